This design comes from an exercise in tuning for small area on the open sky130 flow, not from production work. Only simulation tests tie the RTL to the original design; equivalence was not proved. Order is by start time. A run may have started before the one above it ended, and the first run may already hold edits. Some runs may be left out. An edit can pass the tests and still lose a function that they never use. Power is estimated from default activity; no workload was simulated.

==> flow/design.v <==
module autofeeder (
	input  logic clk,					 
	input  logic reset,
	input  logic tag,					 
	input  logic [3:0] col, 			 
	output logic [3:0] row, 			 
	output logic [6:0] seg,				 
	output logic L1, L2, L3, L4, LC, 	 
	output logic M1, M1B, M2, M2B,  	 
	output logic interrupt,
	output logic [2:0] EncodedState);	 
	logic [2:0] rp;
	logic slwen;
	logic [3:0] keys0, keys1, keys2, keys3;
	always_ff @(posedge clk)
		if (~reset) rp <= 0;
		else        rp <= rp + 1;
	assign slwen = (rp == 3'b011);
	always_comb
		case (rp[1:0])
			2'b00: row = 4'b1110;
			2'b01: row = 4'b1101;
			2'b10: row = 4'b1011;
			2'b11: row = 4'b0111;
		endcase
	always_ff @(posedge clk)
		if      (~reset)            {keys0, keys1, keys2, keys3} <= 16'hFFFF;
		else if (rp[1:0] == 2'b00) keys0 <= col;
		else if (rp[1:0] == 2'b01) keys1 <= col;
		else if (rp[1:0] == 2'b10) keys2 <= col;
		else                       keys3 <= col;
	function automatic logic onez(input logic [3:0] k);
		case (k)
			4'b1110, 4'b1101, 4'b1011, 4'b0111: onez = 1'b1;
			default:                            onez = 1'b0;
		endcase
	endfunction
	logic pressed;
	assign pressed = ~&{keys0, keys1, keys2, keys3};
	logic [3:0] bkeys;
	logic [1:0] brow;
	always_comb
		if      (onez(keys0)) begin brow = 2'd0; bkeys = keys0; end
		else if (onez(keys1)) begin brow = 2'd1; bkeys = keys1; end
		else if (onez(keys2)) begin brow = 2'd2; bkeys = keys2; end
		else                  begin brow = 2'd3; bkeys = keys3; end
	logic [6:0] kst;
	logic ButtonPressed;
	always_ff @(posedge clk)
		if (~reset) kst <= 0;
		else if (slwen) begin
			if      (kst == 7'd0)  begin if (pressed)  kst <= 7'd1; end
			else if (kst == 7'd35) begin if (~pressed) kst <= 7'd36; end
			else if (kst == 7'd67) kst <= 7'd0;
			else                   kst <= kst + 1;
		end
	assign ButtonPressed = (kst == 7'd2);
	logic mode, edit, cfg, DigitPressed;
	logic [3:0] digit;
	assign mode = ButtonPressed & (keys0 == 4'b0111);
	assign edit = ButtonPressed & ~onez(keys0) & (keys1 == 4'b0111);
	assign cfg  = ButtonPressed & ~onez(keys0) & ~onez(keys1) & (keys2 == 4'b0111);
	always_comb begin
		DigitPressed = ButtonPressed;
		digit = 4'd0;
		case ({brow, bkeys})
			6'b00_1110: digit = 4'd1;
			6'b00_1101: digit = 4'd2;
			6'b00_1011: digit = 4'd3;
			6'b01_1110: digit = 4'd4;
			6'b01_1101: digit = 4'd5;
			6'b01_1011: digit = 4'd6;
			6'b10_1110: digit = 4'd7;
			6'b10_1101: digit = 4'd8;
			6'b10_1011: digit = 4'd9;
			6'b11_1101: digit = 4'd0;
			default:    DigitPressed = 1'b0;
		endcase
	end
	logic [5:0] dcnt;
	always_ff @(posedge clk)
		if (~reset)              dcnt <= 0;
		else if (dcnt == 6'd61)  dcnt <= 6'd11;
		else                     dcnt <= dcnt + 1;
	assign L1 = ~((dcnt >= 6'd51) & (dcnt <= 6'd59));
	assign L2 = ~((dcnt >= 6'd11) & (dcnt <= 6'd18));
	assign L3 = ~((dcnt >= 6'd21) & (dcnt <= 6'd28));
	assign L4 = ~((dcnt >= 6'd31) & (dcnt <= 6'd38));
	assign LC = ~((dcnt >= 6'd41) & (dcnt <= 6'd48));
	localparam logic [3:0] WRLD = 4'b0000, WRWT = 4'b0010, FDTM = 4'b0011,
	                       FRWT = 4'b0100, FAMT = 4'b0101, ARWT = 4'b0110,
	                       RES  = 4'b1000, WSTR = 4'b1010, FSTR = 4'b1100,
	                       ASTR = 4'b1110;
	logic [3:0] state, nextstate;
	logic stinterrupt, rfinterrupt;
	logic [2:0] cnt;
	logic RFID;
	always_ff @(posedge clk)
		if (~reset)     state <= RES;
		else if (slwen) state <= nextstate;
	always_comb begin
		nextstate = state;
		stinterrupt = 1'b0;
		case (state)
			RES:  begin nextstate = WRLD; stinterrupt = 1'b1; end
			WRLD: if (mode) begin nextstate = FDTM; stinterrupt = 1'b1; end
			      else if (edit) begin nextstate = WSTR; stinterrupt = 1'b1; end
			WSTR: nextstate = WRWT;
			WRWT: if (cnt == 3'd4) begin nextstate = WRLD; stinterrupt = 1'b1; end
			FDTM: if (mode) begin nextstate = FAMT; stinterrupt = 1'b1; end
			      else if (edit) begin nextstate = FSTR; stinterrupt = 1'b1; end
			FSTR: nextstate = FRWT;
			FRWT: if (cnt == 3'd4) begin nextstate = FDTM; stinterrupt = 1'b1; end
			FAMT: if (mode) begin nextstate = WRLD; stinterrupt = 1'b1; end
			      else if (edit) begin nextstate = ASTR; stinterrupt = 1'b1; end
			ASTR: nextstate = ARWT;
			ARWT: if (cnt == 3'd2) begin nextstate = FAMT; stinterrupt = 1'b1; end
			default: nextstate = RES;
		endcase
	end
	assign interrupt = stinterrupt | rfinterrupt;
	assign EncodedState = state[3] ? 3'b111 :
	                      {state[2:1], state[0] | (RFID & (state[2:0] == 3'b000))};
	logic [7:0] coloncnt;
	logic flash, PrevF0, SecondInc;
	always_ff @(posedge clk)
		if (~reset) begin
			coloncnt <= 0;
			RFID <= 0;
			flash <= 0;
			rfinterrupt <= 0;
			PrevF0 <= 0;
		end else if (slwen) begin
			PrevF0 <= flash;
			coloncnt <= coloncnt + 1;
			rfinterrupt <= 0;
			if (coloncnt == 8'd75) flash <= 1;
			else if (coloncnt == 8'd150) begin
				flash <= 0;
				coloncnt <= 0;
			end else if (cfg) begin
				RFID <= ~RFID;
				rfinterrupt <= 1;
			end
		end
	assign SecondInc = flash ^ PrevF0;
	logic [2:0] WT1, WT3, FT1, FT3, RF1, RF3, P1, P3;
	logic [3:0] WT2, WT4, FT2, FT4, RF2, RF4, P2, P4;
	logic [3:0] FA3, FA4;
	logic [3:0] D1, D2, D3, D4;
	logic DC;			 
	logic feedstart;
	function automatic logic [13:0] tinc(input logic [13:0] t);
		logic [2:0] a, c; logic [3:0] b, d;
		{a, b, c, d} = t;
		if (d != 4'd9) d = d + 1;
		else begin
			d = 0;
			if (c != 3'd5) c = c + 1;
			else begin
				c = 0;
				if (b != 4'd9) b = b + 1;
				else begin
					b = 0;
					if (a != 3'd5) a = a + 1;
					else a = 0;
				end
			end
		end
		tinc = {a, b, c, d};
	endfunction
	wire [13:0] WT = {WT1, WT2, WT3, WT4};
	wire [13:0] FT = {FT1, FT2, FT3, FT4};
	wire [13:0] RF = {RF1, RF2, RF3, RF4};
	wire [13:0] PT = {P1, P2, P3, P4};
	wire digbig = (digit >= 4'd6);
	always_ff @(posedge clk) begin
		if (~reset) begin
			{WT1, WT2, WT3, WT4} <= 14'b0;
			{FT1, FT2, FT3, FT4} <= 14'b0;
			{RF1, RF2, RF3, RF4} <= 14'b0;
			{FA3, FA4} <= 8'b0;
			{D1, D2, D3, D4} <= 16'hEEEE;
			DC <= 1'b0;
		end else if (slwen) begin
			if (SecondInc) begin
				{WT1, WT2, WT3, WT4} <= tinc(WT);
				if (state == WRWT) {P1, P2, P3, P4} <= tinc(PT);
				if (RF4 != 0) RF4 <= RF4 - 1;
				else begin
					RF4 <= 4'd9;
					if (RF3 != 0) RF3 <= RF3 - 1;
					else begin
						RF3 <= 3'd5;
						if (RF2 != 0) RF2 <= RF2 - 1;
						else begin
							RF2 <= 4'd9;
							if (RF1 != 0) RF1 <= RF1 - 1;
							else if (feedstart) {RF1, RF2, RF3, RF4} <= FT;
							else {RF1, RF2, RF3, RF4} <= 14'b0;
						end
					end
				end
			end
			case (state)
				WRLD: begin
					cnt <= 0;
					{D1, D2, D3, D4} <= {1'b0, WT1, WT2, 1'b0, WT3, WT4};
					DC <= flash;
				end
				WSTR: begin
					{P1, P2, P3, P4} <= WT;
					{D1, D2, D3, D4} <= 16'hEEEE;
					DC <= 1'b1;
				end
				WRWT:
					if (DigitPressed) begin
						cnt <= cnt + 1;
						case (cnt)
							3'd0: begin
								WT1 <= digit[2:0]; D1 <= digit;
								if (digbig) begin cnt <= 4; {WT1, WT2, WT3, WT4} <= PT; end
							end
							3'd1: begin WT2 <= digit; D2 <= digit; end
							3'd2: begin
								WT3 <= digit[2:0]; D3 <= digit;
								if (digbig) begin cnt <= 4; {WT1, WT2, WT3, WT4} <= PT; end
							end
							3'd3: begin WT4 <= digit; D4 <= digit; end
							default: ;
						endcase
					end else if (edit) begin
						cnt <= 4;
						{WT1, WT2, WT3, WT4} <= PT;
					end
				FDTM: begin
					cnt <= 0;
					if (RFID) {D1, D2, D3, D4} <= {1'b0, RF1, RF2, 1'b0, RF3, RF4};
					else      {D1, D2, D3, D4} <= {1'b0, FT1, FT2, 1'b0, FT3, FT4};
					DC <= 1'b1;
				end
				FSTR: begin
					{P1, P2, P3, P4} <= FT;
					{D1, D2, D3, D4} <= 16'hEEEE;
					DC <= 1'b1;
				end
				FRWT:
					if (DigitPressed) begin
						cnt <= cnt + 1;
						case (cnt)
							3'd0: begin
								FT1 <= digit[2:0]; D1 <= digit;
								if (digbig) begin cnt <= 4; {FT1, FT2, FT3, FT4} <= PT; end
							end
							3'd1: begin FT2 <= digit; D2 <= digit; end
							3'd2: begin
								FT3 <= digit[2:0]; D3 <= digit;
								if (digbig) begin cnt <= 4; {FT1, FT2, FT3, FT4} <= PT; end
							end
							3'd3: begin
								FT4 <= digit; D4 <= digit;
								{RF1, RF2, RF3, RF4} <= FT;
							end
							default: ;
						endcase
					end else if (edit) begin
						cnt <= 4;
						{FT1, FT2, FT3, FT4} <= PT;
					end
				FAMT: begin
					cnt <= 0;
					{D1, D2, D3, D4} <= {8'hEE, FA3, FA4};
					DC <= 1'b0;
				end
				ASTR: begin
					P2 <= FA3;
					P4 <= FA4;
					{D1, D2, D3, D4} <= 16'hEEEE;
					DC <= 1'b0;
				end
				ARWT:
					if (DigitPressed) begin
						cnt <= cnt + 1;
						if (cnt == 3'd0) begin FA3 <= digit; D3 <= digit; end
						else if (cnt == 3'd1) begin FA4 <= digit; D4 <= digit; end
					end else if (edit) begin
						cnt <= 2;
						FA3 <= P2;
						FA4 <= P4;
					end
				default: ;
			endcase
		end
	end
	logic [3:0] dsel;
	always_comb
		if      (dcnt >= 6'd51) dsel = D1;
		else if (dcnt <= 6'd10) dsel = 4'd11;
		else if (dcnt <= 6'd20) dsel = D2;
		else if (dcnt <= 6'd30) dsel = D3;
		else if (dcnt <= 6'd40) dsel = D4;
		else                    dsel = {3'b111, DC};
	always_comb
		case (dsel)
			4'b0000 : seg = 7'b0000001;  
			4'b0001 : seg = 7'b1001111;  
			4'b0010 : seg = 7'b0010010;  
			4'b0011 : seg = 7'b0000110;  
			4'b0100 : seg = 7'b1001100;  
			4'b0101 : seg = 7'b0100100;  
			4'b0110 : seg = 7'b0100000;  
			4'b0111 : seg = 7'b0001111;  
			4'b1000 : seg = 7'b0000000;  
			4'b1001 : seg = 7'b0000100;  
			4'b1011 : seg = 7'b1000010;  
			4'b1100 : seg = 7'b1100000;  
			4'b1110 : seg = 7'b1111111;  
			4'b1111 : seg = 7'b0010000;  
			default : seg = 7'b1111110;  
		endcase
	always_ff @(posedge clk)
		if (~reset) feedstart <= 0;
		else if (slwen)
			if (RFID) feedstart <= tag & (RF == 14'b0);
			else      feedstart <= (WT == FT);
	localparam logic [1:0] IDLE = 2'd0, BUSY = 2'd1, DONE = 2'd2;
	logic [1:0] mstate;
	logic [4:0] QStep;
	logic [5:0] Step;
	logic [3:0] R3, R4;		 
	logic Finished;
	always_ff @(posedge clk)
		if (~reset) mstate <= IDLE;
		else if (slwen)
			case (mstate)
				IDLE: if (feedstart) mstate <= BUSY;
				BUSY: if (Finished) mstate <= DONE;
				default: mstate <= IDLE;
			endcase
	always_ff @(posedge clk) begin
		if (~reset) begin
			QStep <= 0;
			Step <= 0;
			{R3, R4} <= 8'b0;
			Finished <= 0;
			{M1, M1B, M2, M2B} <= 4'b0;
		end else if (slwen) begin
			QStep <= QStep + 1;
			if (mstate == IDLE) begin
				QStep <= 0;
				{R3, R4} <= 8'b0;
				Finished <= 0;
				{M1, M1B, M2, M2B} <= 4'b0;
			end else if (mstate == BUSY) begin
				if ((R3 > FA3) | ((R3 == FA3) & (R4 >= FA4))) Finished <= 1;
			end
			if (QStep == 5'd5) {M1, M1B, M2, M2B} <= 4'b1001;
			else if (QStep == 5'd10) {M1, M1B, M2, M2B} <= 4'b1010;
			else if (QStep == 5'd15) {M1, M1B, M2, M2B} <= 4'b0110;
			else if (QStep == 5'd20) begin
				QStep <= 0;
				{M1, M1B, M2, M2B} <= 4'b0101;
				if (Step == 6'd49) begin
					Step <= 0;
					if (R4 == 4'd9) {R3, R4} <= {R3 + 4'd1, 4'd0};
					else            {R3, R4} <= {R3, R4 + 4'd1};
				end else Step <= Step + 1;
			end else if (mstate == DONE) {M1, M1B, M2, M2B} <= 4'b0;
		end
	end
endmodule
==> flow/run.sh <==
#!/bin/bash
# synth_recipe.tcl (not shown) runs the flow's synth.tcl, then flattens the netlist and writes it again
# the make line also repeats each setting of config.mk as NAME=value (left out here)
make -C /OpenROAD-flow-scripts/flow DESIGN_CONFIG=/design/flow/config.mk WORK_HOME=/design/flow/orfs CLKGATE_MAP_FILE= SYNTH_SCRIPT=/design/flow/synth_recipe.tcl finish
==> flow/config.mk <==
export PLATFORM = sky130hd
export DESIGN_NAME = autofeeder
export DESIGN_NICKNAME = autofeeder
export VERILOG_FILES = /design/flow/design.v
export SDC_FILE = /design/flow/constraint.sdc
export NUM_CORES = 4
export LEC_CHECK = 0
export CAP_MARGIN = 20
export CORE_MARGIN = 2
export CORE_UTILIZATION = 40
export SLEW_MARGIN = 20
==> flow/constraint.sdc <==
create_clock -name core_clock -period 12.0 [get_ports {clk}]
set_input_delay 2.4000 -clock core_clock [delete_from_list [all_inputs] [get_ports {clk}]]
set_output_delay 2.4000 -clock core_clock [all_outputs]
set_load 0.01 [all_outputs]
==> results.toml, run 1 <==
[setup_path]
r2r-start = "keys0[1]"
r2r_end = "WT2[0]"
path_buf_inv = 2
reg2reg_slack_ns = 7.53
crit_path_end_kind = "primary output"
cp_max_fo = 13
start_kind = "register"
required_ns = 9.60
cp_cell_sequence = "and2_0 > a31o_2 > o21ai_0 > o22ai_1 > o211ai_1 > o21ai_1 > inv_1 > ha_1 > mux2_2 > a21oi_1 > clkdlybuf4s50_1"
critPathTopFamily = "compound AO/OA/AOI/OAI gates"
worstRegToRegCells = 9
crit_cells = 11
crit_type = "register to primary output"
slowest_delay_ns = 0.55
cp_slowest_cell = "clkdlybuf4s50_1"
crit_arrival_ns = 3.87

[synthesis]
syn_area_sq_um = 11770
synth_edf_count = 17
netlist.area_leader.share = 0.2415
synth_area_leaders = "dfxtp_1, nand2_1, ha_1"
avgSynthCellArea_sq_um = 7.573
synth.distinct_cells = 90
synth_top_area_cell = "dfxtp_1"
ys_async_sr_fraction = 0
ys_warn_count = 1
postSynthCellCount = 1554
synth_seq_cells = 159
syn_nets = 1611
ys.flop_type = "dfxtp_1"
ys_seq_area_frac = 0.2849

[global_route]
grt_pass1_vias = 10736
antenna_found_initial = 0
track_usage = 0.2422
grt_overflow = 0
grt_pass1_wl_um = 59670
grt_max_degree = 64

[pwr]
peakVddDrop_uv = 90.45
power_density_nw_per_um2 = 111.7
power_leakage_nw = 4.515

[cts]
worstSkewPairLatency_ns = 0.44
cts_tree = "done"
cts_root_buf = "clkbuf_16"
path_clk_slew_ns = 0.06
cts_resized = 0
clock_sinks = 159
cts_setup_buffers = 0
cts_hold_buf = 0
clock_path_buffers = 2
cts_buffers = 17
h-tree-depth = 4

[die]
die_area_sq_um = 30810
core-area_sq_um = 28860
boundaryPins = 31
placementRows = 62
fp.dieW_um = 175.5
dieHeight_um = 175.5
start_util = 0.4078

[sta]
fin_crit_ns = 6.273
max_freq_mhz = 159.4
skew_ns = 0.01446
max_slew_margin = 0.2633
post-route-period-util = 0.5227
finalHoldViolCount = 0
worstMarginPinSlew_ns = 1.101
slew_viol_final = 0
tns_ns = 0
setup_violations = 0
rsz0062_at_grt = "false"

[status]
outcome = "no timing/DRC/antenna violations"

[layout]
fill_cells = 2949
area_growth_pct = 9.728
stdcell_area_sq_um = 12910
insertedDiodeCount = 0
multi_input_area_sq_um = 7756
regArea_sq_um = 3353
finalNetCount = 1569
drive_above_1_share = 0.06492

[placed_design]
dpl_cell_area_sq_um = 12230
io_buffers = 30
hpwl_um = 27150
gp_congestion = 0.9698

[route]
wl_per_cell_um = 19.83
detail-route-antenna-nets = 0
first_pass_iters = 7
drc = 0
via_per_inst = 6.206
first_iter_violations = 1460
vias = 11847
wl_um = 37850

[hold_path]
worstHoldStart = "M2B"
min_path_type = "register to register"
hold_path_depth = 2
whs_endpoint = "M2B"

[job]
drv_cap = 0
==> kinds of logic after synthesis <==
family | after synthesis | share of synthesized area
simple gates | 574 | 0.2292
compound gates | 488 | 0.2811
buf+inv | 169 | 0.05699
flops | 159 | 0.2849
mux | 69 | 0.06039
fa+ha+maj | 51 | 0.05401
xor+xnor | 44 | 0.03338
==> how the worst max path moves through the flow <==
stage / start / to / slack (ns)
CTS: dcnt[3] / seg[2] / 5.76
global route: dcnt[3] / seg[2] / 5.47
detailed placement: dcnt[3] / seg[3] / 6.24
finish: dcnt[3] / seg[2] / 5.73
floorplan: dcnt[0] / seg[2] / 7.15
global placement: dcnt[3] / seg[2] / 6.33
==> worst reg2reg max path, cell delays in order (launching register included) <==
cell and delay, ns:
dfxtp_1 0.54, and4b_4 0.29, a311o_2 0.42, nor2_1 0.26, o2111ai_1 0.24, a211oi_4 0.55
a211o_1 0.63, nand2_1 0.77, nor4_1 0.51, o31ai_1 0.14
==> state kept, by name, indices dropped and copies added, names as in the netlist, 5 cells and up <==
register  cells
kst           7
coloncnt      8
Step          6
QStep         5
dcnt          6
==> layer usage <==
layer | global-route usage | up-vias | wire length (um)
li1 | - | 5643 | -
met1 | 0.3440 | 5613 | 16910
met2 | 0.3689 | 512 | 16500
met3 | 0.03918 | 79 | 3179
met4 | 0.09022 | 0 | 1266
met5 | 0 | - | 0
==> layout by cell type, fill, tap and decap left out, types with 23 or more instances in the layout <==
master,count
nand2_1,167
nor2_1,164
dfxtp_1,142
a21oi_1,120
o21ai_0,108
inv_1,61
nor3_1,54
nand3_1,54
mux2i_1,53
ha_1,49
clkdlybuf4s50_1,29
o211ai_1,25
a211oi_1,23
xor2_1,23
==> metrics by stage <==
stage | hold slack, ns | std cells | setup slack, ns | power (mW) | utilization
floorplan | 0.4477 | 1554 | 7.147 | 0.7379 | -
global placement | 0.4428 | 1877 | 6.331 | 0.8027 | 0.4238
detailed placement | 0.4510 | 1877 | 6.239 | 0.8046 | 0.4238
CTS | 0.4604 | 1909 | 5.760 | 1.444 | 0.4474
global route | 0.4800 | 1909 | 5.468 | 1.488 | 0.4475
finish | 0.4564 | 1909 | 5.727 | 1.442 | 0.4475
==> synthesized netlist by cell type, types with 7 or more instances <==
cell type / instances
buf_2: 11
nor4_1: 15
inv_1: 61
nand4_1: 17
dfxtp_1: 142
nor3_1: 54
a2111oi_0: 7
and2_1: 7
o2111ai_1: 8
a222oi_1: 12
o211ai_1: 25
nand2_1: 167
ha_1: 50
nand2b_1: 18
a22oi_1: 14
o21ai_0: 108
a211oi_1: 23
nor2b_1: 17
mux2i_1: 53
mux2_2: 16
and3_1: 13
a21oi_1: 120
nand4b_1: 7
o22ai_1: 20
nand3_1: 54
xnor2_1: 20
nor2_1: 164
edfxtp_1: 17
a21o_1: 12
or2_2: 8
a31oi_1: 17
o31ai_1: 10
xor2_1: 23
a221oi_1: 14
clkbuf_1: 85
==> layout make-up <==
| cell class | instances | share of cell area |
|---|---|---|
| multi-input cells | 1226 | 0.6006 |
| well taps | 384 | 0.03721 |
| clock buffers | 17 | 0.03294 |
| repair buffers | 45 | 0.03159 |
| clock inverters | 15 | 0.01967 |
| inverters | 63 | 0.01831 |
| flip-flops and latches | 159 | 0.2597 |
==> report_power, final <==
part | switching, mW | leakage (nW) | internal, mW
combinational | 0.161 | 2.88 | 0.0742
sequential | 0.0200 | 1.30 | 0.546
clock | 0.246 | 0.330 | 0.394
total | 0.427 | 4.51 | 1.01
==> run 2: changes to the inputs <==
--- a/flow/design.v
+++ b/flow/design.v
@@ -11,7 +11,6 @@
 	output logic [2:0] EncodedState);	 
 	logic [2:0] rp;
 	logic slwen;
-	logic [3:0] keys0, keys1, keys2, keys3;
 	always_ff @(posedge clk)
 		if (~reset) rp <= 0;
 		else        rp <= rp + 1;
@@ -23,27 +22,35 @@
 			2'b10: row = 4'b1011;
 			2'b11: row = 4'b0111;
 		endcase
-	always_ff @(posedge clk)
-		if      (~reset)            {keys0, keys1, keys2, keys3} <= 16'hFFFF;
-		else if (rp[1:0] == 2'b00) keys0 <= col;
-		else if (rp[1:0] == 2'b01) keys1 <= col;
-		else if (rp[1:0] == 2'b10) keys2 <= col;
-		else                       keys3 <= col;
-	function automatic logic onez(input logic [3:0] k);
-		case (k)
-			4'b1110, 4'b1101, 4'b1011, 4'b0111: onez = 1'b1;
-			default:                            onez = 1'b0;
+	logic cone, cany;
+	logic [1:0] cidx;
+	always_comb begin
+		cone = 1'b1;
+		cidx = 2'd0;
+		case (col)
+			4'b1110: cidx = 2'd0;
+			4'b1101: cidx = 2'd1;
+			4'b1011: cidx = 2'd2;
+			4'b0111: cidx = 2'd3;
+			default: cone = 1'b0;
 		endcase
-	endfunction
+	end
+	assign cany = ~&col;
+	logic [2:0] k0, k1;		 
+	logic [3:0] r23;		 
+	always_ff @(posedge clk) begin
+		if (rp[1:0] == 2'b00) k0 <= cone ? {1'b1, cidx} : {1'b0, cany, 1'b0};
+		if (rp[1:0] == 2'b01) k1 <= cone ? {1'b1, cidx} : {1'b0, cany, 1'b0};
+	end
+	always_ff @(posedge clk)
+		if (~reset) r23 <= 4'b0;
+		else if (rp[1:0] == 2'b11) r23 <= {cany, 1'b0, 1'b0, (col == 4'b1101)};
+		else if (rp[1:0] == 2'b10) begin
+			r23[3] <= r23[3] | cany;
+			if (cone) r23[2:0] <= {1'b1, cidx};
+		end
 	logic pressed;
-	assign pressed = ~&{keys0, keys1, keys2, keys3};
-	logic [3:0] bkeys;
-	logic [1:0] brow;
-	always_comb
-		if      (onez(keys0)) begin brow = 2'd0; bkeys = keys0; end
-		else if (onez(keys1)) begin brow = 2'd1; bkeys = keys1; end
-		else if (onez(keys2)) begin brow = 2'd2; bkeys = keys2; end
-		else                  begin brow = 2'd3; bkeys = keys3; end
+	assign pressed = k0[2] | k0[1] | k1[2] | k1[1] | r23[3];
 	logic [6:0] kst;
 	logic ButtonPressed;
 	always_ff @(posedge clk)
@@ -57,25 +64,34 @@
 	assign ButtonPressed = (kst == 7'd2);
 	logic mode, edit, cfg, DigitPressed;
 	logic [3:0] digit;
-	assign mode = ButtonPressed & (keys0 == 4'b0111);
-	assign edit = ButtonPressed & ~onez(keys0) & (keys1 == 4'b0111);
-	assign cfg  = ButtonPressed & ~onez(keys0) & ~onez(keys1) & (keys2 == 4'b0111);
+	assign mode = ButtonPressed & (k0 == 3'b111);
+	assign edit = ButtonPressed & ~k0[2] & (k1 == 3'b111);
+	assign cfg  = ButtonPressed & ~k0[2] & ~k1[2] & (r23[2:0] == 3'b111);
 	always_comb begin
 		DigitPressed = ButtonPressed;
 		digit = 4'd0;
-		case ({brow, bkeys})
-			6'b00_1110: digit = 4'd1;
-			6'b00_1101: digit = 4'd2;
-			6'b00_1011: digit = 4'd3;
-			6'b01_1110: digit = 4'd4;
-			6'b01_1101: digit = 4'd5;
-			6'b01_1011: digit = 4'd6;
-			6'b10_1110: digit = 4'd7;
-			6'b10_1101: digit = 4'd8;
-			6'b10_1011: digit = 4'd9;
-			6'b11_1101: digit = 4'd0;
-			default:    DigitPressed = 1'b0;
-		endcase
+		if (k0[2])
+			case (k0[1:0])
+				2'd0: digit = 4'd1;
+				2'd1: digit = 4'd2;
+				2'd2: digit = 4'd3;
+				default: DigitPressed = 1'b0;
+			endcase
+		else if (k1[2])
+			case (k1[1:0])
+				2'd0: digit = 4'd4;
+				2'd1: digit = 4'd5;
+				2'd2: digit = 4'd6;
+				default: DigitPressed = 1'b0;
+			endcase
+		else
+			case (r23[2:0])
+				3'd4: digit = 4'd7;
+				3'd5: digit = 4'd8;
+				3'd6: digit = 4'd9;
+				3'd1: digit = 4'd0;
+				default: DigitPressed = 1'b0;
+			endcase
 	end
 	logic [5:0] dcnt;
 	always_ff @(posedge clk)
@@ -150,30 +166,36 @@
 	logic [3:0] D1, D2, D3, D4;
 	logic DC;			 
 	logic feedstart;
+	function automatic logic [3:0] inc10(input logic [3:0] d);
+		inc10 = (d[3] & d[0]) ? 4'd0 : d + 4'd1;
+	endfunction
+	function automatic logic [2:0] inc6(input logic [2:0] d);
+		inc6 = (d[2] & d[0]) ? 3'd0 : d + 3'd1;
+	endfunction
 	function automatic logic [13:0] tinc(input logic [13:0] t);
 		logic [2:0] a, c; logic [3:0] b, d;
+		logic c1, c2, c3;
 		{a, b, c, d} = t;
-		if (d != 4'd9) d = d + 1;
-		else begin
-			d = 0;
-			if (c != 3'd5) c = c + 1;
-			else begin
-				c = 0;
-				if (b != 4'd9) b = b + 1;
-				else begin
-					b = 0;
-					if (a != 3'd5) a = a + 1;
-					else a = 0;
-				end
-			end
-		end
-		tinc = {a, b, c, d};
+		c1 = d[3] & d[0];
+		c2 = c1 & c[2] & c[0];
+		c3 = c2 & b[3] & b[0];
+		tinc = {c3 ? inc6(a) : a, c2 ? inc10(b) : b, c1 ? inc6(c) : c, inc10(d)};
 	endfunction
 	wire [13:0] WT = {WT1, WT2, WT3, WT4};
 	wire [13:0] FT = {FT1, FT2, FT3, FT4};
 	wire [13:0] RF = {RF1, RF2, RF3, RF4};
 	wire [13:0] PT = {P1, P2, P3, P4};
 	wire digbig = (digit >= 4'd6);
+	logic [13:0] rdec;
+	always_comb begin
+		logic b1, b2, b3;
+		b1 = (RF4 == 4'd0);
+		b2 = b1 & (RF3 == 3'd0);
+		b3 = b2 & (RF2 == 4'd0);
+		rdec = {b3 ? RF1 - 3'd1 : RF1, b2 ? (RF2 == 4'd0 ? 4'd9 : RF2 - 4'd1) : RF2,
+		        b1 ? (RF3 == 3'd0 ? 3'd5 : RF3 - 3'd1) : RF3, b1 ? 4'd9 : RF4 - 4'd1};
+		if (b3 & (RF1 == 3'd0)) rdec = feedstart ? FT : 14'b0;
+	end
 	always_ff @(posedge clk) begin
 		if (~reset) begin
 			{WT1, WT2, WT3, WT4} <= 14'b0;
@@ -186,21 +208,7 @@
 			if (SecondInc) begin
 				{WT1, WT2, WT3, WT4} <= tinc(WT);
 				if (state == WRWT) {P1, P2, P3, P4} <= tinc(PT);
-				if (RF4 != 0) RF4 <= RF4 - 1;
-				else begin
-					RF4 <= 4'd9;
-					if (RF3 != 0) RF3 <= RF3 - 1;
-					else begin
-						RF3 <= 3'd5;
-						if (RF2 != 0) RF2 <= RF2 - 1;
-						else begin
-							RF2 <= 4'd9;
-							if (RF1 != 0) RF1 <= RF1 - 1;
-							else if (feedstart) {RF1, RF2, RF3, RF4} <= FT;
-							else {RF1, RF2, RF3, RF4} <= 14'b0;
-						end
-					end
-				end
+				{RF1, RF2, RF3, RF4} <= rdec;
 			end
 			case (state)
 				WRLD: begin
@@ -341,8 +349,6 @@
 		if (~reset) begin
 			QStep <= 0;
 			Step <= 0;
-			{R3, R4} <= 8'b0;
-			Finished <= 0;
 			{M1, M1B, M2, M2B} <= 4'b0;
 		end else if (slwen) begin
 			QStep <= QStep + 1;
--- a/flow/config.mk
+++ b/flow/config.mk
@@ -5,6 +5,7 @@
 export SDC_FILE = /design/flow/constraint.sdc
 export NUM_CORES = 4
 export LEC_CHECK = 0
+export ABC_AREA = 1
 export CAP_MARGIN = 20
 export CORE_MARGIN = 2
 export CORE_UTILIZATION = 40
==> run 2 against run 1 <==
Core utilization about the same. Critical path depth up 1. Routed wire length is 3.4% lower. Total power decreased by 13%. Sequential power decreased by 3%. Die area is 5.2% lower. Register-to-register slack better by 1.3 ns. Non-clock buffer count down 9. Via count down 2.4%. Cell count rose by 10%. Clock power is 14% lower. Maximum frequency rose by 11%.
==> results.toml, run 2 <==
[route]
first_iter_violations = 1175
drc = 0
wl_um = 36550
wl_met3_um = 2855
wl_met2_um = 16300
detail-route-antenna-nets = 0
first_pass_iters = 6
topRoutingLayerUsed = "met4"
wl_per_cell_um = 17.36
wl_met1_um = 15590
via_per_inst = 5.491
vias = 11563

[setup_path]
required_ns = 9.60
crit_arrival_ns = 3.27
worstRegToRegCells = 9
cp_max_fo = 7
r2r-start = "rp[1]"
reg2reg_slack_ns = 8.81
crit_type = "register to primary output"
r2r_end = "coloncnt[6]"
crit_path_end_kind = "primary output"
startpoint = "dcnt[1]"
start_kind = "register"

[global_route]
antenna_found_initial = 0
grt_pass1_wl_um = 58030
grt_overflow = 0
track_usage = 0.2561
grt_max_degree = 47
grt_pass1_vias = 10742

[sta]
post-route-period-util = 0.4722
slew_viol_final = 0
fin_crit_ns = 5.667
whs_ns = 0.4818
worstMarginPinSlew_ns = 0.9883
max_freq_mhz = 176.5
setup_violations = 0
finalHoldViolCount = 0
rsz0062_at_grt = "false"
skew_ns = 0.008611
max_slew_margin = 0.3387
tns_ns = 0

[cts]
clock_sinks = 153
cts_hold_buf = 0
cts_tree = "done"
h-tree-depth = 4
cts_setup_buffers = 0
cts_resized = 0
cts_root_buf = "clkbuf_16"
cts_buffers = 17
path_clk_slew_ns = 0.07
worstSkewPairLatency_ns = 0.45
clock_path_buffers = 2

[layout]
largest_reg_flops = 8
finalNetCount = 1779
multi_input_area_sq_um = 6626
reg_top3 = "coloncnt: 8 flops, kst: 7 flops"
area_growth_pct = 10.98
regArea_sq_um = 3383
layout.cells.most_common = "nand2_1"
insertedDiodeCount = 0
drive_above_1_share = 0.07755
largest_register = "coloncnt"
most-common-layout-cells = "nand2_1, inv_1, nor2_1"
fill_cells = 2922
fin_util = 0.4476

[synthesis]
syn_area_sq_um = 11140
synth.distinct_cells = 55
ys.flop_type = "dfxtp_1"
ys_async_sr_fraction = 0
synth_edf_count = 32
avgSynthCellArea_sq_um = 6.546
syn_nets = 1766
synth_area_leaders = "dfxtp_1, nand2_1, edfxtp_1"
synth.most_common_cell = "nand2_1"
synth_top_area_cell = "dfxtp_1"
synthTopCellsByCount = "nand2_1, inv_1, nor2_1"
postSynthCellCount = 1702
ys_warn_count = 1
synth_seq_cells = 153
ys_seq_area_frac = 0.3036
netlist.area_leader.share = 0.2174

[pwr]
peakVddDrop_uv = 58.19
power_density_nw_per_um2 = 101.8
power_leakage_nw = 5.290

[die]
placementRows = 61
dieHeight_um = 170.9
die_area_sq_um = 29210
core-area_sq_um = 27630
fp.dieW_um = 170.9
start_util = 0.4033
boundaryPins = 31

[job]
drv_cap = 0

[hold_path]
min_path_type = "register to register"
hold_path_depth = 2
worstHoldStart = "D4[1]"
whs_endpoint = "D4[1]"

[placed_design]
hpwl_um = 26920
gp_congestion = 0.9773
io_buffers = 30

[status]
outcome = "no timing/DRC/antenna violations"
-- run 2: cell count changes after synthesis, sizes merged, moves of 30 or more --
| cell | previous run | this run |
|---|---|---|
| clkbuf | 85 | 22 |
| inv | 61 | 249 |
| mux2i | 53 | 1 |
| nand2 | 167 | 431 |
| nand3 | 54 | 114 |
| o21ai | 114 | 144 |
-- run 2: metal layers --
layer	track usage	vias to the layer above
li1	-	5690
met1	0.3363	5266
met2	0.4017	494
met3	0.04557	113
met4	0.1349	0
met5	0	-
-- run 2: report_power, final --
group          switching, mW  internal (mW)  leakage [nW]
Combinational          0.115         0.0463          3.73
Sequential            0.0121          0.535          1.27
Clock                  0.270          0.281         0.288
Total                  0.397          0.862          5.29
-- run 2: worst max path at each step --
stage / cells after the start / end / slack, ns
global route: 12 / seg[3] / 6.03
global placement: 12 / seg[3] / 6.84
CTS: 12 / seg[3] / 6.32
detailed placement: 12 / seg[3] / 6.81
floorplan: 12 / seg[1] / 7.62
finish: 12 / seg[3] / 6.33
-- run 2: cell type report --
type / count / area share
well taps: 378 / 0.03825
flip-flops and latches: 153 / 0.2736
repair buffers: 36 / 0.02752
multi-input cells: 1254 / 0.5359
clock buffers: 17 / 0.03440
clock inverters: 15 / 0.01356
inverters: 253 / 0.07680
-- run 2: critical path, stage by stage, from the launching register on --
cell and delay [ns]:
dfxtp_1 0.44, ha_1 0.26, inv_1 0.08, a21oi_1 0.30, nor2_1 0.13, inv_1 0.10, a21oi_1 0.06, a21oi_1 0.33
ha_1 0.33, nand2_1 0.12, nand3_1 0.07, nand2_1 0.07, clkdlybuf4s50_1 0.52
-- run 2: logic make-up after synthesis --
family,share of synthesized area
buf+inv,0.1019
fa+ha+maj,0.06401
mux,0.0008984
flops,0.3036
xor+xnor,0.01808
compound gates,0.1973
simple gates,0.3142
-- run 2: stage by stage --
step | power [mW] | instances | worst slack, ns | area, sq um
4_1_cts | 1.264 | 2106 | 6.319 | 12370
3_3_place_gp | 0.7160 | 2074 | 6.835 | 11770
2_1_floorplan | 0.6656 | 1702 | 7.616 | 11140
6_report | 1.259 | 2106 | 6.333 | 12370
5_1_grt | 1.310 | 2106 | 6.033 | 12370
3_5_place_dp | 0.7162 | 2074 | 6.809 | 11770
==> run 3: changes to the inputs <==
--- a/flow/design.v
+++ b/flow/design.v
@@ -51,17 +51,19 @@
 		end
 	logic pressed;
 	assign pressed = k0[2] | k0[1] | k1[2] | k1[1] | r23[3];
+	localparam logic [6:0] K_SCAN = 7'b0000001, K_UNDO = 7'b0000111,
+	                       K_DISP = 7'b0101100, K_LAST = 7'b0001110;
 	logic [6:0] kst;
 	logic ButtonPressed;
 	always_ff @(posedge clk)
-		if (~reset) kst <= 0;
+		if (~reset) kst <= K_SCAN;
 		else if (slwen) begin
-			if      (kst == 7'd0)  begin if (pressed)  kst <= 7'd1; end
-			else if (kst == 7'd35) begin if (~pressed) kst <= 7'd36; end
-			else if (kst == 7'd67) kst <= 7'd0;
-			else                   kst <= kst + 1;
+			if      (kst == K_SCAN) begin if (pressed)  kst <= {kst[5:0], kst[6] ^ kst[0]}; end
+			else if (kst == K_DISP) begin if (~pressed) kst <= {kst[5:0], kst[6] ^ kst[0]}; end
+			else if (kst == K_LAST) kst <= K_SCAN;
+			else                    kst <= {kst[5:0], kst[6] ^ kst[0]};
 		end
-	assign ButtonPressed = (kst == 7'd2);
+	assign ButtonPressed = (kst == K_UNDO);
 	logic mode, edit, cfg, DigitPressed;
 	logic [3:0] digit;
 	assign mode = ButtonPressed & (k0 == 3'b111);
@@ -137,23 +139,24 @@
 	assign interrupt = stinterrupt | rfinterrupt;
 	assign EncodedState = state[3] ? 3'b111 :
 	                      {state[2:1], state[0] | (RFID & (state[2:0] == 3'b000))};
+	localparam logic [7:0] C_0 = 8'b00000001, C_75 = 8'b11000110, C_150 = 8'b01000110;
 	logic [7:0] coloncnt;
 	logic flash, PrevF0, SecondInc;
 	always_ff @(posedge clk)
 		if (~reset) begin
-			coloncnt <= 0;
+			coloncnt <= C_0;
 			RFID <= 0;
 			flash <= 0;
 			rfinterrupt <= 0;
 			PrevF0 <= 0;
 		end else if (slwen) begin
 			PrevF0 <= flash;
-			coloncnt <= coloncnt + 1;
+			coloncnt <= {coloncnt[6:0], coloncnt[7] ^ coloncnt[2]};
 			rfinterrupt <= 0;
-			if (coloncnt == 8'd75) flash <= 1;
-			else if (coloncnt == 8'd150) begin
+			if (coloncnt == C_75) flash <= 1;
+			else if (coloncnt == C_150) begin
 				flash <= 0;
-				coloncnt <= 0;
+				coloncnt <= C_0;
 			end else if (cfg) begin
 				RFID <= ~RFID;
 				rfinterrupt <= 1;
@@ -333,6 +336,9 @@
 			else      feedstart <= (WT == FT);
 	localparam logic [1:0] IDLE = 2'd0, BUSY = 2'd1, DONE = 2'd2;
 	logic [1:0] mstate;
+	localparam logic [4:0] Q_0 = 5'b00001, Q_5 = 5'b11110, Q_10 = 5'b10100,
+	                       Q_15 = 5'b11000, Q_20 = 5'b10000;
+	localparam logic [5:0] S_0 = 6'b000001, S_49 = 6'b010100;
 	logic [4:0] QStep;
 	logic [5:0] Step;
 	logic [3:0] R3, R4;		 
@@ -347,30 +353,30 @@
 			endcase
 	always_ff @(posedge clk) begin
 		if (~reset) begin
-			QStep <= 0;
-			Step <= 0;
+			QStep <= Q_0;
+			Step <= S_0;
 			{M1, M1B, M2, M2B} <= 4'b0;
 		end else if (slwen) begin
-			QStep <= QStep + 1;
+			QStep <= {QStep[3:0], QStep[4] ^ QStep[0]};
 			if (mstate == IDLE) begin
-				QStep <= 0;
+				QStep <= Q_0;
 				{R3, R4} <= 8'b0;
 				Finished <= 0;
 				{M1, M1B, M2, M2B} <= 4'b0;
 			end else if (mstate == BUSY) begin
 				if ((R3 > FA3) | ((R3 == FA3) & (R4 >= FA4))) Finished <= 1;
 			end
-			if (QStep == 5'd5) {M1, M1B, M2, M2B} <= 4'b1001;
-			else if (QStep == 5'd10) {M1, M1B, M2, M2B} <= 4'b1010;
-			else if (QStep == 5'd15) {M1, M1B, M2, M2B} <= 4'b0110;
-			else if (QStep == 5'd20) begin
-				QStep <= 0;
+			if (QStep == Q_5) {M1, M1B, M2, M2B} <= 4'b1001;
+			else if (QStep == Q_10) {M1, M1B, M2, M2B} <= 4'b1010;
+			else if (QStep == Q_15) {M1, M1B, M2, M2B} <= 4'b0110;
+			else if (QStep == Q_20) begin
+				QStep <= Q_0;
 				{M1, M1B, M2, M2B} <= 4'b0101;
-				if (Step == 6'd49) begin
-					Step <= 0;
+				if (Step == S_49) begin
+					Step <= S_0;
 					if (R4 == 4'd9) {R3, R4} <= {R3 + 4'd1, 4'd0};
 					else            {R3, R4} <= {R3, R4 + 4'd1};
-				end else Step <= Step + 1;
+				end else Step <= {Step[4:0], Step[5] ^ Step[0]};
 			end else if (mstate == DONE) {M1, M1B, M2, M2B} <= 4'b0;
 		end
 	end
==> flow/flow/run.sh (new file) <==
#!/bin/bash
# Standard layout, with one change: the synthesis's ABC step uses the area
# script in flow/abc_area.script (deeper logic optimisation before mapping).
# Every other synthesis step, and every step after synthesis, is standard.sh's.
set -euo pipefail
rm -rf scripts_mod
cp -r "$FLOW_HOME/scripts" scripts_mod
cp flow/abc_area.script scripts_mod/abc_area.script
bash standard.sh SCRIPTS_DIR="$PWD/scripts_mod" synth > synth.log 2>&1
bash standard.sh > layout.log 2>&1
==> flow/flow/abc_area.script (new file) <==
strash
&get -n
&fraig -x
&put
dc2
strash
&get -n
&deepsyn -T 60
&put
strash
&get -n
&dch -f
&nf -R 1000
&put
topo
dnsize -c
==> flow/standard.sh (new file) <==
#!/bin/bash
# synth_recipe.tcl (not shown) runs the flow's synth.tcl, then flattens the netlist and writes it again
# the make line also repeats each setting of config.mk as NAME=value (left out here)
make -C /OpenROAD-flow-scripts/flow DESIGN_CONFIG=/design/flow/config.mk WORK_HOME=/design/flow/orfs CLKGATE_MAP_FILE= SYNTH_SCRIPT=/design/flow/synth_recipe.tcl "${@:-finish}"
removed: flow/run.sh
==> run 3 against run 2 <==
Maximum frequency down 13%. First-iteration DRC count down 22%. Largest cell class unchanged. Still clean. Via count down 27%. Largest power group is now registers. Critical path depth unchanged. Sequential share of layout area up 6.5 points.
==> results.toml, run 3 <==
[status]
outcome = "no timing/DRC/antenna violations"

[global_route]
track_usage = 0.2467
grt-busiest-layer = "met2"
grt_max_degree = 33
antenna_found_initial = 0
grt_pass1_wl_um = 43220
use_met2 = 0.3910
grt_overflow = 0
grtUsageMet3 = 0.04398
use_met1 = 0.3340
grt_pass1_vias = 7857

[layout]
largest_register = "coloncnt"
largest_reg_flops = 8
area_growth_pct = 15.11
drive_above_1_share = 0.03904
stdcell_count = 1402
finalNetCount = 1169
layout.cells.most_common = "nand2_1"
fin_util = 0.4722
insertedDiodeCount = 0
reg_top3 = "coloncnt: 8 flops, kst: 7 flops"
fill_cells = 2104
most-common-layout-cells = "nand2_1, dfxtp_1, nor2_1"

[cts]
cts_root_buf = "clkbuf_16"
clock_sinks = 153
worstSkewPairLatency_ns = 0.44
cts_hold_buf = 0
cts_tree = "done"
path_clk_slew_ns = 0.06
h-tree-depth = 4
cts_buffers = 17
cts_setup_buffers = 0
cts_resized = 0
clock_path_buffers = 2

[pwr]
peakVddDrop_uv = 100.1
power_density_nw_per_um2 = 118.5
power.total_mw = 1.184
power_leakage_nw = 3.684

[synthesis]
syn_nets = 1110
ys_warn_count = 1
synth.distinct_cells = 56
synth_edf_count = 32
postSynthCellCount = 1055
synth_area_leaders = "dfxtp_1, edfxtp_1, nand2_1"
synthTopCellsByCount = "nand2_1, dfxtp_1, nor2_1"
synth.most_common_cell = "nand2_1"
synth_seq_cells = 153
ys_async_sr_fraction = 0
ys_seq_area_frac = 0.3899
syn_area_sq_um = 8677
ys.flop_type = "dfxtp_1"
avgSynthCellArea_sq_um = 8.225
synth_top_area_cell = "dfxtp_1"
netlist.area_leader.share = 0.2792

[sta]
rsz0062_at_grt = "false"
fin_crit_ns = 6.512
skew_ns = 0.008524
whs_ns = 0.4573
worstMarginPinSlew_ns = 0.9544
max_slew_margin = 0.3598
slew_viol_final = 0
setup_violations = 0
finalHoldViolCount = 0
max_freq_mhz = 153.6
post-route-period-util = 0.5426
tns_ns = 0

[placed_design]
io_buffers = 30
dp.cells = 1370
hpwl_um = 20430
gp_congestion = 0.9870

[setup_path]
cp_max_fo = 7
required_ns = 9.60
crit_arrival_ns = 4.11
r2r-start = "k0[2]"
worstRegToRegCells = 10
crit_type = "register to primary output"
startpoint = "dcnt[0]"
start_kind = "register"
crit_path_end_kind = "primary output"

[hold_path]
hold_path_depth = 2
min_path_type = "register to register"
worstHoldStart = "r23[3]"

[route]
detail-route-antenna-nets = 0
wl_um = 27350
drc = 0
first_pass_iters = 6
vias = 8479
wl_per_cell_um = 19.51
first_iter_violations = 919
via_per_inst = 6.048

[die]
placementRows = 53
core-area_sq_um = 21150
fp.dieW_um = 151.3
die_area_sq_um = 22890
dieHeight_um = 151.3
boundaryPins = 31
start_util = 0.4102

[job]
drv_cap = 0
-- run 3: cell count changes in the layout (fill, tap and decap cells not counted), moves of 24 or more --
cell      change
a21oi_1      -65
clkinv_1     +48
inv_1       -221
inv_2        -28
nand2_1     -251
nand2b_1     +24
nand3_1      -65
nor2_1       -50
o21ai_0      -28
-- run 3: report_power, final --
group / switching (mW) / total, mW / internal [mW]
logic: 0.0686 / 0.106 / 0.0372
clock network: 0.230 / 0.526 / 0.297
registers: 0.0154 / 0.551 / 0.536
total: 0.314 / 1.18 / 0.870
-- run 3: final timing paths --
check                               to  slack (ns)
worst min-delay path            r23[3]        0.46
worst max register to register  RF4[1]        7.20
worst min register to register  r23[3]        0.46
worst max-delay path            seg[1]        5.49
-- run 3: cells by family (layout without fill, tap and decap cells) --
family / count (synthesis) / after routing / synth area share
buffers and inverters: 52 / 124 / 0.02249
muxes: 10 / 10 / 0.01168
xor gates and xnor gates: 18 / 18 / 0.01817
DFF: 153 / 153 / 0.3899
adders and majority gates: 48 / 48 / 0.06921
and+or+nand+nor: 442 / 442 / 0.2326
AOI/OAI and AO/OA: 332 / 332 / 0.2559
-- run 3: routing by layer --
layer	wire, um	share of wire
met1	11930	0.44
met2	12320	0.45
met3	2208	0.081
met4	894	0.033
met5	0	0
-- run 3: area by class of cell --
class	instances	area, sq um	share of cell area
well taps	275	344.1	0.03445
flip-flops and latches	153	3383	0.3387
clock buffers	22	495.5	0.04961
repair buffers	40	375.4	0.03758
clock inverters	10	81.33	0.008142
inverters	52	195.2	0.01954
multi-input cells	850	5114	0.5120
-- run 3: per-stage QoR --
step | instance area (sq um) | worst slack (ns)
after floorplan | 8677 | 6.397
after global placement | 9405 | 5.669
after detailed placement | 9405 | 5.642
after CTS | 9982 | 5.140
after global routing | 9988 | 5.118
final | 9988 | 5.489
-- run 3: worst max-delay path, cell delays in order (launching register included) --
cell and delay [ns]:
dfxtp_1 0.45, clkinv_1 0.20, ha_1 0.28, nor2_1 0.10, o21ai_0 0.10, nor2b_1 0.19, nand2_1 0.12, nor2_1 0.06
nor4_2 0.62, clkinv_1 0.32, ha_1 0.26, a2111oi_0 0.37, clkdlybuf4s50_1 0.61
==> run 4: changes to the inputs <==
==> flow/flow/run.sh (replaced) <==
#!/bin/bash
# Standard layout, with these changes:
# - the synthesis's ABC step uses the area script in flow/abc_area.script
#   (deeper logic optimisation before mapping); every other synthesis step
#   is standard.sh's;
# - the port buffers are sky130_fd_sc_hd__buf_1;
# - the clock tree uses sky130_fd_sc_hd__clkbuf_8 and no dummy loads.
# Everything else is standard.sh's.
set -euo pipefail
rm -rf scripts_mod
cp -r "$FLOW_HOME/scripts" scripts_mod
cp flow/abc_area.script scripts_mod/abc_area.script
bash standard.sh SCRIPTS_DIR="$PWD/scripts_mod" synth > synth.log 2>&1
bash standard.sh "BUFFER_PORTS_ARGS=-buffer_cell sky130_fd_sc_hd__buf_1" \
  "CTS_ARGS=-sink_clustering_enable -repair_clock_nets -dont_use_dummy_load -buf_list sky130_fd_sc_hd__clkbuf_8" \
  > layout.log 2>&1
==> run 4 against run 3 <==
Largest power group unchanged. Die area fell by 0.13%. Area after synthesis fell by 0.13%. Cell count fell by 1.2%. Worst hold slack got worse by 0.018 ns. Still clean on timing, DRC and antenna. Final area fell by 5.4%. Sequential power fell by 0.9%. Combinational power fell by 16%. Critical endpoint unchanged.
==> results.toml, run 4 <==
[status]
outcome = "no timing/DRC/antenna violations"

[synthesis]
syn_nets = 1107
synthTopCellsByCount = "nand2_1, dfxtp_1, nor2_1"
synth.distinct_cells = 60
syn_area_sq_um = 8666
postSynthCellCount = 1052
synth_area_leaders = "dfxtp_1, edfxtp_1, ha_1"
ys.flop_type = "dfxtp_1"
synth_seq_cells = 153
synth_top_area_cell = "dfxtp_1"
synth_edf_count = 32
ys_async_sr_fraction = 0
ys_seq_area_frac = 0.3904
ys_warn_count = 1
synth.most_common_cell = "nand2_1"
avgSynthCellArea_sq_um = 8.237
netlist.area_leader.share = 0.2795

[setup_path]
slowest_delay_ns = 0.77
cp_cell_sequence = "clkinv_1 > ha_1 > nor2_1 > o21ai_0 > nor2b_1 > nand2_1 > nor2_1 > nor4_1 > clkinv_1 > ha_1 > or3_1 > nand3_1 > buf_1"
r2r-start = "k0[2]"
reg2reg_slack_ns = 7.51
r2r_end = "WT1[2]"
cp_max_fo = 6
crit_cells = 13
start_kind = "register"
crit_arrival_ns = 3.83
worstRegToRegCells = 14
crit_path_end_kind = "primary output"
path_buf_inv = 3
cp_slowest_cell = "nor4_1"
crit_type = "register to primary output"
required_ns = 9.60
critPathTopFamily = "simple AND/OR/NAND/NOR gates"

[job]
drv_cap = 0

[sta]
finalHoldViolCount = 0
max_slew_margin = 0.2127
rsz0062_at_grt = "false"
slew_viol_final = 0
max_freq_mhz = 160.6
skew_ns = 0.03279
setup_violations = 0
tns_ns = 0
post-route-period-util = 0.5190
worst_slack_ns = 5.772
worstMarginPinSlew_ns = 1.169
fin_crit_ns = 6.228

[hold_path]
whs_endpoint = "r23[3]"
hold_path_depth = 2
worstHoldStart = "r23[3]"
min_path_type = "register to register"

[layout]
finalNetCount = 1167
largest_register = "coloncnt"
multi_input_area_sq_um = 5057
reg_top3 = "coloncnt: 8 flops, kst: 7 flops"
largest_reg_flops = 8
most-common-layout-cells = "nand2_1, dfxtp_1, nor2_1"
drive_above_1_share = 0.02793
insertedDiodeCount = 0
fill_cells = 2112
regArea_sq_um = 3383
area_growth_pct = 9.024
layout.cells.most_common = "nand2_1"

[global_route]
track_usage = 0.2422
grt_pass1_vias = 7699
grt_overflow = 0
grt_max_degree = 55
grt_pass1_wl_um = 42390
antenna_found_initial = 0

[cts]
cts_hold_buf = 0
cts_setup_buffers = 0
cts_tree = "done"
clock_path_buffers = 2
path_clk_slew_ns = 0.07
cts_resized = 0
worstSkewPairLatency_ns = 0.46
clock_sinks = 153
cts_root_buf = "clkbuf_8"
cts_buffers = 17
h-tree-depth = 4

[die]
core-area_sq_um = 21150
die_area_sq_um = 22860
fp.dieW_um = 151.2
start_util = 0.4097
placementRows = 53
dieHeight_um = 151.2
boundaryPins = 31

[route]
drc = 0
wl_per_cell_um = 19.56
first_iter_violations = 950
first_pass_iters = 9
detail-route-antenna-nets = 0
wl_um = 27100
via_per_inst = 6.019
vias = 8337

[placed_design]
io_buffers = 30
hpwl_um = 20150
gp_congestion = 0.9637
pre_cts_slack_ns = 6.241

[pwr]
power_density_nw_per_um2 = 97.90
power_leakage_nw = 3.355
peakVddDrop_uv = 61.80
==> run 4: through the flow <==
| stage | instances | hold slack, ns | instance area, sq um | power (mW) | util |
|---|---|---|---|---|---|
| 2_1_floorplan | 1052 | 0.4166 | 8666 | 0.6096 | - |
| 5_1_grt | 1385 | 0.4660 | 9448 | 0.9675 | 0.4466 |
| 4_1_cts | 1385 | 0.4446 | 9448 | 0.9307 | 0.4466 |
| 3_5_place_dp | 1368 | 0.4348 | 9214 | 0.6447 | 0.4356 |
| 6_report | 1385 | 0.4393 | 9448 | 0.9250 | 0.4466 |
| 3_3_place_gp | 1368 | 0.4338 | 9209 | 0.6444 | 0.4353 |
==> run 4: area by class of cell <==
type                       count  area share
tap                          275     0.03642
clock buffer                  17     0.02476
timing repair buffer          41     0.02079
sequential                   153      0.3581
inverter                      62     0.02463
multi-input combinational    837      0.5353
==> run 4: worst max-delay path by stage <==
stage | from | endpoint | slack [ns]
global route | dcnt[2] | seg[1] | 5.27
global placement | dcnt[2] | seg[1] | 6.32
finish | dcnt[0] | seg[1] | 5.77
detailed placement | dcnt[2] | seg[1] | 6.24
floorplan | dcnt[2] | seg[1] | 6.76
CTS | dcnt[2] | seg[1] | 5.76
==> run 4: worst register-to-register path, delay by kind of cell, from the launching register on <==
family / cells / cell delay (ns)
AO/OA/AOI/OAI: 7 / 2.03
AND/OR/NAND/NOR: 6 / 1.73
flip-flops: 1 / 0.57
buffers and inverters: 1 / 0.10
==> run 4: cells by family after synthesis <==
logic type / count (synthesis) / synth area share
and+or+nand+nor: 422 / 0.2238
DFF: 153 / 0.3904
xor gates and xnor gates: 12 / 0.01213
muxes: 11 / 0.01299
AOI/OAI and AO/OA: 344 / 0.2645
buffers and inverters: 62 / 0.02685
adders and majority gates: 48 / 0.06930
==> run 4: layer usage <==
metal,GRT usage,up-vias,routed length [um],share of wire
met1,0.3259,3851,11910,0.44
met3,0.06175,69,2443,0.090
met4,0.09206,0,852,0.031
li1,-,4049,-,-
met2,0.3740,368,11890,0.44
met5,0,-,0,0
==> run 4: power breakdown <==
| part | total (mW) | internal (mW) | switching [mW] |
|---|---|---|---|
| registers | 0.546 | 0.534 | 0.0122 |
| logic | 0.0888 | 0.0273 | 0.0615 |
| clock network | 0.290 | 0.125 | 0.165 |
==> run 5: changes to the inputs <==
==> flow/flow/run.sh (replaced) <==
#!/bin/bash
# Standard layout, with these changes:
# - the synthesis's ABC step uses the area script in flow/abc_area.script
#   (deeper logic optimisation before mapping); every other synthesis step
#   is standard.sh's, except that adders are left to ABC instead of being
#   mapped to the library's half/full-adder cells beforehand;
# - the port buffers are sky130_fd_sc_hd__buf_1;
# - the clock tree uses sky130_fd_sc_hd__clkbuf_8 and no dummy loads.
# Everything else is standard.sh's.
set -euo pipefail
rm -rf scripts_mod
cp -r "$FLOW_HOME/scripts" scripts_mod
cp flow/abc_area.script scripts_mod/abc_area.script
bash standard.sh SCRIPTS_DIR="$PWD/scripts_mod" ADDER_MAP_FILE= synth > synth.log 2>&1
bash standard.sh "BUFFER_PORTS_ARGS=-buffer_cell sky130_fd_sc_hd__buf_1" \
  "CTS_ARGS=-sink_clustering_enable -repair_clock_nets -dont_use_dummy_load -buf_list sky130_fd_sc_hd__clkbuf_8" \
  > layout.log 2>&1
==> run 5 against run 4 <==
Critical path type is now input port to register. Via count down 6.7%. Sequential cell count unchanged. Sequential power about the same. Area after synthesis down 10%. Non-clock buffer count unchanged. Total power down 2.2%. Global-route usage up 1.1 points.
==> results.toml, run 5 <==
[status]
outcome = "no timing/DRC/antenna violations"

[placed_design]
hpwl_um = 18840
io_buffers = 30
gp_congestion = 1.014
dp.cells = 1252

[sta]
setup_violations = 0
max_freq_mhz = 170.3
fin_crit_ns = 5.874
rsz0062_at_grt = "false"
skew_ns = 0.02847
max_slew_margin = 0.2836
slew_viol_final = 0
tns_ns = 0
finalHoldViolCount = 0
worstMarginPinSlew_ns = 1.071
post-route-period-util = 0.4895

[pwr]
power.total_mw = 0.9050
peakVddDrop_uv = 67.04
switchingPower_mw = 0.2270
clkPwrFrac = 0.332
p_int_mw = 0.6780
seqPwrFrac = 0.604
comb_power_share = 0.064
swShare = 0.2508
power_leakage_nw = 2.853
power_density_nw_per_um2 = 105.9

[route]
drc = 0
detail-route-antenna-nets = 0
first_pass_iters = 8
first_iter_violations = 1034
wl_um = 25560
vias = 7776
via_per_inst = 6.128
wl_per_cell_um = 20.14

[layout]
insertedDiodeCount = 0
largest_reg_flops = 8
finalNetCount = 1013
most-common-layout-cells = "nand2_1, dfxtp_1, nor2_1"
drive_above_1_share = 0.02988
layout.cells.most_common = "nand2_1"
largest_register = "coloncnt"
stdcell_count = 1269
fill_cells = 2029
fin_util = 0.4434
reg_top3 = "coloncnt: 8 flops, kst: 7 flops"
area_growth_pct = 9.809

[setup_path]
required_ns = 12.36
r2r-start = "kst[1]"
crit_type = "input port to register"
cp_max_fo = 36
crit_arrival_ns = 6.24
start_kind = "input port"
startpoint = "reset"
crit_path_end_kind = "register"

[job]
drv_cap = 0

[synthesis]
postSynthCellCount = 946
ys_seq_area_frac = 0.4348
syn_nets = 953
ys_warn_count = 1
synthTopCellsByCount = "nand2_1, dfxtp_1, nor2_1"
synth.distinct_cells = 56
syn_area_sq_um = 7781
synth_edf_count = 32
synth_seq_cells = 153
synth_area_leaders = "dfxtp_1, edfxtp_1, nand2_1"
ys_async_sr_fraction = 0
synth.most_common_cell = "nand2_1"
synth_top_area_cell = "dfxtp_1"
avgSynthCellArea_sq_um = 8.225
ys.flop_type = "dfxtp_1"
netlist.area_leader.share = 0.3113

[cts]
cts_tree = "done"
clock_path_buffers = 2
cts_root_buf = "clkbuf_8"
cts_buffers = 17
cts_hold_buf = 0
worstSkewPairLatency_ns = 0.48
cts_setup_buffers = 0
clock_sinks = 153
path_clk_slew_ns = 0.08
cts_resized = 0
h-tree-depth = 4

[global_route]
grt_pass1_wl_um = 39630
grt_max_degree = 37
track_usage = 0.2531
grt_pass1_vias = 6960
grt_overflow = 0
antenna_found_initial = 0

[die]
fp.dieW_um = 143.5
boundaryPins = 31
start_util = 0.4038
placementRows = 51
core-area_sq_um = 19270
die_area_sq_um = 20590
dieHeight_um = 143.5

[hold_path]
worstHoldStart = "D3[3]"
min_path_type = "register to register"
## run 5: cell count changes in the layout (fill, tap and decap cells not counted), moves of 7 or more
cell      previous run  this run
a221o_1              5        12
a31oi_1             18        10
clkinv_1            62        47
ha_1                48         0
nand2_1            144       135
nor2_1             120       102
nor2b_1             23        11
nor3_1              18        29
o21ai_0            104        88
o22ai_1             17        24
## run 5: final timing paths
kind                            depth (start not counted)  endpoint  slack, ns
worst min-delay path                                    2     D3[3]       0.47
worst min register to register                          2     D3[3]       0.47
worst max register to register                         11    RF4[3]       8.03
worst max-delay path                                    7    RF4[3]       6.13
## run 5: layout make-up
class,count,area (sq um),share of cell area
clock buffers,17,234.0,0.02738
multi-input cells,746,4225,0.4945
repair buffers,41,193.9,0.02270
flip-flops and latches,153,3383,0.3960
well taps,265,331.6,0.03881
inverters,47,176.4,0.02065
## run 5: cells by family (layout without fill, tap and decap cells)
logic type | Yosys count | in the layout | synth area share
AND/OR/NAND/NOR | 387 | 387 | 0.2269
AO/OA/AOI/OAI | 333 | 333 | 0.2851
flip-flops | 153 | 153 | 0.4348
buffers and inverters | 47 | 105 | 0.02267
XOR/XNOR | 19 | 19 | 0.02139
multiplexers | 5 | 5 | 0.006593
adder cells (fa/ha/maj) | 2 | 2 | 0.002573
## run 5: per-stage QoR
step,hold slack (ns),area [sq um],worst slack (ns)
after floorplan,0.4240,7781,7.148
after global placement,0.4371,8304,5.835
after detailed placement,0.4483,8309,5.731
after CTS,0.4691,8543,6.216
after global routing,0.4866,8544,5.902
final,0.4689,8544,6.126
## run 5: layer usage
metal | part of all wire | wire, um | GRT usage
met1 | 0.43 | 10950 | 0.3436
met5 | 0 | 0 | 0
met2 | 0.45 | 11510 | 0.3937
met4 | 0.038 | 965 | 0.1058
met3 | 0.083 | 2128 | 0.05032
## run 5: power by group through the flow
| stage | logic [mW] | clock network, mW | registers [mW] |
|---|---|---|---|
| floorplan | 0.0364 | 0 | 0.555 |
| global placement | 0.0560 | 0 | 0.558 |
| detailed placement | 0.0562 | 0 | 0.558 |
| CTS | 0.0565 | 0.301 | 0.547 |
| global route | 0.0638 | 0.323 | 0.549 |
| finish | 0.0577 | 0.301 | 0.547 |
## run 5: critical path, cell delays in order
cell	delay, ns
clkbuf_2	0.66
clkinv_1	0.84
or4_1	0.87
o21ai_0	0.68
nand2b_1	0.37
a22oi_1	0.14
a221o_1	0.27
==> run 6: changes to the inputs <==
==> flow/flow/run.sh (replaced) <==
#!/bin/bash
# Standard layout, with these changes:
# - synthesis is standard.sh's, except that its ABC step uses the area
#   script in flow/abc_area.script (a randomised deep logic optimisation
#   before mapping) and that adders are left to ABC instead of being mapped
#   to the library's half/full-adder cells beforehand. The synthesis runs
#   with four seeds of that optimisation and keeps the smallest netlist;
# - the port buffers are sky130_fd_sc_hd__buf_1;
# - the clock tree uses sky130_fd_sc_hd__clkbuf_8 and no dummy loads.
# Everything else is standard.sh's.
set -euo pipefail
for S in 1 2 3 4; do
  rm -rf syn_$S; mkdir -p syn_$S
  cp -r "$FLOW_HOME/scripts" syn_$S/scripts
  sed "s/SEED/$S/" flow/abc_area.script > syn_$S/scripts/abc_area.script
  bash standard.sh WORK_HOME="$PWD/syn_$S/orfs" SCRIPTS_DIR="$PWD/syn_$S/scripts" ADDER_MAP_FILE= synth \
    > syn_$S/synth.log 2>&1 &
done
wait
best=""; besta=""
for S in 1 2 3 4; do
  a=$(sed -n "s/.*Chip area for module.*: \([0-9.]*\).*/\1/p" syn_$S/orfs/reports/sky130hd/autofeeder/base/synth_stat.txt || true)
  echo "seed $S area $a" >> synth_choice.log
  if [[ -n "$a" ]] && { [[ -z "$besta" ]] || awk "BEGIN{exit !($a < $besta)}"; }; then best=$S; besta=$a; fi
done
echo "chosen seed $best area $besta" >> synth_choice.log
rm -rf orfs
mv syn_$best/orfs orfs
bash standard.sh "BUFFER_PORTS_ARGS=-buffer_cell sky130_fd_sc_hd__buf_1" \
  "CTS_ARGS=-sink_clustering_enable -repair_clock_nets -dont_use_dummy_load -buf_list sky130_fd_sc_hd__clkbuf_8" \
  > layout.log 2>&1
==> flow/flow/abc_area.script (replaced) <==
strash
&get -n
&fraig -x
&put
dc2
strash
&get -n
&deepsyn -T 60 -S SEED
&put
strash
&get -n
&dch -f
&nf -p -R 1000
&put
topo
dnsize -c
==> run 6 against run 5 <==
Still clean on timing, DRC and antenna. Worst setup slack worse by 0.074 ns. Sequential share of layout area up 0.56 points. First-iteration DRC count down 5.6%. Clock skew up 0.0041 ns. Area after synthesis down 1.2%. Via count down 3.6%. Core utilization up 0.55 points. Sequential power about the same. Critical path type is now register to primary output. Critical endpoint is now seg[3].
==> results.toml, run 6 <==
[placed_design]
io_buffers = 30
hpwl_um = 18380
gp_congestion = 0.9519
dp.cells = 1211

[hold_path]
min_path_type = "register to register"
worstHoldStart = "M1"
hold_path_depth = 2
whs_endpoint = "M1"

[die]
dieHeight_um = 142.6
fp.dieW_um = 142.6
start_util = 0.4096
boundaryPins = 31
core-area_sq_um = 18770
die_area_sq_um = 20340
placementRows = 50

[sta]
tns_ns = 0
rsz0062_at_grt = "false"
post-route-period-util = 0.4956
fin_crit_ns = 5.947
max_freq_mhz = 168.1
setup_violations = 0
max_slew_margin = 0.2992
worstMarginPinSlew_ns = 1.040
skew_ns = 0.03256
finalHoldViolCount = 0
slew_viol_final = 0

[cts]
cts_setup_buffers = 0
cts_resized = 0
cts_root_buf = "clkbuf_8"
cts_hold_buf = 0
cts_buffers = 17
worstSkewPairLatency_ns = 0.46
path_clk_slew_ns = 0.08
clock_path_buffers = 2
cts_tree = "done"
h-tree-depth = 4
clock_sinks = 153

[layout]
finalNetCount = 1003
multi_input_area_sq_um = 4180
most-common-layout-cells = "nand2_1, dfxtp_1, nor2_1"
regArea_sq_um = 3383
insertedDiodeCount = 0
reg_top3 = "coloncnt: 8 flops, kst: 7 flops"
drive_above_1_share = 0.03119
fill_cells = 1922
fin_util = 0.4489
stdcell_count = 1228
layout.cells.most_common = "nand2_1"
largest_register = "coloncnt"
area_growth_pct = 9.603
largest_reg_flops = 8

[setup_path]
r2r-start = "kst[6]"
cp_max_fo = 7
required_ns = 9.60
worstRegToRegCells = 12
reg2reg_slack_ns = 7.61
crit_path_end_kind = "primary output"
crit_type = "register to primary output"
r2r_end = "WT2[0]"
crit_arrival_ns = 3.55
start_kind = "register"

[synthesis]
syn_area_sq_um = 7687
ys_warn_count = 1
synth.distinct_cells = 56
netlist.area_leader.share = 0.3151
avgSynthCellArea_sq_um = 8.231
synth_area_leaders = "dfxtp_1, edfxtp_1, nand2_1"
synth_seq_cells = 153
synth.most_common_cell = "nand2_1"
ys_async_sr_fraction = 0
synthTopCellsByCount = "nand2_1, dfxtp_1, nor2_1"
postSynthCellCount = 934
synth_top_area_cell = "dfxtp_1"
ys_seq_area_frac = 0.4401
ys.flop_type = "dfxtp_1"
syn_nets = 941
synth_edf_count = 32

[global_route]
antenna_found_initial = 0
grt_pass1_wl_um = 38550
track_usage = 0.2488
grt_pass1_vias = 6848
grt_max_degree = 46
grt_overflow = 0

[route]
wl_um = 24730
first_pass_iters = 8
first_iter_violations = 976
vias = 7497
detail-route-antenna-nets = 0
wl_per_cell_um = 20.14
drc = 0
via_per_inst = 6.105

[pwr]
power_leakage_nw = 2.872
peakVddDrop_uv = 94.90
power_density_nw_per_um2 = 115.7

[status]
outcome = "no timing/DRC/antenna violations"

[job]
drv_cap = 0
## run 6: changes by cell type in the layout (fill, tap and decap cells not counted), moves of 8 or more
| cell | previous run | this run |
|---|---|---|
| nor3_1 | 29 | 18 |
| nand3_1 | 35 | 26 |
| nand2_1 | 135 | 157 |
| a221o_1 | 12 | 4 |
| clkinv_1 | 47 | 33 |
## run 6: final cells by class
cell class / count / share of cell area
multi-input combinational: 748 / 0.4961
tap: 234 / 0.03475
timing repair buffer: 43 / 0.02510
clock buffer: 17 / 0.02777
sequential: 153 / 0.4015
inverter: 33 / 0.01470
## run 6: logic make-up (layout without fill, tap and decap cells)
group	after synthesis	after routing	share of synthesized area
simple gates	404	404	0.2404
fa+ha+maj	2	2	0.002604
flops	153	153	0.4401
mux	2	2	0.002604
xor+xnor	23	23	0.02620
buf+inv	33	93	0.01611
compound gates	317	317	0.2720
## run 6: where the power goes
| part | total (mW) | switching, mW | internal, mW |
|---|---|---|---|
| clock | 0.291 | 0.167 | 0.125 |
| sequential | 0.548 | 0.0123 | 0.535 |
| combinational | 0.136 | 0.0979 | 0.0378 |
| total | 0.975 | 0.277 | 0.698 |
## run 6: how the worst max path moves through the flow
stage,end,from,depth (start not counted),slack [ns]
6_report,seg[3],dcnt[0],15,6.05
5_1_grt,seg[3],dcnt[0],15,5.59
4_1_cts,seg[3],dcnt[0],15,6.07
3_5_place_dp,P1[2],reset,9,5.96
3_3_place_gp,P1[0],reset,9,6.20
2_1_floorplan,seg[3],dcnt[0],14,6.95
## run 6: stage by stage
| step | setup slack (ns) | area (sq um) | power (mW) | hold WS, ns |
|---|---|---|---|---|
| after floorplan | 6.950 | 7687 | 0.6376 | 0.4340 |
| after global placement | 6.196 | 8192 | 0.6916 | 0.4333 |
| after detailed placement | 5.962 | 8192 | 0.6901 | 0.4478 |
| after CTS | 6.067 | 8426 | 0.9782 | 0.4647 |
| after global routing | 5.588 | 8426 | 1.015 | 0.4746 |
| final | 6.053 | 8426 | 0.9747 | 0.4605 |
## run 6: worst max-delay path, stage by stage (launching register included)
cell	delay (ns)
dfxtp_1	0.35
nor2_1	0.15
nor2b_1	0.08
o21ai_0	0.27
nor2_1	0.14
a22oi_1	0.37
nor2_1	0.08
nor3_1	0.65
nand2_1	0.14
nand2_1	0.12
nor2_1	0.05
nand2_1	0.06
nand3_1	0.10
o221a_1	0.25
o21a_1	0.17
buf_1	0.12
## run 6: per-layer routing
layer	GRT usage	share of wire	vias up	wire length (um)
li1	-	-	3603	-
met1	0.3582	0.46	3475	11460
met2	0.3616	0.42	364	10410
met3	0.05097	0.081	55	2007
met4	0.1053	0.034	0	844
met5	0	0	-	0
==> run 7: changes to the inputs <==
--- a/flow/config.mk
+++ b/flow/config.mk
@@ -9,4 +9,5 @@
 export CAP_MARGIN = 20
 export CORE_MARGIN = 2
 export CORE_UTILIZATION = 40
+export GPL_TIMING_DRIVEN = 0
 export SLEW_MARGIN = 20
==> run 7 against run 6 <==
Via count shrank 1.5%. Clock power hardly changed. Largest cell class unchanged. Sequential power about the same. Critical path type is now input port to register. Worst setup slack better by 0.059 ns. Routed wire length decreased by 4.7%. First-iteration DRC count shrank 20%. Cell count fell by 1.4%. Clock skew down 0.0021 ns. Sequential cell count is the same. Core utilization down 0.35 points. Non-clock buffer count is 11 lower.
==> results.toml, run 7 <==
[setup_path]
required_ns = 12.36
crit_type = "input port to register"
slowest_delay_ns = 0.67
cp_slowest_cell = "nand2_1"
cp_max_fo = 24
crit_path_end_kind = "register"
reg2reg_slack_ns = 6.79
start_kind = "input port"
cp_cell_sequence = "buf_2 > nand2_1 > clkinv_1 > nand2_1 > nor3_1 > nand2_1 > o21ai_0 > nor2b_1 > nand2_1 > o21ai_0"
crit_top_cell = "nand2_1"
crit_arrival_ns = 6.25

[sta]
fin_crit_ns = 5.888
rsz0062_at_grt = "false"
skew_ns = 0.03049
whs_ns = 0.4575
slew_viol_final = 0
finalHoldViolCount = 0
worstMarginPinSlew_ns = 1.091
setup_violations = 0
tns_ns = 0
max_slew_margin = 0.2714
max_freq_mhz = 169.8
post-route-period-util = 0.4907

[die]
core-area_sq_um = 18710
placementRows = 50
dieHeight_um = 142.2
fp.dieW_um = 142.2
boundaryPins = 31
start_util = 0.4082
die_area_sq_um = 20210

[cts]
cts_buffers = 17
cts_setup_buffers = 0
cts_resized = 0
cts_hold_buf = 0
path_clk_slew_ns = 0.08
clock_sinks = 153
worstSkewPairLatency_ns = 0.46
clock_path_buffers = 2
h-tree-depth = 4
cts_root_buf = "clkbuf_8"
cts_tree = "done"

[synthesis]
synth_edf_count = 32
synth_top_area_cell = "dfxtp_1"
ys.flop_type = "dfxtp_1"
avgSynthCellArea_sq_um = 8.227
syn_area_sq_um = 7635
synth_seq_cells = 153
ys_seq_area_frac = 0.4431
syn_nets = 935
ys_async_sr_fraction = 0
ys_warn_count = 1
postSynthCellCount = 928
synth.most_common_cell = "nand2_1"
synthTopCellsByCount = "nand2_1, dfxtp_1, o21ai_0"
netlist.area_leader.share = 0.3173
synth_area_leaders = "dfxtp_1, edfxtp_1, nand2_1"
synth.distinct_cells = 55

[global_route]
antenna_found_initial = 0
grt_max_degree = 26
track_usage = 0.2380
grt_overflow = 0
grt_pass1_vias = 6959
grt_pass1_wl_um = 37510

[route]
detail-route-antenna-nets = 0
wl_um = 23560
via_per_inst = 6.097
first_pass_iters = 8
vias = 7384
drc = 0
wl_per_cell_um = 19.45
first_iter_violations = 777

[pwr]
peakVddDrop_uv = 67.52
power_density_nw_per_um2 = 112.9
power_leakage_nw = 2.749

[layout]
finalNetCount = 986
regArea_sq_um = 3383
drive_above_1_share = 0.02559
area_growth_pct = 9.128
multi_input_area_sq_um = 4130
largest_reg_flops = 8
layout.cells.most_common = "nand2_1"
largest_register = "coloncnt"
reg_top3 = "coloncnt: 8 flops, kst: 7 flops"
fill_cells = 1896
most-common-layout-cells = "nand2_1, dfxtp_1, o21ai_0"
insertedDiodeCount = 0

[hold_path]
min_path_type = "register to register"

[job]
drv_cap = 0

[placed_design]
io_buffers = 30
gp_congestion = 0.9582
hpwl_um = 17230

[status]
outcome = "no timing/DRC/antenna violations"
[run 7: cell count changes after synthesis, sizes merged, moves of 7 or more]
| cell | previous run | this run |
|---|---|---|
| o22ai | 20 | 27 |
| nand2 | 157 | 147 |
| nand3 | 26 | 19 |
| o21ai | 87 | 101 |
| nor2 | 101 | 88 |
| a21oi | 66 | 80 |
| xnor2 | 17 | 9 |
| nor3 | 18 | 28 |
[run 7: metrics by stage]
step	utilization	std cells	setup slack, ns	area [sq um]	total power [mW]
final	0.4454	1211	6.112	8332	0.9409
after global routing	0.4454	1211	5.848	8332	0.9788
after CTS	0.4453	1211	5.999	8329	0.9435
after detailed placement	0.4328	1194	5.795	8095	0.6550
after global placement	0.4298	1192	3.774	8040	0.6539
after floorplan	-	928	7.124	7635	0.6173
[run 7: path summary, 6_finish.rpt]
| path | startpoint | endpoint | depth (start not counted) |
|---|---|---|---|
| worst max register to register | rp[1] | RF4[0] | 12 |
| worst min register to register | M1 | M1 | 1 |
| worst max-delay path | reset | RF4[0] | 10 |
| worst min-delay path | M1 | M1 | 1 |
[run 7: cells by family after synthesis]
family / share of synthesized area
and+or+nand+nor: 0.2360
muxes: 0.01049
xor gates and xnor gates: 0.01721
adders and majority gates: 0.001311
DFF: 0.4431
AOI/OAI and AO/OA: 0.2732
buffers and inverters: 0.01868
[run 7: worst max-delay path: cells and delay by family]
| kind | cells | cell delay, ns |
|---|---|---|
| simple gates | 6 | 2.33 |
| buf+inv | 2 | 1.05 |
| compound gates | 2 | 0.45 |
[run 7: metal layers]
layer | wire length [um] | up-vias | global-route usage
met5 | 0 | - | 0
li1 | - | 3582 | -
met1 | 11060 | 3458 | 0.3331
met4 | 584 | 0 | 0.08579
met3 | 1639 | 45 | 0.04139
met2 | 10280 | 299 | 0.3697
[run 7: cell type report]
class	instances	share of cell area
flip-flops and latches	153	0.4061
clock buffers	17	0.02808
repair buffers	32	0.01787
multi-input cells	737	0.4957
inverters	38	0.01712
well taps	234	0.03514
[run 7: power breakdown]
| part | switching (mW) | total, mW | internal, mW |
|---|---|---|---|
| sequential | 0.0136 | 0.548 | 0.534 |
| combinational | 0.0719 | 0.0994 | 0.0275 |
| clock | 0.169 | 0.294 | 0.125 |
| total | 0.254 | 0.941 | 0.687 |
==> run 8: changes to the inputs <==
--- a/flow/design.v
+++ b/flow/design.v
@@ -111,7 +111,9 @@
 	                       ASTR = 4'b1110;
 	logic [3:0] state, nextstate;
 	logic stinterrupt, rfinterrupt;
-	logic [2:0] cnt;
+	logic [2:0] cnt;		 
+	wire cnt0 = ~cnt[1] & ~cnt[0], cnt1 = ~cnt[1] & cnt[0], cnt2 = cnt[1] & ~cnt[2],
+	     cnt3 = cnt[2] & cnt[0], cnt4 = cnt[2] & ~cnt[0];
 	logic RFID;
 	always_ff @(posedge clk)
 		if (~reset)     state <= RES;
@@ -124,45 +126,38 @@
 			WRLD: if (mode) begin nextstate = FDTM; stinterrupt = 1'b1; end
 			      else if (edit) begin nextstate = WSTR; stinterrupt = 1'b1; end
 			WSTR: nextstate = WRWT;
-			WRWT: if (cnt == 3'd4) begin nextstate = WRLD; stinterrupt = 1'b1; end
+			WRWT: if (cnt4) begin nextstate = WRLD; stinterrupt = 1'b1; end
 			FDTM: if (mode) begin nextstate = FAMT; stinterrupt = 1'b1; end
 			      else if (edit) begin nextstate = FSTR; stinterrupt = 1'b1; end
 			FSTR: nextstate = FRWT;
-			FRWT: if (cnt == 3'd4) begin nextstate = FDTM; stinterrupt = 1'b1; end
+			FRWT: if (cnt4) begin nextstate = FDTM; stinterrupt = 1'b1; end
 			FAMT: if (mode) begin nextstate = WRLD; stinterrupt = 1'b1; end
 			      else if (edit) begin nextstate = ASTR; stinterrupt = 1'b1; end
 			ASTR: nextstate = ARWT;
-			ARWT: if (cnt == 3'd2) begin nextstate = FAMT; stinterrupt = 1'b1; end
+			ARWT: if (cnt2) begin nextstate = FAMT; stinterrupt = 1'b1; end
 			default: nextstate = RES;
 		endcase
 	end
 	assign interrupt = stinterrupt | rfinterrupt;
 	assign EncodedState = state[3] ? 3'b111 :
 	                      {state[2:1], state[0] | (RFID & (state[2:0] == 3'b000))};
-	localparam logic [7:0] C_0 = 8'b00000001, C_75 = 8'b11000110, C_150 = 8'b01000110;
 	logic [7:0] coloncnt;
-	logic flash, PrevF0, SecondInc;
+	logic flash, SecondInc;
 	always_ff @(posedge clk)
 		if (~reset) begin
-			coloncnt <= C_0;
+			coloncnt <= 8'd0;
 			RFID <= 0;
-			flash <= 0;
 			rfinterrupt <= 0;
-			PrevF0 <= 0;
 		end else if (slwen) begin
-			PrevF0 <= flash;
-			coloncnt <= {coloncnt[6:0], coloncnt[7] ^ coloncnt[2]};
+			coloncnt <= (coloncnt == 8'd151) ? 8'd1 : coloncnt + 8'd1;
 			rfinterrupt <= 0;
-			if (coloncnt == C_75) flash <= 1;
-			else if (coloncnt == C_150) begin
-				flash <= 0;
-				coloncnt <= C_0;
-			end else if (cfg) begin
+			if ((coloncnt != 8'd75) & (coloncnt != 8'd150) & cfg) begin
 				RFID <= ~RFID;
 				rfinterrupt <= 1;
 			end
 		end
-	assign SecondInc = flash ^ PrevF0;
+	assign flash = (coloncnt >= 8'd76) & (coloncnt <= 8'd150);
+	assign SecondInc = (coloncnt == 8'd76) | (coloncnt == 8'd151);
 	logic [2:0] WT1, WT3, FT1, FT3, RF1, RF3, P1, P3;
 	logic [3:0] WT2, WT4, FT2, FT4, RF2, RF4, P2, P4;
 	logic [3:0] FA3, FA4;
@@ -226,22 +221,22 @@
 				end
 				WRWT:
 					if (DigitPressed) begin
-						cnt <= cnt + 1;
-						case (cnt)
-							3'd0: begin
+						cnt <= {cnt[1:0], ~cnt[2]};
+						case (1'b1)
+							cnt0: begin
 								WT1 <= digit[2:0]; D1 <= digit;
-								if (digbig) begin cnt <= 4; {WT1, WT2, WT3, WT4} <= PT; end
+								if (digbig) begin cnt <= 3'b110; {WT1, WT2, WT3, WT4} <= PT; end
 							end
-							3'd1: begin WT2 <= digit; D2 <= digit; end
-							3'd2: begin
+							cnt1: begin WT2 <= digit; D2 <= digit; end
+							cnt2: begin
 								WT3 <= digit[2:0]; D3 <= digit;
-								if (digbig) begin cnt <= 4; {WT1, WT2, WT3, WT4} <= PT; end
+								if (digbig) begin cnt <= 3'b110; {WT1, WT2, WT3, WT4} <= PT; end
 							end
-							3'd3: begin WT4 <= digit; D4 <= digit; end
+							cnt3: begin WT4 <= digit; D4 <= digit; end
 							default: ;
 						endcase
 					end else if (edit) begin
-						cnt <= 4;
+						cnt <= 3'b110;
 						{WT1, WT2, WT3, WT4} <= PT;
 					end
 				FDTM: begin
@@ -257,25 +252,25 @@
 				end
 				FRWT:
 					if (DigitPressed) begin
-						cnt <= cnt + 1;
-						case (cnt)
-							3'd0: begin
+						cnt <= {cnt[1:0], ~cnt[2]};
+						case (1'b1)
+							cnt0: begin
 								FT1 <= digit[2:0]; D1 <= digit;
-								if (digbig) begin cnt <= 4; {FT1, FT2, FT3, FT4} <= PT; end
+								if (digbig) begin cnt <= 3'b110; {FT1, FT2, FT3, FT4} <= PT; end
 							end
-							3'd1: begin FT2 <= digit; D2 <= digit; end
-							3'd2: begin
+							cnt1: begin FT2 <= digit; D2 <= digit; end
+							cnt2: begin
 								FT3 <= digit[2:0]; D3 <= digit;
-								if (digbig) begin cnt <= 4; {FT1, FT2, FT3, FT4} <= PT; end
+								if (digbig) begin cnt <= 3'b110; {FT1, FT2, FT3, FT4} <= PT; end
 							end
-							3'd3: begin
+							cnt3: begin
 								FT4 <= digit; D4 <= digit;
 								{RF1, RF2, RF3, RF4} <= FT;
 							end
 							default: ;
 						endcase
 					end else if (edit) begin
-						cnt <= 4;
+						cnt <= 3'b110;
 						{FT1, FT2, FT3, FT4} <= PT;
 					end
 				FAMT: begin
@@ -291,11 +286,11 @@
 				end
 				ARWT:
 					if (DigitPressed) begin
-						cnt <= cnt + 1;
-						if (cnt == 3'd0) begin FA3 <= digit; D3 <= digit; end
-						else if (cnt == 3'd1) begin FA4 <= digit; D4 <= digit; end
+						cnt <= {cnt[1:0], ~cnt[2]};
+						if (cnt0) begin FA3 <= digit; D3 <= digit; end
+						else if (cnt1) begin FA4 <= digit; D4 <= digit; end
 					end else if (edit) begin
-						cnt <= 2;
+						cnt <= 3'b011;
 						FA3 <= P2;
 						FA4 <= P4;
 					end
==> run 8 against run 7 <==
Sequential power down 2%. Sequential cell count fell by 2. Total power down 4.7%. Clock power decreased by 1%. Final area rose by 1.1%. Routed wire length is 1.9% higher. Clock skew down 0.0044 ns. Worst hold slack lost 0.013 ns. Die area increased by 1.2%. Sequential share of layout area down 0.93 points. Clock-buffer cell count unchanged. Largest cell class unchanged. Largest power group unchanged.
==> results.toml, run 8 <==
[sta]
setup_violations = 0
finalHoldViolCount = 0
rsz0062_at_grt = "false"
max_freq_mhz = 167.0
skew_ns = 0.02608
worst_slack_ns = 6.011
post-route-period-util = 0.4991
worstMarginPinSlew_ns = 1.129
slew_viol_final = 0
fin_crit_ns = 5.989
max_slew_margin = 0.2376
tns_ns = 0

[setup_path]
r2r-start = "rp[1]"
crit_path_end_kind = "primary output"
crit_type = "register to primary output"
reg2reg_slack_ns = 7.63
start_kind = "register"
r2r_end = "FA3[1]"
required_ns = 9.60
crit_arrival_ns = 3.59
cp_max_fo = 6
worstRegToRegCells = 9
startpoint = "dcnt[0]"

[global_route]
grt_max_degree = 36
antenna_found_initial = 0
grt_pass1_vias = 6962
track_usage = 0.2398
grt_pass1_wl_um = 37780
grt_overflow = 0

[route]
first_pass_iters = 10
detail-route-antenna-nets = 0
wl_um = 24010
via_per_inst = 6.120
wl_per_cell_um = 19.14
vias = 7675
first_iter_violations = 801
drc = 0

[die]
fp.dieW_um = 143.0
start_util = 0.4106
boundaryPins = 31
dieHeight_um = 143.0
core-area_sq_um = 18830
placementRows = 50
die_area_sq_um = 20460

[synthesis]
ys.flop_type = "dfxtp_1"
ys_warn_count = 1
avgSynthCellArea_sq_um = 8.172
syn_area_sq_um = 7731
synthTopCellsByCount = "nand2_1, dfxtp_1, nor2_1"
postSynthCellCount = 946
ys_async_sr_fraction = 0
synth_top_area_cell = "dfxtp_1"
synth_seq_cells = 151
synth.most_common_cell = "nand2_1"
netlist.area_leader.share = 0.3081
ys_seq_area_frac = 0.4324
synth_edf_count = 32
synth.distinct_cells = 57
synth_area_leaders = "dfxtp_1, edfxtp_1, nand2_1"
syn_nets = 953

[cts]
h-tree-depth = 4
cts_resized = 0
path_clk_slew_ns = 0.08
cts_buffers = 17
cts_root_buf = "clkbuf_8"
cts_tree = "done"
clock_sinks = 151
cts_hold_buf = 0
worstSkewPairLatency_ns = 0.45
clock_path_buffers = 2
cts_setup_buffers = 0

[placed_design]
hpwl_um = 17900
io_buffers = 30
pre_cts_slack_ns = 5.946
gp_congestion = 0.9386

[pwr]
comb_power_share = 0.079
peakVddDrop_uv = 69.79
p_int_mw = 0.6720
power_leakage_nw = 2.815
swShare = 0.2509
power_density_nw_per_um2 = 106.5
seqPwrFrac = 0.598
switchingPower_mw = 0.2250
clkPwrFrac = 0.323

[layout]
finalNetCount = 1003
layout.cells.most_common = "nand2_1"
largest_reg_flops = 8
reg_top3 = "coloncnt: 8 flops, kst: 7 flops"
largest_register = "coloncnt"
most-common-layout-cells = "nand2_1, dfxtp_1, nor2_1"
area_growth_pct = 8.998
insertedDiodeCount = 0
drive_above_1_share = 0.02012

[job]
drv_cap = 0

[hold_path]
worstHoldStart = "rfinterrupt"
whs_endpoint = "rfinterrupt"
min_path_type = "register to register"
hold_path_depth = 2

[status]
outcome = "no timing/DRC/antenna violations"
-- run 8: changes by cell type after synthesis, sizes merged, moves of 7 or more --
| cell | before | now |
|---|---|---|
| a32oi | 1 | 8 |
| nand3 | 19 | 35 |
| a22oi | 10 | 17 |
| mux2i | 8 | 0 |
| nor2 | 88 | 97 |
| a21oi | 80 | 72 |
| o21ai | 101 | 76 |
| o22ai | 27 | 34 |
-- run 8: cell type report --
cell class                 instances  area, sq um
fill                            1912        10400
multi-input combinational        759         4255
timing repair buffer              31        133.9
tap                              260        325.3
clock buffer                      17        234.0
inverter                          36        135.1
sequential                       151         3343
-- run 8: cell families (layout without fill, tap and decap cells) --
family / count (synthesis) / count (layout) / synth area share
fa+ha+maj: 4 / 4 / 0.005179
mux: 1 / 1 / 0.001456
xor+xnor: 14 / 14 / 0.01586
flops: 151 / 151 / 0.4324
compound gates: 324 / 324 / 0.2759
simple gates: 416 / 416 / 0.2517
buf+inv: 36 / 84 / 0.01748
-- run 8: worst max path at each step --
stage	endpoint	slack, ns	depth (start not counted)
final	seg[1]	6.01	13
after global routing	seg[1]	5.50	14
after CTS	seg[1]	5.98	13
after detailed placement	D3[2]	5.95	8
after global placement	FA3[0]	3.47	8
after floorplan	seg[1]	6.98	12
-- run 8: power groups by stage --
| stage | Clock [mW] | Combinational, mW | Sequential (mW) |
|---|---|---|---|
| after floorplan | 0 | 0.0448 | 0.544 |
| after global placement | 0 | 0.0688 | 0.547 |
| after detailed placement | 0 | 0.0696 | 0.548 |
| after CTS | 0.297 | 0.0698 | 0.536 |
| after global routing | 0.320 | 0.0780 | 0.538 |
| final | 0.290 | 0.0709 | 0.536 |
-- run 8: per-stage QoR --
step / hold slack [ns] / power [mW] / instances / utilization / area, sq um
after floorplan: 0.4172 / 0.5890 / 946 / - / 7731
after global placement: 0.4333 / 0.6163 / 1236 / 0.4338 / 8169
after detailed placement: 0.4353 / 0.6171 / 1237 / 0.4351 / 8193
after CTS: 0.4467 / 0.9032 / 1254 / 0.4475 / 8427
after global routing: 0.4739 / 0.9360 / 1254 / 0.4475 / 8427
final: 0.4446 / 0.8970 / 1254 / 0.4475 / 8427
-- run 8: per-layer routing --
metal / share of wire / GRT usage
met1: 0.45 / 0.3343
met2: 0.44 / 0.3639
met3: 0.075 / 0.04326
met4: 0.034 / 0.1032
met5: 0 / 0
-- run 8: worst max-delay path, stage by stage (launching register included) --
cell	delay (ns)
dfxtp_1	0.36
nor2_1	0.19
nor2b_1	0.06
o21ai_0	0.31
nor2b_1	0.30
nand2b_1	0.17
nand2_1	0.16
nor2_1	0.05
nor3_1	0.45
or2_0	0.27
nand2b_1	0.08
mux2_1	0.35
o31a_1	0.24
buf_1	0.13
==> run 9: changes to the inputs <==
==> flow/design.v: back to that of run 3 <==
==> flow/flow/run.sh (replaced) <==
#!/bin/bash
# Standard layout, with these changes:
# - synthesis is standard.sh's, except that its ABC step uses the area
#   script in flow/abc_area.script (a randomised deep logic optimisation
#   before mapping) and that adders are left to ABC instead of being mapped
#   to the library's half/full-adder cells beforehand. The synthesis runs
#   with eight seeds of that optimisation (four at a time) and keeps the
#   smallest netlist;
# - the port buffers are sky130_fd_sc_hd__buf_1;
# - the clock tree uses sky130_fd_sc_hd__clkbuf_8 and no dummy loads.
# Everything else is standard.sh's.
set -euo pipefail
for R in 0 4; do
  for K in 1 2 3 4; do
    S=$((R + K))
    rm -rf syn_$S; mkdir -p syn_$S
    cp -r "$FLOW_HOME/scripts" syn_$S/scripts
    sed "s/SEED/$S/" flow/abc_area.script > syn_$S/scripts/abc_area.script
    bash standard.sh WORK_HOME="$PWD/syn_$S/orfs" SCRIPTS_DIR="$PWD/syn_$S/scripts" ADDER_MAP_FILE= synth \
      > syn_$S/synth.log 2>&1 &
  done
  wait
done
best=""; besta=""
for S in 1 2 3 4 5 6 7 8; do
  a=$(sed -n "s/.*Chip area for module.*: \([0-9.]*\).*/\1/p" syn_$S/orfs/reports/sky130hd/autofeeder/base/synth_stat.txt || true)
  echo "seed $S area $a" >> synth_choice.log
  if [[ -n "$a" ]] && { [[ -z "$besta" ]] || awk "BEGIN{exit !($a < $besta)}"; }; then best=$S; besta=$a; fi
done
echo "chosen seed $best area $besta" >> synth_choice.log
rm -rf orfs
mv syn_$best/orfs orfs
bash standard.sh "BUFFER_PORTS_ARGS=-buffer_cell sky130_fd_sc_hd__buf_1" \
  "CTS_ARGS=-sink_clustering_enable -repair_clock_nets -dont_use_dummy_load -buf_list sky130_fd_sc_hd__clkbuf_8" \
  > layout.log 2>&1
==> run 9 against run 8 <==
Total power grew 4.9%. Clock-buffer cell count unchanged. Sequential share of layout area rose by 0.93 points. Still clean on timing, DRC and antenna. Routed wire length is 1.9% lower. Largest power group unchanged. Cell count fell by 3.4%. Sequential power increased by 2%. Global-route usage decreased by 0.18 points. Final area decreased by 1.1%. Combinational power is about 40% higher. Non-clock buffer count increased by 1. Critical path type is now input port to register. Clock skew grew 0.0044 ns. Synthesized cell count fell by 1.9%.
==> results.toml, run 9 <==
[synthesis]
synth.distinct_cells = 55
synth_area_leaders = "dfxtp_1, edfxtp_1, nand2_1"
syn_area_sq_um = 7635
ys_seq_area_frac = 0.4431
ys.flop_type = "dfxtp_1"
synth_seq_cells = 153
netlist.area_leader.share = 0.3173
synth_top_area_cell = "dfxtp_1"
ys_warn_count = 1
syn_nets = 935
synth_edf_count = 32
synthTopCellsByCount = "nand2_1, dfxtp_1, o21ai_0"
postSynthCellCount = 928
avgSynthCellArea_sq_um = 8.227
ys_async_sr_fraction = 0
synth.most_common_cell = "nand2_1"

[pwr]
peakVddDrop_uv = 67.52
comb_power_share = 0.106
power_density_nw_per_um2 = 112.9
switchingPower_mw = 0.2544
power.total_mw = 0.9409
swShare = 0.2703
power_leakage_nw = 2.749
seqPwrFrac = 0.582
p_int_mw = 0.6865
clkPwrFrac = 0.312

[global_route]
grt_pass1_wl_um = 37510
grt_overflow = 0
grt_pass1_vias = 6959
track_usage = 0.2380
grt_max_degree = 26
antenna_found_initial = 0

[setup_path]
required_ns = 12.36
crit_arrival_ns = 6.25
worstRegToRegCells = 12
crit_path_end_kind = "register"
cp_max_fo = 24
start_kind = "input port"
crit_type = "input port to register"

[layout]
multi_input_area_sq_um = 4130
fill_cells = 1896
most-common-layout-cells = "nand2_1, dfxtp_1, o21ai_0"
layout.cells.most_common = "nand2_1"
area_growth_pct = 9.128
drive_above_1_share = 0.02559
stdcell_area_sq_um = 8332
insertedDiodeCount = 0
reg_top3 = "coloncnt: 8 flops, kst: 7 flops"
fin_util = 0.4454
regArea_sq_um = 3383
stdcell_count = 1211
largest_reg_flops = 8
largest_register = "coloncnt"
finalNetCount = 986

[placed_design]
io_buffers = 30
hpwl_um = 17230
pre_cts_slack_ns = 5.795
gp_congestion = 0.9582
dpl_cell_area_sq_um = 8095
dp.cells = 1194

[cts]
clock_path_buffers = 2
cts_hold_buf = 0
path_clk_slew_ns = 0.08
worstSkewPairLatency_ns = 0.46
cts_buffers = 17
clock_sinks = 153
h-tree-depth = 4
cts_setup_buffers = 0
cts_root_buf = "clkbuf_8"
cts_tree = "done"
cts_resized = 0

[hold_path]
min_path_type = "register to register"
hold_path_depth = 1

[sta]
max_slew_margin = 0.2714
setup_violations = 0
post-route-period-util = 0.4907
worst_slack_ns = 6.112
rsz0062_at_grt = "false"
skew_ns = 0.03049
finalHoldViolCount = 0
worstMarginPinSlew_ns = 1.091
tns_ns = 0
max_freq_mhz = 169.8
slew_viol_final = 0
whs_ns = 0.4575
fin_crit_ns = 5.888

[route]
via_per_inst = 6.097
first_pass_iters = 8
detail-route-antenna-nets = 0
drc = 0
wl_per_cell_um = 19.45
vias = 7384
wl_um = 23560
first_iter_violations = 777

[die]
start_util = 0.4082
placementRows = 50
fp.dieW_um = 142.2
boundaryPins = 31
die_area_sq_um = 20210
core-area_sq_um = 18710
dieHeight_um = 142.2

[status]
outcome = "no timing/DRC/antenna violations"

[job]
drv_cap = 0
## run 9: cell types whose count changed after synthesis, sizes merged, moves of 7 or more
| cell | before | now |
|---|---|---|
| a21oi | 72 | 80 |
| a22oi | 17 | 10 |
| a32oi | 8 | 1 |
| mux2i | 0 | 8 |
| nand3 | 35 | 19 |
| nor2 | 97 | 88 |
| o21ai | 76 | 101 |
| o22ai | 34 | 27 |
## run 9: final timing paths
path | from | to | slack [ns]
hold reg to reg | M1 | M1 | 0.46
hold / removal | M1 | M1 | 0.46
setup reg to reg | rp[1] | RF4[0] | 6.79
setup / recovery | reset | RF4[0] | 6.11
## run 9: metal layers
| metal | wire (um) | share of wire | global-route usage |
|---|---|---|---|
| met1 | 11060 | 0.47 | 0.3331 |
| met2 | 10280 | 0.44 | 0.3697 |
| met3 | 1639 | 0.070 | 0.04139 |
| met4 | 584 | 0.025 | 0.08579 |
| met5 | 0 | 0 | 0 |
## run 9: logic make-up after synthesis
family,Yosys count,synth area share
and+or+nand+nor,385,0.2360
muxes,8,0.01049
xor gates and xnor gates,15,0.01721
DFF,153,0.4431
buffers and inverters,38,0.01868
AOI/OAI and AO/OA,328,0.2732
adders and majority gates,1,0.001311
## run 9: worst max-delay path, cell delays in order
cell and delay (ns):
buf_2 0.44, nand2_1 0.67, clkinv_1 0.61, nand2_1 0.25
nor3_1 0.43, nand2_1 0.24, o21ai_0 0.35, nor2b_1 0.62
nand2_1 0.12, o21ai_0 0.10
## run 9: area by class of cell
type,instances,area share
Multi-Input combinational cell,737,0.4957
Sequential cell,153,0.4061
Tap cell,234,0.03514
Clock buffer,17,0.02808
Timing Repair Buffer,32,0.01787
Inverter,38,0.01712
## run 9: power groups by stage
| stage | sequential [mW] | combinational, mW | clock [mW] |
|---|---|---|---|
| detailed placement | 0.559 | 0.0961 | 0 |
| CTS | 0.547 | 0.0966 | 0.300 |
| floorplan | 0.554 | 0.0630 | 0 |
| global placement | 0.559 | 0.0950 | 0 |
| finish | 0.548 | 0.0994 | 0.294 |
| global route | 0.549 | 0.109 | 0.321 |
==> run 10: changes to the inputs <==
--- a/flow/design.v
+++ b/flow/design.v
@@ -105,64 +105,79 @@
 	assign L3 = ~((dcnt >= 6'd21) & (dcnt <= 6'd28));
 	assign L4 = ~((dcnt >= 6'd31) & (dcnt <= 6'd38));
 	assign LC = ~((dcnt >= 6'd41) & (dcnt <= 6'd48));
-	localparam logic [3:0] WRLD = 4'b0000, WRWT = 4'b0010, FDTM = 4'b0011,
-	                       FRWT = 4'b0100, FAMT = 4'b0101, ARWT = 4'b0110,
-	                       RES  = 4'b1000, WSTR = 4'b1010, FSTR = 4'b1100,
-	                       ASTR = 4'b1110;
-	logic [3:0] state, nextstate;
+	localparam logic [4:0] WRLD = 5'b00_000, WSTR = 5'b00_001, FSTR = 5'b00_010,
+	                       FDTM = 5'b00_011, ASTR = 5'b00_100, FAMT = 5'b00_101,
+	                       RES  = 5'b00_111, W0 = 5'b01_000, F0 = 5'b10_000,
+	                       A0   = 5'b11_000;
+	logic [4:0] state, nextstate;
 	logic stinterrupt, rfinterrupt;
-	logic [2:0] cnt;
 	logic RFID;
+	wire [2:0] cnt = state[2:0];
+	wire cnt0 = ~cnt[1] & ~cnt[0], cnt1 = ~cnt[1] & cnt[0], cnt2 = cnt[1] & ~cnt[2],
+	     cnt3 = cnt[2] & cnt[0], cnt4 = cnt[2] & ~cnt[0];
+	wire sWRLD = (state == WRLD), sWSTR = (state == WSTR), sFSTR = (state == FSTR),
+	     sFDTM = (state == FDTM), sASTR = (state == ASTR), sFAMT = (state == FAMT),
+	     sRES  = (state == RES);
+	wire sW = (state[4:3] == 2'b01), sF = (state[4:3] == 2'b10), sA = (state[4:3] == 2'b11);
+	wire digbig;
 	always_ff @(posedge clk)
 		if (~reset)     state <= RES;
 		else if (slwen) state <= nextstate;
+	logic [2:0] cnt_next;
+	always_comb begin
+		cnt_next = cnt;
+		if (DigitPressed) begin
+			cnt_next = {cnt[1:0], ~cnt[2]};
+			if ((sW | sF) & (cnt0 | cnt2) & digbig) cnt_next = 3'b110;
+		end else if (edit) cnt_next = sA ? 3'b011 : 3'b110;
+	end
 	always_comb begin
 		nextstate = state;
 		stinterrupt = 1'b0;
-		case (state)
-			RES:  begin nextstate = WRLD; stinterrupt = 1'b1; end
-			WRLD: if (mode) begin nextstate = FDTM; stinterrupt = 1'b1; end
-			      else if (edit) begin nextstate = WSTR; stinterrupt = 1'b1; end
-			WSTR: nextstate = WRWT;
-			WRWT: if (cnt == 3'd4) begin nextstate = WRLD; stinterrupt = 1'b1; end
-			FDTM: if (mode) begin nextstate = FAMT; stinterrupt = 1'b1; end
-			      else if (edit) begin nextstate = FSTR; stinterrupt = 1'b1; end
-			FSTR: nextstate = FRWT;
-			FRWT: if (cnt == 3'd4) begin nextstate = FDTM; stinterrupt = 1'b1; end
-			FAMT: if (mode) begin nextstate = WRLD; stinterrupt = 1'b1; end
-			      else if (edit) begin nextstate = ASTR; stinterrupt = 1'b1; end
-			ASTR: nextstate = ARWT;
-			ARWT: if (cnt == 3'd2) begin nextstate = FAMT; stinterrupt = 1'b1; end
-			default: nextstate = RES;
-		endcase
+		if (sRES) begin nextstate = WRLD; stinterrupt = 1'b1; end
+		else if (sWRLD) begin
+			if (mode) begin nextstate = FDTM; stinterrupt = 1'b1; end
+			else if (edit) begin nextstate = WSTR; stinterrupt = 1'b1; end
+		end else if (sWSTR) nextstate = W0;
+		else if (sW) begin
+			if (cnt4) begin nextstate = WRLD; stinterrupt = 1'b1; end
+			else nextstate = {2'b01, cnt_next};
+		end else if (sFDTM) begin
+			if (mode) begin nextstate = FAMT; stinterrupt = 1'b1; end
+			else if (edit) begin nextstate = FSTR; stinterrupt = 1'b1; end
+		end else if (sFSTR) nextstate = F0;
+		else if (sF) begin
+			if (cnt4) begin nextstate = FDTM; stinterrupt = 1'b1; end
+			else nextstate = {2'b10, cnt_next};
+		end else if (sFAMT) begin
+			if (mode) begin nextstate = WRLD; stinterrupt = 1'b1; end
+			else if (edit) begin nextstate = ASTR; stinterrupt = 1'b1; end
+		end else if (sASTR) nextstate = A0;
+		else if (sA) begin
+			if (cnt2) begin nextstate = FAMT; stinterrupt = 1'b1; end
+			else nextstate = {2'b11, cnt_next};
+		end else nextstate = RES;
 	end
 	assign interrupt = stinterrupt | rfinterrupt;
-	assign EncodedState = state[3] ? 3'b111 :
-	                      {state[2:1], state[0] | (RFID & (state[2:0] == 3'b000))};
-	localparam logic [7:0] C_0 = 8'b00000001, C_75 = 8'b11000110, C_150 = 8'b01000110;
+	assign EncodedState = (state[4:3] != 2'b00) ? {state[4:3], 1'b0} :
+	                      sWRLD ? {2'b00, RFID} : sFDTM ? 3'b011 : sFAMT ? 3'b101 : 3'b111;
 	logic [7:0] coloncnt;
-	logic flash, PrevF0, SecondInc;
+	logic flash, SecondInc;
 	always_ff @(posedge clk)
 		if (~reset) begin
-			coloncnt <= C_0;
+			coloncnt <= 8'd0;
 			RFID <= 0;
-			flash <= 0;
 			rfinterrupt <= 0;
-			PrevF0 <= 0;
 		end else if (slwen) begin
-			PrevF0 <= flash;
-			coloncnt <= {coloncnt[6:0], coloncnt[7] ^ coloncnt[2]};
+			coloncnt <= (coloncnt == 8'd151) ? 8'd1 : coloncnt + 8'd1;
 			rfinterrupt <= 0;
-			if (coloncnt == C_75) flash <= 1;
-			else if (coloncnt == C_150) begin
-				flash <= 0;
-				coloncnt <= C_0;
-			end else if (cfg) begin
+			if ((coloncnt != 8'd75) & (coloncnt != 8'd150) & cfg) begin
 				RFID <= ~RFID;
 				rfinterrupt <= 1;
 			end
 		end
-	assign SecondInc = flash ^ PrevF0;
+	assign flash = (coloncnt >= 8'd76) & (coloncnt <= 8'd150);
+	assign SecondInc = (coloncnt == 8'd76) | (coloncnt == 8'd151);
 	logic [2:0] WT1, WT3, FT1, FT3, RF1, RF3, P1, P3;
 	logic [3:0] WT2, WT4, FT2, FT4, RF2, RF4, P2, P4;
 	logic [3:0] FA3, FA4;
@@ -188,7 +203,7 @@
 	wire [13:0] FT = {FT1, FT2, FT3, FT4};
 	wire [13:0] RF = {RF1, RF2, RF3, RF4};
 	wire [13:0] PT = {P1, P2, P3, P4};
-	wire digbig = (digit >= 4'd6);
+	assign digbig = (digit >= 4'd6);
 	logic [13:0] rdec;
 	always_comb begin
 		logic b1, b2, b3;
@@ -210,92 +225,83 @@
 		end else if (slwen) begin
 			if (SecondInc) begin
 				{WT1, WT2, WT3, WT4} <= tinc(WT);
-				if (state == WRWT) {P1, P2, P3, P4} <= tinc(PT);
+				if (sW) {P1, P2, P3, P4} <= tinc(PT);
 				{RF1, RF2, RF3, RF4} <= rdec;
 			end
-			case (state)
-				WRLD: begin
-					cnt <= 0;
+			case (1'b1)
+				sWRLD: begin
 					{D1, D2, D3, D4} <= {1'b0, WT1, WT2, 1'b0, WT3, WT4};
 					DC <= flash;
 				end
-				WSTR: begin
+				sWSTR: begin
 					{P1, P2, P3, P4} <= WT;
 					{D1, D2, D3, D4} <= 16'hEEEE;
 					DC <= 1'b1;
 				end
-				WRWT:
+				sW:
 					if (DigitPressed) begin
-						cnt <= cnt + 1;
-						case (cnt)
-							3'd0: begin
+						case (1'b1)
+							cnt0: begin
 								WT1 <= digit[2:0]; D1 <= digit;
-								if (digbig) begin cnt <= 4; {WT1, WT2, WT3, WT4} <= PT; end
+								if (digbig) begin {WT1, WT2, WT3, WT4} <= PT; end
 							end
-							3'd1: begin WT2 <= digit; D2 <= digit; end
-							3'd2: begin
+							cnt1: begin WT2 <= digit; D2 <= digit; end
+							cnt2: begin
 								WT3 <= digit[2:0]; D3 <= digit;
-								if (digbig) begin cnt <= 4; {WT1, WT2, WT3, WT4} <= PT; end
+								if (digbig) begin {WT1, WT2, WT3, WT4} <= PT; end
 							end
-							3'd3: begin WT4 <= digit; D4 <= digit; end
+							cnt3: begin WT4 <= digit; D4 <= digit; end
 							default: ;
 						endcase
 					end else if (edit) begin
-						cnt <= 4;
 						{WT1, WT2, WT3, WT4} <= PT;
 					end
-				FDTM: begin
-					cnt <= 0;
+				sFDTM: begin
 					if (RFID) {D1, D2, D3, D4} <= {1'b0, RF1, RF2, 1'b0, RF3, RF4};
 					else      {D1, D2, D3, D4} <= {1'b0, FT1, FT2, 1'b0, FT3, FT4};
 					DC <= 1'b1;
 				end
-				FSTR: begin
+				sFSTR: begin
 					{P1, P2, P3, P4} <= FT;
 					{D1, D2, D3, D4} <= 16'hEEEE;
 					DC <= 1'b1;
 				end
-				FRWT:
+				sF:
 					if (DigitPressed) begin
-						cnt <= cnt + 1;
-						case (cnt)
-							3'd0: begin
+						case (1'b1)
+							cnt0: begin
 								FT1 <= digit[2:0]; D1 <= digit;
-								if (digbig) begin cnt <= 4; {FT1, FT2, FT3, FT4} <= PT; end
+								if (digbig) begin {FT1, FT2, FT3, FT4} <= PT; end
 							end
-							3'd1: begin FT2 <= digit; D2 <= digit; end
-							3'd2: begin
+							cnt1: begin FT2 <= digit; D2 <= digit; end
+							cnt2: begin
 								FT3 <= digit[2:0]; D3 <= digit;
-								if (digbig) begin cnt <= 4; {FT1, FT2, FT3, FT4} <= PT; end
+								if (digbig) begin {FT1, FT2, FT3, FT4} <= PT; end
 							end
-							3'd3: begin
+							cnt3: begin
 								FT4 <= digit; D4 <= digit;
 								{RF1, RF2, RF3, RF4} <= FT;
 							end
 							default: ;
 						endcase
 					end else if (edit) begin
-						cnt <= 4;
 						{FT1, FT2, FT3, FT4} <= PT;
 					end
-				FAMT: begin
-					cnt <= 0;
+				sFAMT: begin
 					{D1, D2, D3, D4} <= {8'hEE, FA3, FA4};
 					DC <= 1'b0;
 				end
-				ASTR: begin
+				sASTR: begin
 					P2 <= FA3;
 					P4 <= FA4;
 					{D1, D2, D3, D4} <= 16'hEEEE;
 					DC <= 1'b0;
 				end
-				ARWT:
+				sA:
 					if (DigitPressed) begin
-						cnt <= cnt + 1;
-						if (cnt == 3'd0) begin FA3 <= digit; D3 <= digit; end
-						else if (cnt == 3'd1) begin FA4 <= digit; D4 <= digit; end
+						if (cnt0) begin FA3 <= digit; D3 <= digit; end
+						else if (cnt1) begin FA4 <= digit; D4 <= digit; end
 					end else if (edit) begin
-						cnt <= 2;
 						FA3 <= P2;
 						FA4 <= P4;
 					end
@@ -343,6 +349,10 @@
 	logic [5:0] Step;
 	logic [3:0] R3, R4;		 
 	logic Finished;
+	logic mon, m1, m2;	 
+	assign {M1, M2} = {m1, m2};
+	assign M1B = mon & ~m1;
+	assign M2B = mon & ~m2;
 	always_ff @(posedge clk)
 		if (~reset) mstate <= IDLE;
 		else if (slwen)
@@ -355,29 +365,29 @@
 		if (~reset) begin
 			QStep <= Q_0;
 			Step <= S_0;
-			{M1, M1B, M2, M2B} <= 4'b0;
+			{mon, m1, m2} <= 3'b000;
 		end else if (slwen) begin
 			QStep <= {QStep[3:0], QStep[4] ^ QStep[0]};
 			if (mstate == IDLE) begin
 				QStep <= Q_0;
 				{R3, R4} <= 8'b0;
 				Finished <= 0;
-				{M1, M1B, M2, M2B} <= 4'b0;
+				{mon, m1, m2} <= 3'b000;
 			end else if (mstate == BUSY) begin
 				if ((R3 > FA3) | ((R3 == FA3) & (R4 >= FA4))) Finished <= 1;
 			end
-			if (QStep == Q_5) {M1, M1B, M2, M2B} <= 4'b1001;
-			else if (QStep == Q_10) {M1, M1B, M2, M2B} <= 4'b1010;
-			else if (QStep == Q_15) {M1, M1B, M2, M2B} <= 4'b0110;
+			if (QStep == Q_5) {mon, m1, m2} <= 3'b110;
+			else if (QStep == Q_10) {mon, m1, m2} <= 3'b111;
+			else if (QStep == Q_15) {mon, m1, m2} <= 3'b101;
 			else if (QStep == Q_20) begin
 				QStep <= Q_0;
-				{M1, M1B, M2, M2B} <= 4'b0101;
+				{mon, m1, m2} <= 3'b100;
 				if (Step == S_49) begin
 					Step <= S_0;
 					if (R4 == 4'd9) {R3, R4} <= {R3 + 4'd1, 4'd0};
 					else            {R3, R4} <= {R3, R4 + 4'd1};
 				end else Step <= {Step[4:0], Step[5] ^ Step[0]};
-			end else if (mstate == DONE) {M1, M1B, M2, M2B} <= 4'b0;
+			end else if (mstate == DONE) {mon, m1, m2} <= 3'b000;
 		end
 	end
 endmodule
==> run 10 against run 9 <==
Sequential share of layout area shrank 1.9 points. Die area rose by 0.78%. Final area grew 0.98%. Core utilization grew 0.28 points. Synthesized cell count rose by 1.3%. Clock-buffer cell count stayed put. Critical path depth up 4. Clock skew down 0.011 ns. Via count is 3.4% higher. Combinational power shrank 24%. Clock power decreased by 1%.
==> results.toml, run 10 <==
[sta]
worstMarginPinSlew_ns = 1.055
tns_ns = 0
post-route-period-util = 0.4963
worst_slack_ns = 6.044
max_slew_margin = 0.2909
max_freq_mhz = 167.9
finalHoldViolCount = 0
slew_viol_final = 0
setup_violations = 0
skew_ns = 0.01999
rsz0062_at_grt = "false"
fin_crit_ns = 5.956

[synthesis]
syn_nets = 947
synthTopCellsByCount = "dfxtp_1, nand2_1, nor2_1"
ys_warn_count = 1
synth.most_common_cell = "dfxtp_1"
synth_seq_cells = 148
syn_area_sq_um = 7696
avgSynthCellArea_sq_um = 8.187
ys_async_sr_fraction = 0
ys.flop_type = "dfxtp_1"
synth_top_area_cell = "dfxtp_1"
synth.distinct_cells = 58
postSynthCellCount = 940
synth_area_leaders = "dfxtp_1, edfxtp_1, nand2_1"
synth_edf_count = 29
netlist.area_leader.share = 0.3095
ys_seq_area_frac = 0.4227

[pwr]
power_leakage_nw = 2.850
power_density_nw_per_um2 = 105.7
peakVddDrop_uv = 67.19

[cts]
path_clk_slew_ns = 0.07
worstSkewPairLatency_ns = 0.46
cts_setup_buffers = 0
cts_hold_buf = 0
cts_root_buf = "clkbuf_8"
cts_resized = 0
clock_sinks = 148
cts_tree = "done"
h-tree-depth = 4
cts_buffers = 17
clock_path_buffers = 2

[die]
fp.dieW_um = 142.7
core-area_sq_um = 18770
die_area_sq_um = 20370
boundaryPins = 31
start_util = 0.4101
dieHeight_um = 142.7
placementRows = 50

[hold_path]
worstHoldStart = "rp[2]"
min_path_type = "register to register"

[layout]
stdcell_count = 1223
most-common-layout-cells = "dfxtp_1, nand2_1, nor2_1"
largest_reg_flops = 8
reg_top3 = "coloncnt: 8 flops, kst: 7 flops"
fin_util = 0.4483
drive_above_1_share = 0.02528
stdcell_area_sq_um = 8413
insertedDiodeCount = 0
largest_register = "coloncnt"
finalNetCount = 998
area_growth_pct = 9.316
fill_cells = 1913
layout.cells.most_common = "dfxtp_1"

[global_route]
grt_pass1_vias = 6929
grt_max_degree = 35
grt_overflow = 0
track_usage = 0.2411
antenna_found_initial = 0
grt_pass1_wl_um = 37850

[placed_design]
dp.cells = 1205
io_buffers = 30
pre_cts_slack_ns = 5.804
dpl_cell_area_sq_um = 8152
gp_congestion = 0.9558
hpwl_um = 18030

[job]
drv_cap = 0

[setup_path]
cp_max_fo = 9
startpoint = "dcnt[0]"
r2r-start = "kst[6]"
required_ns = 9.60
crit_path_end_kind = "primary output"
crit_arrival_ns = 3.56
crit_type = "register to primary output"
start_kind = "register"

[route]
detail-route-antenna-nets = 0
first_pass_iters = 5
wl_met1_um = 10720
first_iter_violations = 815
wl_met2_um = 10430
vias = 7634
wl_met3_um = 2134
topRoutingLayerUsed = "met4"
wl_um = 23990
wl_per_cell_um = 19.61
drc = 0
via_per_inst = 6.242

[status]
outcome = "no timing/DRC/antenna violations"
[run 10: kinds of logic after synthesis]
family | share of synthesized area
AO/OA/AOI/OAI | 0.2900
buffers and inverters | 0.01756
AND/OR/NAND/NOR | 0.2419
adder cells (fa/ha/maj) | 0.005203
XOR/XNOR | 0.01479
flip-flops | 0.4227
multiplexers | 0.007804
[run 10: path summary, 6_finish.rpt]
path / end / slack (ns) / cells after the start
hold / removal: rp[2] / 0.48 / 2
setup reg to reg: WT1[2] / 7.55 / 11
setup / recovery: seg[3] / 6.04 / 14
hold reg to reg: rp[2] / 0.48 / 2
[run 10: layout make-up]
class | count | area [sq um] | area share
clock buffer | 17 | 234.0 | 0.02781
inverter | 36 | 135.1 | 0.01606
multi-input combinational | 756 | 4337 | 0.5155
sequential | 148 | 3253 | 0.3867
tap | 234 | 292.8 | 0.03480
timing repair buffer | 32 | 161.4 | 0.01919
[run 10: worst max-delay path: stages (launching register included)]
cell	delay [ns]
dfxtp_1	0.47
and3_1	0.30
nor2b_1	0.19
nor2_1	0.07
or2_0	0.34
nand2_1	0.22
o22ai_1	0.12
a21oi_1	0.39
nand3_1	0.12
and2_0	0.19
nor2b_1	0.11
nor2_1	0.05
nor3_1	0.24
o21a_1	0.16
buf_1	0.14
[run 10: metrics by stage]
step	total power [mW]	hold slack, ns
4_1_cts	0.8949	0.4806
3_3_place_gp	0.6073	0.4509
3_5_place_dp	0.6085	0.4680
2_1_floorplan	0.5796	0.4301
5_1_grt	0.9242	0.4945
6_report	0.8893	0.4771
[run 10: where the power goes]
part | internal [mW] | switching [mW] | total (mW)
Sequential | 0.513 | 0.0104 | 0.524
Clock | 0.125 | 0.165 | 0.290
Combinational | 0.0233 | 0.0526 | 0.0760
[run 10: layer usage]
layer	up-vias	track usage
met3	59	0.05600
met5	-	0
met1	3575	0.3335
met2	327	0.3639
met4	0	0.09640
li1	3673	-
==> run 11: changes to the inputs <==
--- a/flow/design.v
+++ b/flow/design.v
@@ -37,20 +37,20 @@
 	end
 	assign cany = ~&col;
 	logic [2:0] k0, k1;		 
-	logic [3:0] r23;		 
+	logic [2:0] r23;		 
 	always_ff @(posedge clk) begin
 		if (rp[1:0] == 2'b00) k0 <= cone ? {1'b1, cidx} : {1'b0, cany, 1'b0};
 		if (rp[1:0] == 2'b01) k1 <= cone ? {1'b1, cidx} : {1'b0, cany, 1'b0};
 	end
 	always_ff @(posedge clk)
-		if (~reset) r23 <= 4'b0;
-		else if (rp[1:0] == 2'b11) r23 <= {cany, 1'b0, 1'b0, (col == 4'b1101)};
+		if (~reset) r23 <= 3'b000;
+		else if (rp[1:0] == 2'b11) r23 <= (col == 4'b1101) ? 3'b010 : {2'b00, cany};
 		else if (rp[1:0] == 2'b10) begin
-			r23[3] <= r23[3] | cany;
-			if (cone) r23[2:0] <= {1'b1, cidx};
+			if (cone) r23 <= {1'b1, cidx};
+			else if (r23 != 3'b010) r23 <= {2'b00, r23[0] | cany};
 		end
 	logic pressed;
-	assign pressed = k0[2] | k0[1] | k1[2] | k1[1] | r23[3];
+	assign pressed = k0[2] | k0[1] | k1[2] | k1[1] | (r23 != 3'b000);
 	localparam logic [6:0] K_SCAN = 7'b0000001, K_UNDO = 7'b0000111,
 	                       K_DISP = 7'b0101100, K_LAST = 7'b0001110;
 	logic [6:0] kst;
@@ -68,7 +68,7 @@
 	logic [3:0] digit;
 	assign mode = ButtonPressed & (k0 == 3'b111);
 	assign edit = ButtonPressed & ~k0[2] & (k1 == 3'b111);
-	assign cfg  = ButtonPressed & ~k0[2] & ~k1[2] & (r23[2:0] == 3'b111);
+	assign cfg  = ButtonPressed & ~k0[2] & ~k1[2] & (r23 == 3'b111);
 	always_comb begin
 		DigitPressed = ButtonPressed;
 		digit = 4'd0;
@@ -87,11 +87,11 @@
 				default: DigitPressed = 1'b0;
 			endcase
 		else
-			case (r23[2:0])
-				3'd4: digit = 4'd7;
-				3'd5: digit = 4'd8;
-				3'd6: digit = 4'd9;
-				3'd1: digit = 4'd0;
+			case (r23)
+				3'b100: digit = 4'd7;
+				3'b101: digit = 4'd8;
+				3'b110: digit = 4'd9;
+				3'b010: digit = 4'd0;
 				default: DigitPressed = 1'b0;
 			endcase
 	end
@@ -340,7 +340,7 @@
 		else if (slwen)
 			if (RFID) feedstart <= tag & (RF == 14'b0);
 			else      feedstart <= (WT == FT);
-	localparam logic [1:0] IDLE = 2'd0, BUSY = 2'd1, DONE = 2'd2;
+	localparam logic [1:0] IDLE = 2'b00, BUSY = 2'b01, BUSYF = 2'b11, DONE = 2'b10;
 	logic [1:0] mstate;
 	localparam logic [4:0] Q_0 = 5'b00001, Q_5 = 5'b11110, Q_10 = 5'b10100,
 	                       Q_15 = 5'b11000, Q_20 = 5'b10000;
@@ -348,7 +348,6 @@
 	logic [4:0] QStep;
 	logic [5:0] Step;
 	logic [3:0] R3, R4;		 
-	logic Finished;
 	logic mon, m1, m2;	 
 	assign {M1, M2} = {m1, m2};
 	assign M1B = mon & ~m1;
@@ -358,7 +357,8 @@
 		else if (slwen)
 			case (mstate)
 				IDLE: if (feedstart) mstate <= BUSY;
-				BUSY: if (Finished) mstate <= DONE;
+				BUSY: if ((R3 > FA3) | ((R3 == FA3) & (R4 >= FA4))) mstate <= BUSYF;
+				BUSYF: mstate <= DONE;
 				default: mstate <= IDLE;
 			endcase
 	always_ff @(posedge clk) begin
@@ -371,10 +371,7 @@
 			if (mstate == IDLE) begin
 				QStep <= Q_0;
 				{R3, R4} <= 8'b0;
-				Finished <= 0;
 				{mon, m1, m2} <= 3'b000;
-			end else if (mstate == BUSY) begin
-				if ((R3 > FA3) | ((R3 == FA3) & (R4 >= FA4))) Finished <= 1;
 			end
 			if (QStep == Q_5) {mon, m1, m2} <= 3'b110;
 			else if (QStep == Q_10) {mon, m1, m2} <= 3'b111;
--- a/flow/flow/run.sh
+++ b/flow/flow/run.sh
@@ -4,13 +4,13 @@
 #   script in flow/abc_area.script (a randomised deep logic optimisation
 #   before mapping) and that adders are left to ABC instead of being mapped
 #   to the library's half/full-adder cells beforehand. The synthesis runs
-#   with eight seeds of that optimisation (four at a time) and keeps the
+#   with twelve seeds of that optimisation (four at a time) and keeps the
 #   smallest netlist;
 # - the port buffers are sky130_fd_sc_hd__buf_1;
 # - the clock tree uses sky130_fd_sc_hd__clkbuf_8 and no dummy loads.
 # Everything else is standard.sh's.
 set -euo pipefail
-for R in 0 4; do
+for R in 0 4 8; do
   for K in 1 2 3 4; do
     S=$((R + K))
     rm -rf syn_$S; mkdir -p syn_$S
@@ -22,7 +22,7 @@
   wait
 done
 best=""; besta=""
-for S in 1 2 3 4 5 6 7 8; do
+for S in 1 2 3 4 5 6 7 8 9 10 11 12; do
   a=$(sed -n "s/.*Chip area for module.*: \([0-9.]*\).*/\1/p" syn_$S/orfs/reports/sky130hd/autofeeder/base/synth_stat.txt || true)
   echo "seed $S area $a" >> synth_choice.log
   if [[ -n "$a" ]] && { [[ -z "$besta" ]] || awk "BEGIN{exit !($a < $besta)}"; }; then best=$S; besta=$a; fi
==> run 11 against run 10 <==
Clock skew is 0.0054 ns higher. Combinational power is 12% higher. Area after synthesis is 0.16% lower. Highest routed layer unchanged.
==> results.toml, run 11 <==
[status]
outcome = "no timing/DRC/antenna violations"

[die]
placementRows = 50
core-area_sq_um = 18770
dieHeight_um = 142.6
start_util = 0.4094
fp.dieW_um = 142.6
die_area_sq_um = 20330
boundaryPins = 31

[synthesis]
postSynthCellCount = 968
ys.flop_type = "dfxtp_1"
ys_seq_area_frac = 0.4169
ys_warn_count = 1
synthTopCellsByCount = "nor2_1, dfxtp_1, nand2_1"
synth.distinct_cells = 59
synth_seq_cells = 146
synth_area_leaders = "dfxtp_1, edfxtp_1, nor2_1"
synth_top_area_cell = "dfxtp_1"
netlist.area_leader.share = 0.3074
syn_nets = 975
synth.most_common_cell = "nor2_1"
ys_async_sr_fraction = 0
avgSynthCellArea_sq_um = 7.938
synth_edf_count = 28
syn_area_sq_um = 7684

[pwr]
peakVddDrop_uv = 68.99
power_leakage_nw = 2.895
power_density_nw_per_um2 = 107.8

[route]
vias = 7783
detail-route-antenna-nets = 0
wl_per_cell_um = 19.70
drc = 0
wl_um = 24660
via_per_inst = 6.216
first_iter_violations = 1006
first_pass_iters = 5

[layout]
largest_reg_flops = 8
most-common-layout-cells = "nor2_1, dfxtp_1, nand2_1"
largest_register = "coloncnt"
drive_above_1_share = 0.02456
insertedDiodeCount = 0
fin_util = 0.4466
reg_top3 = "coloncnt: 8 flops, kst: 7 flops"
layout.cells.most_common = "nor2_1"
stdcell_count = 1252
finalNetCount = 1027
area_growth_pct = 9.086

[setup_path]
slowest_delay_ns = 0.45
cp_slowest_cell = "nor3_1"
crit_type = "register to primary output"
crit_arrival_ns = 3.46
start_kind = "register"
cp_cell_sequence = "nor3_1 > nand3_1 > o21ai_0 > a21o_1 > or2_0 > o22ai_1 > nor3_1 > nand2b_1 > o22ai_1 > nand2b_1 > nand2_1 > nor2_1 > a31o_1 > o21a_1 > buf_1"
crit_path_end_kind = "primary output"
required_ns = 9.60
cp_max_fo = 8
reg2reg_slack_ns = 7.34

[sta]
slew_viol_final = 0
rsz0062_at_grt = "false"
post-route-period-util = 0.4885
setup_violations = 0
finalHoldViolCount = 0
worst_slack_ns = 6.138
max_slew_margin = 0.2474
worstMarginPinSlew_ns = 1.119
tns_ns = 0
max_freq_mhz = 170.6
whs_ns = 0.4732
skew_ns = 0.02539
fin_crit_ns = 5.862

[placed_design]
hpwl_um = 18280
io_buffers = 30
gp_congestion = 0.9627
dp.cells = 1235
pre_cts_slack_ns = 6.570

[global_route]
track_usage = 0.2476
grt_pass1_wl_um = 38530
grt-busiest-layer = "met2"
use_met1 = 0.3486
use_met2 = 0.3639
grtUsageMet3 = 0.05754
grt_max_degree = 38
grt_pass1_vias = 6927
antenna_found_initial = 0
grt_overflow = 0

[cts]
cts_resized = 0
cts_tree = "done"
path_clk_slew_ns = 0.07
cts_hold_buf = 0
clock_sinks = 146
h-tree-depth = 4
clock_path_buffers = 2
cts_setup_buffers = 0
cts_buffers = 17
worstSkewPairLatency_ns = 0.47
cts_root_buf = "clkbuf_8"

[job]
drv_cap = 0

[hold_path]
min_path_type = "register to register"
==> run 11: cell count changes after synthesis, moves of 8 or more <==
cell	before	now
nor2_1	107	126
o21ai_0	74	91
a21oi_1	75	88
a22oi_1	21	10
o22a_1	13	5
o22ai_1	40	32
==> run 11: worst max-delay path: cells and delay by family, from the launching register on <==
family	cells	cell delay (ns)
buffers and inverters	1	0.12
and+or+nand+nor	8	1.62
AOI/OAI and AO/OA	6	0.87
DFF	1	0.37
==> run 11: cell type report <==
type                       count  area, sq um
multi-input combinational    782         4345
clock buffer                  17        234.0
sequential                   146         3203
timing repair buffer          33        156.4
fill                        1913        10390
inverter                      40        150.1
tap                          234        292.8
==> run 11: where the power goes <==
| part | leakage (nW) | switching [mW] | internal [mW] |
|---|---|---|---|
| Clock | 0.122 | 0.166 | 0.125 |
| Sequential | 1.22 | 0.0157 | 0.512 |
| Combinational | 1.56 | 0.0591 | 0.0263 |
| Total | 2.89 | 0.241 | 0.663 |
==> run 11: cells by family after synthesis <==
group,after synthesis,synth area share
AOI/OAI and AO/OA,328,0.2706
DFF,146,0.4169
and+or+nand+nor,426,0.2591
xor gates and xnor gates,18,0.02052
muxes,6,0.008142
buffers and inverters,40,0.01954
adders and majority gates,4,0.005211
==> run 11: per-stage QoR <==
step	area (sq um)	total power [mW]
after floorplan	7684	0.5879
after global placement	8089	0.6206
after detailed placement	8143	0.6219
after CTS	8377	0.9063
after global routing	8382	0.9390
final	8382	0.9038
==> run 11: worst paths after layout <==
check | start | endpoint | depth (start not counted)
setup / recovery | dcnt[0] | seg[3] | 15
hold / removal | D4[0] | D4[0] | 2
setup reg to reg | rp[0] | RF4[2] | 15
hold reg to reg | D4[0] | D4[0] | 2
==> run 11: layer usage <==
metal	vias to the layer above	wire length, um
li1	3719	-
met1	3647	11390
met2	356	10510
met3	61	1998
met4	0	765
met5	-	0
==> run 12: changes to the inputs <==
==> flow/design.v: back to that of run 3 <==
==> run 12 against run 11 <==
Maximum frequency down 0.45%. Clock power is 1% higher. Via count decreased by 5.1%. Total power is 4.1% higher. Area after synthesis shrank 0.64%. Worst hold slack got worse by 0.016 ns. Non-clock buffer count shrank 1. Largest cell class unchanged.
==> results.toml, run 12 <==
[placed_design]
hpwl_um = 17230
gp_congestion = 0.9582
dpl_cell_area_sq_um = 8095
io_buffers = 30

[pwr]
power_density_nw_per_um2 = 112.9
power_leakage_nw = 2.749
peakVddDrop_uv = 67.52
power.total_mw = 0.9409

[layout]
largest_register = "coloncnt"
reg_top3 = "coloncnt: 8 flops, kst: 7 flops"
most-common-layout-cells = "nand2_1, dfxtp_1, o21ai_0"
largest_reg_flops = 8
insertedDiodeCount = 0
layout.cells.most_common = "nand2_1"
drive_above_1_share = 0.02559
fin_util = 0.4454
finalNetCount = 986
stdcell_area_sq_um = 8332
area_growth_pct = 9.128

[sta]
post-route-period-util = 0.4907
finalHoldViolCount = 0
max_freq_mhz = 169.8
whs_ns = 0.4575
setup_violations = 0
max_slew_margin = 0.2714
tns_ns = 0
worstMarginPinSlew_ns = 1.091
skew_ns = 0.03049
fin_crit_ns = 5.888
slew_viol_final = 0
rsz0062_at_grt = "false"

[synthesis]
netlist.area_leader.share = 0.3173
synthTopCellsByCount = "nand2_1, dfxtp_1, o21ai_0"
synth_seq_cells = 153
syn_area_sq_um = 7635
ys_seq_area_frac = 0.4431
ys_async_sr_fraction = 0
synth_edf_count = 32
synth.distinct_cells = 55
ys.flop_type = "dfxtp_1"
synth_top_area_cell = "dfxtp_1"
avgSynthCellArea_sq_um = 8.227
postSynthCellCount = 928
synth.most_common_cell = "nand2_1"
ys_warn_count = 1
syn_nets = 935
synth_area_leaders = "dfxtp_1, edfxtp_1, nand2_1"

[route]
first_pass_iters = 8
first_iter_violations = 777
wl_per_cell_um = 19.45
detail-route-antenna-nets = 0
drc = 0
wl_um = 23560
via_per_inst = 6.097
vias = 7384

[global_route]
antenna_found_initial = 0
grt_pass1_vias = 6959
grt_max_degree = 26
grtUsageMet3 = 0.04139
grt_overflow = 0
use_met2 = 0.3697
grt_pass1_wl_um = 37510
use_met1 = 0.3331
track_usage = 0.2380
grt-busiest-layer = "met2"

[status]
outcome = "no timing/DRC/antenna violations"

[setup_path]
reg2reg_slack_ns = 6.79
worstRegToRegCells = 12
crit_arrival_ns = 6.25
required_ns = 12.36
r2r-start = "rp[1]"
crit_path_end_kind = "register"
r2r_end = "RF4[0]"
cp_max_fo = 24
start_kind = "input port"
crit_type = "input port to register"

[cts]
clock_sinks = 153
cts_hold_buf = 0
cts_root_buf = "clkbuf_8"
cts_setup_buffers = 0
clock_path_buffers = 2
h-tree-depth = 4
cts_resized = 0
cts_buffers = 17
worstSkewPairLatency_ns = 0.46
cts_tree = "done"
path_clk_slew_ns = 0.08

[die]
die_area_sq_um = 20210
core-area_sq_um = 18710
fp.dieW_um = 142.2
dieHeight_um = 142.2
placementRows = 50
boundaryPins = 31
start_util = 0.4082

[hold_path]
min_path_type = "register to register"
hold_path_depth = 1
worstHoldStart = "M1"
whs_endpoint = "M1"

[job]
drv_cap = 0
run 12: final cells by class:
| type | instances | area (sq um) |
|---|---|---|
| Multi-Input combinational cell | 737 | 4130 |
| Sequential cell | 153 | 3383 |
| Fill cell | 1896 | 10370 |
| Timing Repair Buffer | 32 | 148.9 |
| Clock buffer | 17 | 234.0 |
| Inverter | 38 | 142.6 |
| Tap cell | 234 | 292.8 |
run 12: how the worst max path moves through the flow:
stage | startpoint | to | slack, ns
2_1_floorplan | dcnt[3] | seg[3] | 7.12
5_1_grt | dcnt[3] | seg[3] | 5.85
6_report | reset | RF4[0] | 6.11
3_5_place_dp | reset | RF2[2] | 5.80
4_1_cts | state[2] | interrupt | 6.00
3_3_place_gp | reset | RF4[0] | 3.77
run 12: worst max-delay path, cell delays in order:
cell and delay (ns):
buf_2 0.44, nand2_1 0.67, clkinv_1 0.61, nand2_1 0.25, nor3_1 0.43, nand2_1 0.24, o21ai_0 0.35, nor2b_1 0.62
nand2_1 0.12, o21ai_0 0.10
run 12: power breakdown:
group	leakage [nW]	internal [mW]	switching (mW)
clock network	0.122	0.125	0.169
registers	1.27	0.534	0.0136
logic	1.36	0.0275	0.0719
run 12: cells by family after synthesis:
logic type | synth area share
fa+ha+maj | 0.001311
flops | 0.4431
compound gates | 0.2732
xor+xnor | 0.01721
mux | 0.01049
buf+inv | 0.01868
simple gates | 0.2360
run 12: per-layer routing:
layer  up-vias  part of all wire  wire length, um
li1       3582                 -                -
met1      3458              0.47            11060
met2       299              0.44            10280
met3        45             0.070             1639
met4         0             0.025              584
met5         -                 0                0
run 12: through the flow:
step / instances / setup slack, ns
floorplan: 928 / 7.124
global placement: 1192 / 3.774
detailed placement: 1194 / 5.795
CTS: 1211 / 5.999
global route: 1211 / 5.848
finish: 1211 / 6.112

## separate check: timing with driven ports
No port has a modelled driver above. Below, the same layouts with a new extraction and two added sets of constraints.
Step 1 assumes that a clkbuf_16 drives the clock port and a buf_2 every other input.
Step 2 adds t to the input delays and takes it off the output delays; t is the mean of the earliest and latest rising clock arrival at the registers after step 1. Input paths then give back, and output paths get back, about the clock's delay inside the block.
Three values: ideal, step 1, step 2; two values: the first two.
run	t, ns	setup WS [ns]	worst setup path at the end	clock arrival spread, ns	worst slew at a driven data input, ns
run 1	0.485	5.727 / 5.679 / 6.164	register to output	0.016 / 0.015	0.04
run 2	0.501	6.333 / 6.279 / 6.780	register to output	0.011 / 0.012	0.03
run 3	0.479	5.489 / 5.442 / 5.831	input to register	0.008 / 0.009	0.04
run 4	0.484	5.772 / 5.730 / 6.214	register to output	0.034 / 0.034	0.03
run 5	0.502	6.126 / 6.145 / 5.642	input to register	0.029 / 0.029	0.03
run 6	0.490	6.053 / 6.011 / 5.959	input to register	0.033 / 0.033	0.03
run 7	0.487	6.112 / 6.102 / 5.644	input to register	0.032 / 0.032	0.03
run 8	0.477	6.011 / 5.974 / 5.878	input to register	0.027 / 0.027	0.03
run 9	0.487	6.112 / 6.102 / 5.644	input to register	0.032 / 0.032	0.03
run 10	0.492	6.044 / 6.002 / 6.212	input to register	0.021 / 0.021	0.03
run 11	0.503	6.138 / 6.096 / 6.548	input to register	0.028 / 0.028	0.03
run 12	0.487	6.112 / 6.102 / 5.644	input to register	0.032 / 0.032	0.03
After both steps every run listed still meets setup and hold. The setup slack of run 5, which loses most, moves by +0.019 ns with the drivers and by -0.484 ns with both steps.
